Background: an optimization exercise with open tools, aiming at small area and a short achievable clock period. Do not read the settings as production practice. At most, simulation tests tie the RTL to the original design; equivalence was not proved. The runs stand in the order in which they began. Some may have run side by side, so a run need not build on the results above it, and the first need not be the original design. Not every run is shown, and edits may drop behaviour that the tests do not exercise. For runs 2 to 4, only the layout was checked, not whether the RTL still works.

--- design/flow/run.sh ---
#!/bin/bash
# synth_recipe.tcl (not shown) runs the flow's synth.tcl, then flattens the netlist and writes it again
# the make line also repeats each setting of config.mk as NAME=value (left out here)
make -C /OpenROAD-flow-scripts/flow DESIGN_CONFIG=/design/flow/config.mk WORK_HOME=/design/flow/orfs CLKGATE_MAP_FILE= SYNTH_SCRIPT=/design/flow/synth_recipe.tcl finish
--- design/flow/config.mk ---
export PLATFORM = sky130hd
export DESIGN_NAME = sgbm_aggr_right_left
export DESIGN_NICKNAME = sgbm_aggr_right_left
export VERILOG_FILES = /design/flow/design.v
export SDC_FILE = /design/flow/constraint.sdc
export NUM_CORES = 8
export LEC_CHECK = 0
export CAP_MARGIN = 35
export CORE_MARGIN = 2
export CORE_UTILIZATION = 40
export SLEW_MARGIN = 35
--- design/flow/constraint.sdc ---
create_clock -name core_clock -period 33.0 [get_ports {clk}]
set_input_delay 6.6000 -clock core_clock [delete_from_list [all_inputs] [get_ports {clk}]]
set_output_delay 6.6000 -clock core_clock [all_outputs]
set_load 0.01 [all_outputs]
--- design/flow/design.v ---
`timescale 1ns / 1ns  
`default_nettype none
`timescale 1ns / 1ns  
`default_nettype none
module sgbm_aggr_right_left
(
    input wire                           clk,
    input wire                           rst,
    input wire [128*12-1:0]   i_cost,
    input wire                           i_cost_valid,
    input wire  [8-1:0]        i_min_disp,
    input wire  [8-1:0]        i_max_disp,
    input wire                           i_rst_aggr,
    input wire  [12-1:0]         i_P1,
    input wire  [12-1:0]         i_P2,
    output wire [128*12-1:0]   o_cost,
    output wire                          o_valid,
    output reg                           o_aggr_done
);
localparam
DispDHeapHeight = $clog2(128-1)+1,
DispDHeapWidth = 2**(DispDHeapHeight-1),
DispDHeapSize = 2**DispDHeapHeight-1;
wire [0:128-1 ][12-1:0]  cost_w;
assign cost_w = i_cost;
assign o_valid = i_cost_valid;
reg               [12-1:0]  Delta;
reg [0:128+1  ][12-1:0]  Lrp;
reg [0:128*4-1][12  :0]  Lr_p_stage0;
reg [0:128*2-1][12  :0]  Lr_p_stage1;
reg [0:128*1-1][12-1:0]  Lr_p_stage2;
reg [1:DispDHeapSize][12-1:0]  minL_heap;
integer ii;
reg       cost_valid_d1;
always @ (posedge clk) begin
    cost_valid_d1  <= i_cost_valid;
end
always @(posedge clk) begin
    Lrp[0]                <= 12'hfff;
    Lrp[128+1]         <= 12'hfff;
    for (ii = 1; ii <= 128; ii = ii+1) begin
        if (~i_cost_valid) begin
            Lrp[ii]       <= '0;
        end
        else begin
            if (ii<=i_max_disp-i_min_disp)
                Lrp[ii]   <= Lr_p_stage2[ii-1];
            else
                Lrp[ii]   <= 12'hfff;
        end
    end
end
always @(posedge clk) begin
    if (~i_cost_valid) begin
        Delta <= i_P2;
    end
    else begin
        Delta <= minL_heap[1] + i_P2;
    end
end
always @(*) begin
    for (ii = 0; ii < 128; ii = ii+1) begin
        Lr_p_stage0[ii*4+0] = Lrp[ii+0]+i_P1;
        Lr_p_stage0[ii*4+1] = Lrp[ii+1];
        Lr_p_stage0[ii*4+2] = Lrp[ii+2]+i_P1;
        Lr_p_stage0[ii*4+3] = Delta;
    end
end
always @(*) begin
        for (ii = 0; ii < 128; ii = ii+1) begin
            if (Lr_p_stage0[ii*4+0] < Lr_p_stage0[ii*4+1])
                Lr_p_stage1[ii*2+0] = Lr_p_stage0[ii*4+0];
            else
                Lr_p_stage1[ii*2+0] = Lr_p_stage0[ii*4+1];
            if (Lr_p_stage0[ii*4+2] < Lr_p_stage0[ii*4+3])
                Lr_p_stage1[ii*2+1] = Lr_p_stage0[ii*4+2];
            else
                Lr_p_stage1[ii*2+1] = Lr_p_stage0[ii*4+3];
        end
end
always @(*) begin
    for (ii = 0; ii < 128; ii = ii+1) begin
        if (Lr_p_stage1[ii*2+0] < Lr_p_stage1[ii*2+1])
            Lr_p_stage2[ii] = Lr_p_stage1[ii*2+0]+cost_w[ii]-Delta;
        else
            Lr_p_stage2[ii] = Lr_p_stage1[ii*2+1]+cost_w[ii]-Delta;
    end
end
reg  [8-1:0]        disp_range;
always @ (posedge clk)
    disp_range       <= i_max_disp-i_min_disp;
always @(*) begin
    for (ii = 0; ii < DispDHeapWidth; ii = ii + 1) begin
        if (ii < disp_range)
            minL_heap[DispDHeapWidth+ii] = Lr_p_stage2[ii];
        else
            minL_heap[DispDHeapWidth+ii] = 12'hfff;
    end
end
always @(*) begin
    for (ii = DispDHeapWidth-1; ii >0; ii = ii - 1) begin
        if (minL_heap[ii*2] < minL_heap[ii*2+1])
            minL_heap[ii] = minL_heap[ii*2];
        else
            minL_heap[ii] = minL_heap[ii*2+1];
    end
end
assign o_cost = Lr_p_stage2;
always @(posedge clk) begin
    if (rst) begin
        o_aggr_done      <= 1;
    end
    else if (i_rst_aggr) begin
        o_aggr_done      <= 0;
    end
    else if (i_cost_valid==0&&cost_valid_d1==1) begin
        o_aggr_done      <= 1;
    end
end
endmodule
==> results of run 1 <==
stage by stage:
step	setup slack, ps	setup TNS (ps)	cell area, um^2
after global routing	-123	-205	595000
after CTS	1010	0	592000
after global placement	-224	-466	582000
after floorplan	2.81	0	510000
final	1200	0	595000
after detailed placement	-87.2	-121	583000
cell usage in the layout, fill, tap and decap left out, types with 106 or more instances in the layout:
cell type        netlist  final
nor2_1              5596   5550
o31ai_1              221    199
xor2_1               775    763
mux2_2               947    947
a21boi_0             143    140
o21ai_0             3474   3310
o21bai_1            1390   1387
nor3_1               591    569
o31a_1               200    195
clkbuf_16              0    279
nor2b_1              727    723
or3_1                175    172
nand3_1              560    557
clkdlybuf4s50_1        0   3068
o2111ai_1            171    171
fa_1                2946   2945
a31oi_1              369    341
a21oi_1             6499   6414
diode_2                0    851
inv_1              12300  12300
mux2i_1             1656   1569
and4_1               106    106
conb_1                 2    256
nand2b_1             786    780
o21ai_1              218    325
o21a_1               824    820
nand4_1              591    591
ha_1               10300  10300
and2_1               257    251
o211ai_1             297    297
dfxtp_1             1558   1539
xnor2_1             3355   3308
a21o_1              2396   2393
a2111oi_0            177    167
or2_2                193    192
and3_1               166    161
a211oi_1             378    358
a211o_1              174    174
buf_4                 14   2932
nand2_1             3456   3418
repair_timing:
item / in CTS / in global routing
resized for setup: 0 / 209
setup buffers: 0 / 25
endpoints found under the setup margin: 0 / 7
area by class of cell:
class,instances,area (um^2),area share [%]
clock buffer,351,7620,1.28
clock inverter,135,1830,0.307
inverter,12300,46400,7.78
sequential,1558,31300,5.25
multi-input combinational,51900,430000,72.2
tap,16800,21100,3.54
timing repair buffer,6147,55200,9.27
antenna,851,2130,0.358
worst paths after layout:
kind	from	end	slack, ps	cells past startpoint
setup / recovery	i_P1[1]	Delta[10]	1200	116
hold reg to reg	cost_valid_d1	o_aggr_done	510	2
hold / removal	cost_valid_d1	o_aggr_done	510	2
setup reg to reg	Delta[9]	Delta[10]	6570	113
cells by family after synthesis:
kind of cell               synth area share, %
AOI/OAI and AO/OA                         22.1
xor gates and xnor gates                  7.11
adders and majority gates                 36.9
buffers and inverters                     10.2
DFF                                       6.13
muxes                                     5.40
other                                  0.00148
and+or+nand+nor                           12.2
metal layers:
metal / track usage (%) / vias up / routed length [um]
met4: 47.6 / 386 / 387000
met5: 0 / - / 2690
met2: 67.6 / 29500 / 1260000
met1: 54.3 / 255000 / 1150000
li1: - / 239000 / -
met3: 14.5 / 8108 / 352000
critical path: cells and delay by family:
kind / cells / cell delay (ps)
muxes: 6 / 1950
adders and majority gates: 12 / 3780
and+or+nand+nor: 35 / 5370
xor gates and xnor gates: 2 / 470
buffers and inverters: 16 / 3450
AOI/OAI and AO/OA: 45 / 10920
flip-flops by register name, summed over array words and instances (netlist names):
name / cells
o_aggr_done: 1
Lr_p_stage0: 1536
Delta: 12
disp_range: 8
cost_valid_d1: 1
==> run notes, run 1 <==
======================================================================================================
Required time reported for the critical path endpoint                                         33990 ps
Register area share after synthesis                                                              6.13%
Distinct cell type count after synthesis                                                           142
Deepest clock path buffer count                                                                      5
Pin count of the biggest net entering global routing                                               134
Top-area cell type share of the netlist area                                                     25.3%
Warning count from the yosys run                                                                     1
Number of violations of the max-capacitance limit                                                    0
Number of remaining DRC errors                                                                       0
Die outline area                                                                          1280000 um^2
Vias after detailed routing                                                                     533000
Largest clock skew in the final design                                                          110 ps
Die height                                                                                     1130 um
Leading cell types by total area after synthesis                                          ha_1, fa_1, inv_1
Hold-fix buffers, CTS                                                                                0
Critical path peak fanout                                                                           20
Clock insertion delay at the later pin of the skew report                                      1170 ps
Fin crit period                                                                               31800 ps
Max-slew violation total from the final report                                                       0
Per-cell via count in the routed design                                                           5.91
Die width                                                                                      1130 um
Peak per-stage delay on the critical path                                                       790 ps
Fraction of layout cells with a size suffix above 1                                              7.62%
Number of DRC markers in iteration 0                                                             59500
Clock transition at the register clock pins on the worst setup and hold paths after CTS          50 ps
Mapped Avg Cell Area                                                                         7.60 um^2
Crit path DAT                                                                                 32790 ps
Average routed wire per standard cell                                                          35.0 um
Initial cell density of the core                                                                 40.1%
Area growth, synth to finish                                                                     17.1%
Layout Cells excl Fill                                                                           90100
Combined area of all synthesized cells                                                     509000 um^2
Routed Wire Length                                                                          3150000 um
Number of hold-slack violations in the final timing report                                           0
Number of flip-flops and latches in the synthesized netlist                                       1558
H-tree lvl count                                                                                     5
Post-route worst hold slack                                                                     512 ps
Ranking of synthesized cells by instance count                                            inv_1, ha_1, a21oi_1, nor2_1, o21ai_0
Sinks on Clock Net                                                                                1558
Via count of the first global-routing pass                                                      494000
Worst min path class                                                                      register to register
TritonCTS clock tree                                                                             built
Total routing usage reported by global routing                                                   47.1%
First-pass GRT wire length                                                                  4170000 um
Setup Viol. Count Final                                                                              0
Worst slew slack as a fraction of its limit                                                      26.0%
Highest achievable clock rate                                                                 31.4 MHz
Sort of element at the end of the critical path                                               register
Crit-path most repeated cell                                                                     buf_4
Final layout net count                                                                           87000
Input/output buffers                                                                              3117
Grt total ovfl                                                                                       0
Post-synthesis async set-or-reset flop share                                                        0%
CORE AREA                                                                                 1270000 um^2
Most instantiated library cell after synthesis                                                   inv_1
Utilization after layout                                                                         46.9%
Number of antenna violations at the first check in global routing                                  859
Number of synthesized flops with an enable pin                                                       0
Row cnt                                                                                            414
Clock buffer count from CTS                                                                        274
Half-perimeter wire length after detailed placement                                         2670000 um
Run status                                                            no timing/DRC/antenna violations
Crit path max-delay cell type                                                                  o21ai_0
Drt pass-1 iters                                                                                     8
Top cell type by total area after synthesis                                                       ha_1
Part of the cycle the worst path needs                                                           96.4%
Critical path type                                                                        input pin to register
Buffer cell driving the clock tree root                                                      clkbuf_16
Final-layout fill cell count                                                                    130000
Kind of start point of the critical path                                                     input pin
Number of instances in the synthesized netlist                                                   66900
Slew at the pin closest to its max-slew limit                                                  1110 ps
Post-synth top flop                                                                            dfxtp_1
Placer congestion estimate                                                                        1.14
Placed cell count                                                                                88700
Antenna-violating nets left                                                                          0
Number of placed I/O pins                                                                         3118
======================================================================================================
Power of run 1 is left out: the tool's default activity adds up to more than one toggle a clock period on the data nets, which glitch-free logic cannot reach.
==> run 2, diff against run 1 <==
==> design/flow/design.v (replaced) <==
`timescale 1ns / 1ns  
`default_nettype none
`timescale 1ns / 1ns  
`default_nettype none
module sgbm_aggr_right_left
(
    input wire                           clk,
    input wire                           rst,
    input wire [128*12-1:0]   i_cost,
    input wire                           i_cost_valid,
    input wire  [8-1:0]        i_min_disp,
    input wire  [8-1:0]        i_max_disp,
    input wire                           i_rst_aggr,
    input wire  [12-1:0]         i_P1,
    input wire  [12-1:0]         i_P2,
    output wire [128*12-1:0]   o_cost,
    output wire                          o_valid,
    output reg                           o_aggr_done
);
localparam D  = 128;
localparam W  = 12;
localparam LG = $clog2(D);
function automatic [W:0] add_rc(input [W-1:0] a, input [W-1:0] b, input cin);
    reg c;
    integer i;
    begin
        c = cin;
        for (i = 0; i < W; i = i + 1) begin
            add_rc[i] = a[i] ^ b[i] ^ c;
            c = (a[i] & b[i]) | (c & (a[i] ^ b[i]));
        end
        add_rc[W] = c;
    end
endfunction
function automatic lt_rc12(input [W-1:0] a, input [W-1:0] b);
    reg c;
    integer i;
    begin
        c = 1'b0;
        for (i = 0; i < W; i = i + 1)
            c = (~a[i] & b[i]) | (~(a[i] & ~b[i]) & c);
        lt_rc12 = c;
    end
endfunction
function automatic lt_rc14(input [13:0] a, input [13:0] b);
    reg c;
    integer i;
    begin
        c = 1'b0;
        for (i = 0; i < 14; i = i + 1)
            c = (~a[i] & b[i]) | (~(a[i] & ~b[i]) & c);
        lt_rc14 = c;
    end
endfunction
function automatic lt_tree12(input [W-1:0] a, input [W-1:0] b);
    reg [15:0] lt, gt;
    integer i, s;
    begin
        lt = 16'b0;
        gt = 16'b0;
        for (i = 0; i < W; i = i + 1) begin
            lt[i] = ~a[i] & b[i];
            gt[i] = a[i] & ~b[i];
        end
        for (s = 1; s < 16; s = s * 2)
            for (i = 0; i + s < 16; i = i + 2 * s) begin
                lt[i] = lt[i+s] | (~gt[i+s] & lt[i]);
                gt[i] = gt[i+s] | (~lt[i+s] & gt[i]);
            end
        lt_tree12 = lt[0];
    end
endfunction
function automatic [W-1:0] add_fast(input [W-1:0] a, input [W-1:0] b);
    reg [15:0] g, p, gg, pp;
    integer i, l;
    begin
        g = 16'b0;
        p = 16'b0;
        for (i = 0; i < W; i = i + 1) begin
            g[i] = a[i] & b[i];
            p[i] = a[i] ^ b[i];
        end
        gg = g;
        pp = p;
        for (l = 0; l < 4; l = l + 1)
            for (i = 0; i < 16; i = i + 1)
                if (i[l]) begin
                    gg[i] = gg[i] | (pp[i] & gg[((i >> l) << l) - 1]);
                    pp[i] = pp[i] & pp[((i >> l) << l) - 1];
                end
        add_fast[0] = p[0];
        for (i = 1; i < W; i = i + 1)
            add_fast[i] = p[i] ^ gg[i-1];
    end
endfunction
function automatic [W-1:0] min2(input [W-1:0] a, input [W-1:0] b, input vb);
    begin
        min2 = (vb & lt_tree12(b, a)) ? b : a;
    end
endfunction
function automatic [W-1:0] min4(input [W-1:0] x0, input [W-1:0] x1, input [W-1:0] x2,
                                input [W-1:0] x3, input v1, input v2, input v3);
    reg c01, c02, c03, c12, c13, c23;
    reg s0, s1, s2, s3;
    begin
        c01 = v1 & lt_tree12(x1, x0);
        c02 = v2 & lt_tree12(x2, x0);
        c03 = v3 & lt_tree12(x3, x0);
        c12 = v2 & lt_tree12(x2, x1);
        c13 = v3 & lt_tree12(x3, x1);
        c23 = v3 & lt_tree12(x3, x2);
        s0 = ~c01 & ~c02 & ~c03;
        s1 = c01 & ~c12 & ~c13;
        s2 = c02 & c12 & ~c23;
        s3 = c03 & c13 & c23;
        min4 = ({W{s0}} & x0) | ({W{s1}} & x1) | ({W{s2}} & x2) | ({W{s3}} & x3);
    end
endfunction
assign o_valid = i_cost_valid;
reg  [0:D-1][W-1:0]  Lp;
reg  [W-1:0]         m_r;
reg  [W-1:0]         P1_r;
reg  [W-1:0]         P2_r;
reg  [8-1:0] R_r;
reg                  cost_valid_d1;
wire [0:D-1][W-1:0]  cost_w;
assign cost_w = i_cost;
wire                 first  = ~cost_valid_d1;
wire [W-1:0]         Delta  = m_r + P2_r;
wire [W:0]           K      = {1'b0, P1_r} - {1'b0, Delta};
wire [W-1:0]         nD     = {W{1'b0}} - Delta;
wire [W-1:0]         Dn     = ~Delta;
wire [D-1:0]         lv;
wire [0:D-1][W-1:0]  L;
genvar d, n;
generate
    for (d = 0; d < D; d = d + 1) begin : g_lane
        assign lv[d] = (d < R_r);
        wire [W-1:0] mbc;
        wire         has_n;
        if (d == 0) begin : g_l0
            assign mbc   = Lp[1];
            assign has_n = lv[1];
        end else if (d == D-1) begin : g_ln
            assign mbc   = Lp[D-2];
            assign has_n = 1'b1;
        end else begin : g_lm
            wire take_r = lv[d+1] & lt_rc12(Lp[d+1], Lp[d-1]);
            assign mbc   = take_r ? Lp[d+1] : Lp[d-1];
            assign has_n = 1'b1;
        end
        wire [W:0]  us = add_rc(Lp[d], Dn, 1'b1);
        wire [W:0]  u  = {~us[W], us[W-1:0]};
        wire [W:0]  vs = add_rc(mbc, K[W-1:0], 1'b0);
        wire [13:0] vn = {K[W] & ~vs[W], K[W] ^ vs[W], vs[W-1:0]};
        wire [13:0] ue     = {u[W], u};
        wire        u_lt_v = ~has_n | lt_rc14({~ue[13], ue[12:0]}, {~vn[13], vn[12:0]});
        wire        take_u = ~first & u_lt_v & u[W];
        wire        take_v = ~first & ~u_lt_v & vn[13];
        wire [W-1:0] t     = ({W{take_u}} & u[W-1:0]) | ({W{take_v}} & vn[W-1:0]) | ({W{first}} & nD);
        assign L[d] = add_fast(cost_w[d], t);
    end
endgenerate
wire [0:63][W-1:0] lv1;
wire [0:31][W-1:0] lv2;
wire [0:15][W-1:0] lv3;
wire [0:3][W-1:0]  lv4;
wire [W-1:0]       minL;
generate
    for (n = 0; n < 64; n = n + 1) begin : g_t1
        assign lv1[n] = min2(L[2*n], L[2*n+1], lv[2*n+1]);
    end
    for (n = 0; n < 32; n = n + 1) begin : g_t2
        assign lv2[n] = min2(lv1[2*n], lv1[2*n+1], lv[4*n+2]);
    end
    for (n = 0; n < 16; n = n + 1) begin : g_t3
        assign lv3[n] = min2(lv2[2*n], lv2[2*n+1], lv[8*n+4]);
    end
    for (n = 0; n < 4; n = n + 1) begin : g_t4
        assign lv4[n] = min4(lv3[4*n], lv3[4*n+1], lv3[4*n+2], lv3[4*n+3],
                             lv[32*n+8], lv[32*n+16], lv[32*n+24]);
    end
endgenerate
assign minL = min4(lv4[0], lv4[1], lv4[2], lv4[3], lv[32], lv[64], lv[96]);
assign o_cost = L;
always @(posedge clk) begin
    Lp            <= L;
    m_r           <= i_cost_valid ? minL : {W{1'b0}};
    P1_r          <= i_P1;
    P2_r          <= i_P2;
    R_r           <= i_max_disp - i_min_disp;
    cost_valid_d1 <= i_cost_valid;
end
always @(posedge clk) begin
    if (rst) begin
        o_aggr_done      <= 1;
    end
    else if (i_rst_aggr) begin
        o_aggr_done      <= 0;
    end
    else if (i_cost_valid==0&&cost_valid_d1==1) begin
        o_aggr_done      <= 1;
    end
end
endmodule
==> run notes, run 2 <==
==========================================================================
Run status                                                    stopped before the end   was no timing/DRC/antenna violations
Die height                                                          849 um   was 1130 um
Ranking of synthesized cells by instance count                o21ai_0, inv_1, nand2_1, fa_1, a21oi_1   was inv_1, ha_1, a21oi_1, nor2_1, o21ai_0
Post-synthesis async set-or-reset flop share                            0%   unchanged
Row cnt                                                                310   was 414
Leading cell types by total area after synthesis              fa_1, dfxtp_1, o21ai_0   was ha_1, fa_1, inv_1
Post-synth top flop                                                dfxtp_1   unchanged
Register area share after synthesis                                  11.1%   was 6.13%
Combined area of all synthesized cells                         285000 um^2   was 509000 um^2
Most instantiated library cell after synthesis                     o21ai_0   was inv_1
Top cell type by total area after synthesis                           fa_1   was ha_1
Tool error message                                            [ERROR PPL-0024] Number of IO pins (3118) exceeds maximum number of available positions (3082). Increase the die perimeter from 3394.88um to 4240.48um.
Number of flip-flops and latches in the synthesized netlist           1582   was 1558
Number of synthesized flops with an enable pin                           0   unchanged
Mapped Avg Cell Area                                             8.08 um^2   was 7.60 um^2
Warning count from the yosys run                                         1   unchanged
Initial cell density of the core                                     40.1%   about the same
Top-area cell type share of the netlist area                         23.4%   was 25.3%
Step where the flow halted                                    3_2_place_iop
Number of instances in the synthesized netlist                       35300   was 66900
Distinct cell type count after synthesis                               142   unchanged
Die width                                                           849 um   was 1130 um
==========================================================================
[run 2: logic make-up after synthesis]
group	share of synthesized area (%)
AO/OA/AOI/OAI	29.1
adder cells (fa/ha/maj)	34.8
XOR/XNOR	2.75
multiplexers	3.18
AND/OR/NAND/NOR	12.5
flip-flops	11.1
buffers and inverters	6.59
==> run 3, diff against run 2 <==
==> design/flow/design.v (replaced) <==
`timescale 1ns / 1ns  
`default_nettype none
`timescale 1ns / 1ns  
`default_nettype none
module sgbm_lt12
(
    input  wire [11:0] a,
    input  wire [11:0] b,
    output wire        lt
);
reg [15:0] l, g;
integer i, s;
always @(*) begin
    l = 16'b0;
    g = 16'b0;
    for (i = 0; i < 12; i = i + 1) begin
        l[i] = ~a[i] & b[i];
        g[i] = a[i] & ~b[i];
    end
    for (s = 1; s < 16; s = s * 2)
        for (i = 0; i + s < 16; i = i + 2 * s) begin
            l[i] = l[i+s] | (~g[i+s] & l[i]);
            g[i] = g[i+s] | (~l[i+s] & g[i]);
        end
end
assign lt = l[0];
endmodule
module sgbm_min2
(
    input  wire [11:0] a,
    input  wire [11:0] b,
    input  wire        vb,
    output wire [11:0] y
);
wire lt;
sgbm_lt12 u_lt (.a(b), .b(a), .lt(lt));
assign y = (vb & lt) ? b : a;
endmodule
module sgbm_min4
(
    input  wire [11:0] x0,
    input  wire [11:0] x1,
    input  wire [11:0] x2,
    input  wire [11:0] x3,
    input  wire        v1,
    input  wire        v2,
    input  wire        v3,
    output wire [11:0] y
);
wire l01, l02, l03, l12, l13, l23;
sgbm_lt12 u01 (.a(x1), .b(x0), .lt(l01));
sgbm_lt12 u02 (.a(x2), .b(x0), .lt(l02));
sgbm_lt12 u03 (.a(x3), .b(x0), .lt(l03));
sgbm_lt12 u12 (.a(x2), .b(x1), .lt(l12));
sgbm_lt12 u13 (.a(x3), .b(x1), .lt(l13));
sgbm_lt12 u23 (.a(x3), .b(x2), .lt(l23));
wire c01 = v1 & l01;
wire c02 = v2 & l02;
wire c03 = v3 & l03;
wire c12 = v2 & l12;
wire c13 = v3 & l13;
wire c23 = v3 & l23;
wire s0 = ~c01 & ~c02 & ~c03;
wire s1 = c01 & ~c12 & ~c13;
wire s2 = c02 & c12 & ~c23;
wire s3 = c03 & c13 & c23;
assign y = ({12{s0}} & x0) | ({12{s1}} & x1) | ({12{s2}} & x2) | ({12{s3}} & x3);
endmodule
module sgbm_add12
(
    input  wire [11:0] a,
    input  wire [11:0] b,
    output wire [11:0] s
);
reg [15:0] g, p, gg, pp;
reg [11:0] r;
integer i, l;
always @(*) begin
    g = 16'b0;
    p = 16'b0;
    for (i = 0; i < 12; i = i + 1) begin
        g[i] = a[i] & b[i];
        p[i] = a[i] ^ b[i];
    end
    gg = g;
    pp = p;
    for (l = 0; l < 4; l = l + 1)
        for (i = 0; i < 16; i = i + 1)
            if (i[l]) begin
                gg[i] = gg[i] | (pp[i] & gg[((i >> l) << l) - 1]);
                pp[i] = pp[i] & pp[((i >> l) << l) - 1];
            end
    r[0] = p[0];
    for (i = 1; i < 12; i = i + 1)
        r[i] = p[i] ^ gg[i-1];
end
assign s = r;
endmodule
module sgbm_lane
#(
    parameter EDGE = 0           
)
(
    input  wire [11:0] lp_l,     
    input  wire [11:0] lp_c,     
    input  wire [11:0] lp_r,     
    input  wire        v_r,      
    input  wire [11:0] Dn,       
    input  wire [12:0] K,        
    input  wire [11:0] nD,       
    input  wire        first,
    input  wire [11:0] c,
    output wire [11:0] L
);
function automatic [12:0] add_rc(input [11:0] a, input [11:0] b, input cin);
    reg cy;
    integer i;
    begin
        cy = cin;
        for (i = 0; i < 12; i = i + 1) begin
            add_rc[i] = a[i] ^ b[i] ^ cy;
            cy = (a[i] & b[i]) | (cy & (a[i] ^ b[i]));
        end
        add_rc[12] = cy;
    end
endfunction
function automatic lt_rc12(input [11:0] a, input [11:0] b);
    reg cy;
    integer i;
    begin
        cy = 1'b0;
        for (i = 0; i < 12; i = i + 1)
            cy = (~a[i] & b[i]) | (~(a[i] & ~b[i]) & cy);
        lt_rc12 = cy;
    end
endfunction
function automatic lt_rc14(input [13:0] a, input [13:0] b);
    reg cy;
    integer i;
    begin
        cy = 1'b0;
        for (i = 0; i < 14; i = i + 1)
            cy = (~a[i] & b[i]) | (~(a[i] & ~b[i]) & cy);
        lt_rc14 = cy;
    end
endfunction
wire [11:0] mbc;
wire        has_n;
generate
    if (EDGE == 1) begin : g_first
        assign mbc   = lp_r;
        assign has_n = v_r;
    end else if (EDGE == 2) begin : g_last
        assign mbc   = lp_l;
        assign has_n = 1'b1;
    end else begin : g_inner
        wire take_r = v_r & lt_rc12(lp_r, lp_l);
        assign mbc   = take_r ? lp_r : lp_l;
        assign has_n = 1'b1;
    end
endgenerate
wire [12:0] us = add_rc(lp_c, Dn, 1'b1);
wire [12:0] u  = {~us[12], us[11:0]};
wire [12:0] vs = add_rc(mbc, K[11:0], 1'b0);
wire [13:0] vn = {K[12] & ~vs[12], K[12] ^ vs[12], vs[11:0]};
wire        u_lt_v = ~has_n | lt_rc14({~u[12], u[12], u[11:0]}, {~vn[13], vn[12:0]});
wire        take_u = ~first & u_lt_v & u[12];
wire        take_v = ~first & ~u_lt_v & vn[13];
wire [11:0] t      = ({12{take_u}} & u[11:0]) | ({12{take_v}} & vn[11:0]) | ({12{first}} & nD);
sgbm_add12 u_add (.a(c), .b(t), .s(L));
endmodule
module sgbm_aggr_right_left
(
    input wire                           clk,
    input wire                           rst,
    input wire [128*12-1:0]   i_cost,
    input wire                           i_cost_valid,
    input wire  [8-1:0]        i_min_disp,
    input wire  [8-1:0]        i_max_disp,
    input wire                           i_rst_aggr,
    input wire  [12-1:0]         i_P1,
    input wire  [12-1:0]         i_P2,
    output wire [128*12-1:0]   o_cost,
    output wire                          o_valid,
    output reg                           o_aggr_done
);
localparam D = 128;
localparam W = 12;
assign o_valid = i_cost_valid;
reg  [0:D-1][W-1:0]    Lp;
reg  [W-1:0]           m_r;
reg  [W-1:0]           P1_r;
reg  [W-1:0]           P2_r;
reg  [8-1:0] R_r;
reg                    cost_valid_d1;
wire [0:D-1][W-1:0]    cost_w;
assign cost_w = i_cost;
wire                   first = ~cost_valid_d1;
wire [W-1:0]           Delta = m_r + P2_r;
wire [W-1:0]           Dn    = ~Delta;
wire [W:0]             K     = {1'b0, P1_r} - {1'b0, Delta};
wire [W-1:0]           nD    = {W{1'b0}} - Delta;
wire [D:0]             lv;
wire [0:D-1][W-1:0]    L;
assign lv[D] = 1'b0;
genvar d, n;
generate
    for (d = 0; d < D; d = d + 1) begin : g_lane
        assign lv[d] = (d < R_r);
        sgbm_lane #(.EDGE(d == 0 ? 1 : (d == D-1 ? 2 : 0))) u_lane (
            .lp_l (Lp[d == 0 ? 0 : d-1]),
            .lp_c (Lp[d]),
            .lp_r (Lp[d == D-1 ? D-1 : d+1]),
            .v_r  (lv[d+1]),
            .Dn   (Dn),
            .K    (K),
            .nD   (nD),
            .first(first),
            .c    (cost_w[d]),
            .L    (L[d])
        );
    end
endgenerate
wire [0:63][W-1:0] t1;
wire [0:15][W-1:0] t2;
wire [0:3][W-1:0]  t3;
wire [W-1:0]       minL;
generate
    for (n = 0; n < 64; n = n + 1) begin : g_t1
        sgbm_min2 u_m (.a(L[2*n]), .b(L[2*n+1]), .vb(lv[2*n+1]), .y(t1[n]));
    end
    for (n = 0; n < 16; n = n + 1) begin : g_t2
        sgbm_min4 u_m (.x0(t1[4*n]), .x1(t1[4*n+1]), .x2(t1[4*n+2]), .x3(t1[4*n+3]),
                       .v1(lv[8*n+2]), .v2(lv[8*n+4]), .v3(lv[8*n+6]), .y(t2[n]));
    end
    for (n = 0; n < 4; n = n + 1) begin : g_t3
        sgbm_min4 u_m (.x0(t2[4*n]), .x1(t2[4*n+1]), .x2(t2[4*n+2]), .x3(t2[4*n+3]),
                       .v1(lv[32*n+8]), .v2(lv[32*n+16]), .v3(lv[32*n+24]), .y(t3[n]));
    end
endgenerate
sgbm_min4 u_root (.x0(t3[0]), .x1(t3[1]), .x2(t3[2]), .x3(t3[3]),
                  .v1(lv[32]), .v2(lv[64]), .v3(lv[96]), .y(minL));
assign o_cost = L;
always @(posedge clk) begin
    Lp            <= L;
    m_r           <= i_cost_valid ? minL : {W{1'b0}};
    P1_r          <= i_P1;
    P2_r          <= i_P2;
    R_r           <= i_max_disp - i_min_disp;
    cost_valid_d1 <= i_cost_valid;
end
always @(posedge clk) begin
    if (rst) begin
        o_aggr_done      <= 1;
    end
    else if (i_rst_aggr) begin
        o_aggr_done      <= 0;
    end
    else if (i_cost_valid==0&&cost_valid_d1==1) begin
        o_aggr_done      <= 1;
    end
end
endmodule
--- a/design/flow/config.mk
+++ b/design/flow/config.mk
@@ -6,6 +6,6 @@
 export NUM_CORES = 8
 export LEC_CHECK = 0
 export CAP_MARGIN = 35
-export CORE_MARGIN = 2
-export CORE_UTILIZATION = 40
+export CORE_AREA = 5 5 1095 1095
+export DIE_AREA = 0 0 1100 1100
 export SLEW_MARGIN = 35
==> run notes, run 3 <==
======================================================================================================
Run status                                                            no timing/DRC/antenna violations   was stopped before the end
Die outline area                                                                          1210000 um^2
Max-slew violation total from the final report                                                       0
Sum Neg Setup Slack                                                                               0 ps
Die height                                                                                     1100 um   was 849 um
Fraction of layout cells with a size suffix above 1                                              7.91%
Part of the cycle the worst path needs                                                           76.8%
Most instantiated library cell after synthesis                                                 o21ai_0   unchanged
Clock buffer count from CTS                                                                        272
Sort of element at the end of the critical path                                               register
Area growth, synth to finish                                                                     24.2%
Number of violations of the max-capacitance limit                                                    0
Number of remaining DRC errors                                                                       0
Number of instances in the synthesized netlist                                                   36600   was 35300
Average routed wire per standard cell                                                          46.6 um
Mapped Avg Cell Area                                                                         8.07 um^2   was 8.08 um^2
Crit-path most repeated cell                                                                      fa_1
Critical path type                                                                        register to register
Worst slew slack as a fraction of its limit                                                      23.1%
Distinct cell type count after synthesis                                                           159   was 142
Routed Wire Length                                                                          2650000 um
Clock transition at the register clock pins on the worst setup and hold paths after CTS          60 ps
Deepest clock path buffer count                                                                      5
Grt total ovfl                                                                                       0
Post-CTS Setup Repair Bufs                                                                           0
Top cell type by total area after synthesis                                                       fa_1   unchanged
Buffer cell driving the clock tree root                                                      clkbuf_16
Top-area cell type share of the netlist area                                                     22.6%   was 23.4%
Fin crit period                                                                               25330 ps
Critical path peak fanout                                                                           24
Hold-fix buffers, CTS                                                                                0
Vias after detailed routing                                                                     357000
Post-synth top flop                                                                            dfxtp_1   unchanged
Input/output buffers                                                                              3117
Peak per-stage delay on the critical path                                                       930 ps
Largest register FFs                                                                              1536
Number of stages on the worst hold path                                                              2
Required time reported for the critical path endpoint                                         33960 ps
Number of hold-slack violations in the final timing report                                           0
Via count of the first global-routing pass                                                      322000
First-pass GRT wire length                                                                  3350000 um
Number of placed I/O pins                                                                         3118
Antenna-violating nets left                                                                          0
Leading cell types by total area after synthesis                                          fa_1, dfxtp_1, ha_1   was fa_1, dfxtp_1, o21ai_0
Sinks on Clock Net                                                                                1582
Crit path max-delay cell type                                                                  o21ai_0
Register area share after synthesis                                                              10.7%   was 11.1%
Number of flip-flops and latches in the synthesized netlist                                       1582   unchanged
Clock insertion delay at the later pin of the skew report                                      1110 ps
Ranking of synthesized cells by instance count                                            o21ai_0, inv_1, nand2_1, fa_1, a21oi_1   unchanged
Die width                                                                                      1100 um   was 849 um
Final layout net count                                                                           46900
Row cnt                                                                                            400   was 310
Slew at the pin closest to its max-slew limit                                                  1150 ps
Initial cell density of the core                                                                 24.9%   was 40.1%
Largest clock skew in the final design                                                          108 ps
Combined area of all synthesized cells                                                     295000 um^2   was 285000 um^2
Quantity of gates resized following cts                                                              0
Number of DRC markers in iteration 0                                                             54900
Setup Viol. Count Final                                                                              0
Worst min path class                                                                      register to register
Drt pass-1 iters                                                                                    10
Unrepaired setup endpoints after global routing                                                  false
Placer congestion estimate                                                                        1.16
Total routing usage reported by global routing                                                   41.7%
Final-layout fill cell count                                                                    127000
H-tree lvl count                                                                                     5
Highest achievable clock rate                                                                 39.5 MHz
Leading cell types in the layout, fill and taps excluded                                  o21ai_0, inv_1, nand2_1
Post-synthesis async set-or-reset flop share                                                        0%   unchanged
Kind of start point of the critical path                                                      register
Number of synthesized flops with an enable pin                                                       0   unchanged
Warning count from the yosys run                                                                     6   was 1
TritonCTS clock tree                                                                             built
Crit path DAT                                                                                 26290 ps
FF-to-FF path depth                                                                                 82
Per-cell via count in the routed design                                                           6.27
Half-perimeter wire length after detailed placement                                         2250000 um
Pin count of the biggest net entering global routing                                                48
Most common cell after layout, fill and taps aside                                             o21ai_0
Number of antenna violations at the first check in global routing                                  718
CORE AREA                                                                                 1190000 um^2
======================================================================================================
## run 3: cell count changes after synthesis, moves of 60 or more
cell	change
mux2_2	-81
o21ai_0	-60
xnor2_1	-91
nand3_1	+97
a221o_1	+73
o22ai_1	+134
mux2i_1	-137
maj3_1	+195
nor2_1	+151
nor3_1	+70
a222oi_1	+62
o221ai_1	+77
## run 3: layer usage
metal / vias to the layer above / GRT usage (%) / share of wire [%]
met3: 8107 / 18.9 / 14
met5: - / 0.523 / 0.091
met2: 29500 / 57.1 / 39
li1: 142000 / - / -
met4: 312 / 40.8 / 12
met1: 177000 / 47.2 / 35
## run 3: final cells by class
class / count / area (um^2) / share of cell area, %
inverter: 3899 / 14700 / 4.00
tap: 15700 / 19600 / 5.35
clock inverter: 145 / 1810 / 0.494
multi-input combinational: 30100 / 248000 / 67.6
clock buffer: 335 / 7550 / 2.06
antenna: 715 / 1790 / 0.488
timing repair buffer: 4477 / 41800 / 11.4
sequential: 1582 / 31700 / 8.65
## run 3: kinds of logic (layout without fill, tap and decap cells)
logic type,Yosys count,count (layout),share of synthesized area (%)
AOI/OAI and AO/OA,13800,13800,30.5
and+or+nand+nor,8349,8349,13.0
adders and majority gates,6377,6377,34.4
buffers and inverters,4955,8856,6.52
DFF,1582,1582,10.7
xor gates and xnor gates,818,818,2.44
muxes,677,677,2.44
other,0,715,0
## run 3: path summary, 6_finish.rpt
path         slack, ps     endpoint         from
max               7670       m_r[8]      Lp[456]
min                570  o_aggr_done  o_aggr_done
max reg2reg       7670       m_r[8]      Lp[456]
min reg2reg        570  o_aggr_done  o_aggr_done
## run 3: stage by stage
stage / instance area, um^2 / hold WS, ps / cells / setup WS (ps) / util, %
after floorplan: 295000 / 532 / 36600 / 1340 / -
after global placement: 354000 / 564 / 55600 / 8170 / 29.8
after detailed placement: 355000 / 557 / 55700 / 8390 / 30.0
after CTS: 364000 / 578 / 56200 / 8300 / 30.7
after global routing: 366000 / 631 / 56600 / 7450 / 30.9
final: 367000 / 565 / 56900 / 7670 / 30.9
## run 3: critical path, delay by kind of cell (launching register included)
kind	cells	cell delay (ps)
xor gates and xnor gates	1	240
buffers and inverters	5	1380
and+or+nand+nor	13	3080
DFF	1	440
adders and majority gates	21	7790
AOI/OAI and AO/OA	41	11260
muxes	1	870
Power of run 3 is left out for the same reason.
==> run 4, diff against run 3 <==
==> design/flow/design.v (replaced) <==
`timescale 1ns / 1ns  
`default_nettype none
`timescale 1ns / 1ns  
`default_nettype none
module sgbm_lt12
(
    input  wire [11:0] a,
    input  wire [11:0] b,
    output wire        lt
);
reg     c;
integer i;
always @(*) begin
    c = 1'b0;
    for (i = 0; i < 12; i = i + 1)
        c = (~a[i] & b[i]) | (~(a[i] & ~b[i]) & c);
end
assign lt = c;
endmodule
module sgbm_min2
(
    input  wire [11:0] a,
    input  wire [11:0] b,
    input  wire        vb,
    output wire [11:0] y
);
wire lt;
sgbm_lt12 u_lt (.a(b), .b(a), .lt(lt));
assign y = (vb & lt) ? b : a;
endmodule
module sgbm_min4
(
    input  wire [11:0] x0,
    input  wire [11:0] x1,
    input  wire [11:0] x2,
    input  wire [11:0] x3,
    input  wire        v1,
    input  wire        v2,
    input  wire        v3,
    output wire [11:0] y
);
wire l01, l02, l03, l12, l13, l23;
sgbm_lt12 u01 (.a(x1), .b(x0), .lt(l01));
sgbm_lt12 u02 (.a(x2), .b(x0), .lt(l02));
sgbm_lt12 u03 (.a(x3), .b(x0), .lt(l03));
sgbm_lt12 u12 (.a(x2), .b(x1), .lt(l12));
sgbm_lt12 u13 (.a(x3), .b(x1), .lt(l13));
sgbm_lt12 u23 (.a(x3), .b(x2), .lt(l23));
wire c01 = v1 & l01;
wire c02 = v2 & l02;
wire c03 = v3 & l03;
wire c12 = v2 & l12;
wire c13 = v3 & l13;
wire c23 = v3 & l23;
wire s0 = ~c01 & ~c02 & ~c03;
wire s1 = c01 & ~c12 & ~c13;
wire s2 = c02 & c12 & ~c23;
wire s3 = c03 & c13 & c23;
assign y = ({12{s0}} & x0) | ({12{s1}} & x1) | ({12{s2}} & x2) | ({12{s3}} & x3);
endmodule
module sgbm_add12
(
    input  wire [11:0] a,
    input  wire [11:0] b,
    output wire [11:0] s
);
reg [15:0] g, p, gg, pp;
reg [11:0] r;
integer i, l;
always @(*) begin
    g = 16'b0;
    p = 16'b0;
    for (i = 0; i < 12; i = i + 1) begin
        g[i] = a[i] & b[i];
        p[i] = a[i] ^ b[i];
    end
    gg = g;
    pp = p;
    for (l = 0; l < 4; l = l + 1)
        for (i = 0; i < 16; i = i + 1)
            if (i[l]) begin
                gg[i] = gg[i] | (pp[i] & gg[((i >> l) << l) - 1]);
                pp[i] = pp[i] & pp[((i >> l) << l) - 1];
            end
    r[0] = p[0];
    for (i = 1; i < 12; i = i + 1)
        r[i] = p[i] ^ gg[i-1];
end
assign s = r;
endmodule
module sgbm_aggr_right_left
(
    input wire                           clk,
    input wire                           rst,
    input wire [128*12-1:0]   i_cost,
    input wire                           i_cost_valid,
    input wire  [8-1:0]        i_min_disp,
    input wire  [8-1:0]        i_max_disp,
    input wire                           i_rst_aggr,
    input wire  [12-1:0]         i_P1,
    input wire  [12-1:0]         i_P2,
    output wire [128*12-1:0]   o_cost,
    output wire                          o_valid,
    output reg                           o_aggr_done
);
localparam D = 128;
localparam W = 12;
function automatic [W:0] add_rc(input [W-1:0] a, input [W-1:0] b, input cin);
    reg cy;
    integer i;
    begin
        cy = cin;
        for (i = 0; i < W; i = i + 1) begin
            add_rc[i] = a[i] ^ b[i] ^ cy;
            cy = (a[i] & b[i]) | (cy & (a[i] ^ b[i]));
        end
        add_rc[W] = cy;
    end
endfunction
assign o_valid = i_cost_valid;
reg  [0:D-1][W-1:0]    Lp;
reg  [W-1:0]           m_r;
reg  [W-1:0]           P2_r;      
reg  [W:0]             PP_r;      
reg  [W-1:0]           nP2_r;     
reg  [8-1:0] R_r;
reg                    cost_valid_d1;
wire [0:D-1][W-1:0]    cost_w;
assign cost_w = i_cost;
wire                   first = ~cost_valid_d1;
wire [W:0]             S     = {1'b0, m_r} + {1'b0, P2_r};
wire [W-1:0]           Dn    = ~S[W-1:0];
wire [W+1:0]           X     = {PP_r[W], PP_r} - {2'b00, m_r};
wire [W:0]             K     = {X[W] ^ S[W], X[W-1:0]};
wire [W-1:0]           nD    = nP2_r - m_r;
wire [D:0]             lv;
wire [0:D-1][W-1:0]    L;
assign lv[D] = 1'b0;
wire [0:D-1][W:0]      u;
wire [0:D-1][W+1:0]    v;
genvar d, n;
generate
    for (d = 0; d < D; d = d + 1) begin : g_reg
        assign lv[d] = (d < R_r);
        wire [W:0] us = add_rc(Lp[d], Dn, 1'b1);
        assign u[d] = {~us[W], us[W-1:0]};
        wire [W:0] vs = add_rc(Lp[d], K[W-1:0], 1'b0);
        assign v[d] = {K[W] & ~vs[W], K[W] ^ vs[W], vs[W-1:0]};
    end
    for (d = 0; d < D; d = d + 1) begin : g_lane
        wire [W+1:0] vn;
        wire         vneg;
        if (d == 0) begin : g_l0
            assign vn   = v[1];
            assign vneg = lv[1] & v[1][W+1];
        end else if (d == D-1) begin : g_ln
            assign vn   = v[D-2];
            assign vneg = v[D-2][W+1];
        end else begin : g_lm
            wire take_r = lv[d+1] & (Lp[d+1] < Lp[d-1]);
            assign vn   = take_r ? v[d+1] : v[d-1];
            assign vneg = vn[W+1];
        end
        wire         uneg   = u[d][W];
        wire         lo_lt  = u[d][W-1:0] < vn[W-1:0];
        wire         take_u = ~first & uneg & (~vneg | lo_lt);
        wire         take_v = ~first & vneg & ~(uneg & lo_lt);
        wire [W-1:0] t      = ({W{take_u}} & u[d][W-1:0]) | ({W{take_v}} & vn[W-1:0]) | ({W{first}} & nD);
        sgbm_add12 u_add (.a(cost_w[d]), .b(t), .s(L[d]));
    end
endgenerate
wire [0:63][W-1:0] t1;
wire [0:15][W-1:0] t2;
wire [0:3][W-1:0]  t3;
wire [W-1:0]       minL;
generate
    for (n = 0; n < 64; n = n + 1) begin : g_t1
        sgbm_min2 u_m (.a(L[2*n]), .b(L[2*n+1]), .vb(lv[2*n+1]), .y(t1[n]));
    end
    for (n = 0; n < 16; n = n + 1) begin : g_t2
        sgbm_min4 u_m (.x0(t1[4*n]), .x1(t1[4*n+1]), .x2(t1[4*n+2]), .x3(t1[4*n+3]),
                       .v1(lv[8*n+2]), .v2(lv[8*n+4]), .v3(lv[8*n+6]), .y(t2[n]));
    end
    for (n = 0; n < 4; n = n + 1) begin : g_t3
        sgbm_min4 u_m (.x0(t2[4*n]), .x1(t2[4*n+1]), .x2(t2[4*n+2]), .x3(t2[4*n+3]),
                       .v1(lv[32*n+8]), .v2(lv[32*n+16]), .v3(lv[32*n+24]), .y(t3[n]));
    end
endgenerate
sgbm_min4 u_root (.x0(t3[0]), .x1(t3[1]), .x2(t3[2]), .x3(t3[3]),
                  .v1(lv[32]), .v2(lv[64]), .v3(lv[96]), .y(minL));
assign o_cost = L;
always @(posedge clk) begin
    Lp            <= L;
    m_r           <= i_cost_valid ? minL : {W{1'b0}};
    P2_r          <= i_P2;
    PP_r          <= {1'b0, i_P1} - {1'b0, i_P2};
    nP2_r         <= {W{1'b0}} - i_P2;
    R_r           <= i_max_disp - i_min_disp;
    cost_valid_d1 <= i_cost_valid;
end
always @(posedge clk) begin
    if (rst) begin
        o_aggr_done      <= 1;
    end
    else if (i_rst_aggr) begin
        o_aggr_done      <= 0;
    end
    else if (i_cost_valid==0&&cost_valid_d1==1) begin
        o_aggr_done      <= 1;
    end
end
endmodule
==> design/flow/flow/run.sh (new file) <==
#!/bin/bash
# Layout flow: the standard ORFS flow (standard.sh), with small port buffers
# and timing repair aimed below the clock period.
set -euo pipefail
bash standard.sh "BUFFER_PORTS_ARGS=-buffer_cell sky130_fd_sc_hd__buf_2" SETUP_SLACK_MARGIN=12 finish > flow_make.log 2>&1
==> design/flow/standard.sh (new file) <==
#!/bin/bash
# synth_recipe.tcl (not shown) runs the flow's synth.tcl, then flattens the netlist and writes it again
# the make line also repeats each setting of config.mk as NAME=value (left out here)
make -C /OpenROAD-flow-scripts/flow DESIGN_CONFIG=/design/flow/config.mk WORK_HOME=/design/flow/orfs CLKGATE_MAP_FILE= SYNTH_SCRIPT=/design/flow/synth_recipe.tcl "${@:-finish}"
--- a/design/flow/config.mk
+++ b/design/flow/config.mk
@@ -9,3 +9,4 @@
 export CORE_AREA = 5 5 1095 1095
 export DIE_AREA = 0 0 1100 1100
 export SLEW_MARGIN = 35
+export SYNTH_HIERARCHICAL = 1
removed: design/flow/run.sh
==> run notes, run 4 <==
======================================================================================================
Placed cell count                                                                                56000   was 55700
Number of antenna violations at the first check in global routing                                  628   was 718
Pin count of the biggest net entering global routing                                                46   was 48
Ranking of synthesized cells by instance count                                            inv_1, ha_1, fa_1, nand2_1, a21oi_1   was o21ai_0, inv_1, nand2_1, fa_1, a21oi_1
Crit path max-delay cell type                                                                     fa_4   was o21ai_0
Final-layout fill cell count                                                                    126000   was 127000
Deepest clock path buffer count                                                                      5   unchanged
Clock insertion delay at the later pin of the skew report                                      1170 ps   was 1110 ps
Critical path type                                                                        register to register   unchanged
Crit-path most repeated cell                                                                      fa_1   unchanged
Slew at the pin closest to its max-slew limit                                                  1160 ps   was 1150 ps
Fin crit period                                                                               20570 ps   was 25330 ps
Register area share after synthesis                                                              9.72%   was 10.7%
H-tree lvl count                                                                                     4   was 5
Clock buffer count from CTS                                                                        241   was 272
Crit path DAT                                                                                 21580 ps   was 26290 ps
TritonCTS clock tree                                                                             built   unchanged
Top cell type by total area after synthesis                                                       fa_1   unchanged
Placer congestion estimate                                                                        1.12   was 1.16
Routed Wire Length                                                                          2450000 um   was 2650000 um
Required time reported for the critical path endpoint                                         34010 ps   was 33960 ps
Layout Cells excl Fill                                                                           57500   was 56900
Buffer cell driving the clock tree root                                                      clkbuf_16   unchanged
Number of synthesized flops with an enable pin                                                       0   unchanged
Clock transition at the register clock pins on the worst setup and hold paths after CTS          70 ps   was 60 ps
Worst min path class                                                                      register to register   unchanged
Part of the cycle the worst path needs                                                           62.3%   was 76.8%
Drt pass-1 iters                                                                                    10   unchanged
Leading cell types by total area after synthesis                                          fa_1, ha_1, dfxtp_1   was fa_1, dfxtp_1, ha_1
Layer carrying the most global-route usage                                                        met2   unchanged
Final worst-path setup slack                                                                  12430 ps   was 7670 ps
Post-synthesis async set-or-reset flop share                                                        0%   unchanged
Post-synth top flop                                                                            dfxtp_1   unchanged
Number of violations of the max-capacitance limit                                                    0   unchanged
Number of DRC markers in iteration 0                                                             45400   was 54900
Top-area cell type share of the netlist area                                                     20.3%   was 22.6%
Number of stages on the worst hold path                                                              2   unchanged
Global routing usage on met2                                                                     53.9%   was 57.1%
Fraction of layout cells with a size suffix above 1                                              18.2%   was 7.91%
Die outline area                                                                          1210000 um^2   unchanged
Die width                                                                                      1100 um   unchanged
Leading cell types in the layout, fill and taps excluded                                  inv_1, ha_1, fa_1   was o21ai_0, inv_1, nand2_1
Number of hold-slack violations in the final timing report                                           0   unchanged
Most instantiated library cell after synthesis                                                   inv_1   was o21ai_0
Area growth, synth to finish                                                                     16.9%   was 24.2%
Final layout net count                                                                           50000   was 46900
Per-cell via count in the routed design                                                           5.86   was 6.27
Critical path peak fanout                                                                           23   was 24
Via count of the first global-routing pass                                                      316000   was 322000
Met3 Use GR                                                                                      15.9%   was 18.9%
Input/output buffers                                                                              3117   unchanged
Minimum setup slack after placement                                                           11810 ps   was 8390 ps
Sort of element at the end of the critical path                                               register   unchanged
Kind of start point of the critical path                                                      register   unchanged
CORE AREA                                                                                 1190000 um^2   unchanged
Total routing usage reported by global routing                                                   38.7%   was 41.7%
Largest clock skew in the final design                                                          128 ps   was 108 ps
Unrepaired setup endpoints after global routing                                                  false   unchanged
Number of remaining DRC errors                                                                       0   unchanged
Peak per-stage delay on the critical path                                                       650 ps   was 930 ps
Highest achievable clock rate                                                                 48.6 MHz   was 39.5 MHz
Routing usage on met1                                                                            43.5%   was 47.2%
Largest register FFs                                                                              1536   unchanged
Most common cell after layout, fill and taps aside                                               inv_1   was o21ai_0
Vias after detailed routing                                                                     337000   was 357000
Worst slew slack as a fraction of its limit                                                      22.5%   was 23.1%
Warning count from the yosys run                                                                     9   was 6
Initial cell density of the core                                                                 27.7%   was 24.9%
Antenna-violating nets left                                                                          0   unchanged
Setup Viol. Count Final                                                                              0   unchanged
Number of flip-flops and latches in the synthesized netlist                                       1594   was 1582
Combined area of all synthesized cells                                                     328000 um^2   was 295000 um^2
Die height                                                                                     1100 um   unchanged
Row cnt                                                                                            400   unchanged
Sinks on Clock Net                                                                                1594   was 1582
Sum Neg Setup Slack                                                                               0 ps   unchanged
Mapped Avg Cell Area                                                                         8.88 um^2   was 8.07 um^2
Max-slew violation total from the final report                                                       0   unchanged
Hold-fix buffers, CTS                                                                                0   unchanged
Number of placed I/O pins                                                                         3118   unchanged
Distinct cell type count after synthesis                                                           111   was 159
Average routed wire per standard cell                                                          42.6 um   was 46.6 um
Grt total ovfl                                                                                       0   unchanged
Number of instances in the synthesized netlist                                                   37000   was 36600
Half-perimeter wire length after detailed placement                                         2080000 um   was 2250000 um
Run status                                                            no timing/DRC/antenna violations   unchanged
FF-to-FF path depth                                                                                 80   was 82
First-pass GRT wire length                                                                  3120000 um   was 3350000 um
======================================================================================================
==> run 4: worst paths after layout <==
path / from / to / slack (ps)
worst min-delay path: o_aggr_done / o_aggr_done / 520
worst max-delay path: m_r[0] / m_r[1] / 12430
worst min register to register: o_aggr_done / o_aggr_done / 520
worst max register to register: m_r[0] / m_r[1] / 12430
==> run 4: logic make-up (layout without fill, tap and decap cells) <==
family                   after synthesis  in the layout  share of synthesized area, %
multiplexers                        2372           2372                          8.34
AO/OA/AOI/OAI                       8053           8053                          17.8
XOR/XNOR                            1082           1082                          2.89
buffers and inverters               8879          12900                          10.6
flip-flops                          1594           1594                          9.72
adder cells (fa/ha/maj)             8668           8668                          40.1
AND/OR/NAND/NOR                     6309           6309                          10.6
other                                  0            866                             0
==> run 4: critical path, delay by kind of cell, from the launching register on <==
kind	cells	cell delay, ps
XOR/XNOR	1	440
adder cells (fa/ha/maj)	25	9150
flip-flops	1	380
AND/OR/NAND/NOR	19	3220
AO/OA/AOI/OAI	20	3910
multiplexers	2	590
buffers and inverters	13	2420
==> run 4: final cells by class <==
type | instances | area (um^2) | area share, %
tap | 15700 | 19600 | 5.11
timing repair buffer | 4530 | 27100 | 7.06
antenna | 866 | 2170 | 0.565
clock inverter | 150 | 2060 | 0.538
multi-input combinational | 26500 | 265000 | 69.0
clock buffer | 290 | 6540 | 1.70
sequential | 1594 | 31900 | 8.33
inverter | 7884 | 29600 | 7.73
==> run 4: metal layers <==
metal  routed length [um]  vias up
li1                     -   138000
met1               864000   165000
met2               969000    25200
met3               309000     7914
met4               307000      290
met5                 2260        -
==> run 4: Yosys stat by module (local to each module, per instance) <==
module                flops+latches  copies in the design  area, um^2  cells
sgbm_add12                        0                   128         472     59
sgbm_min4                         0                    21         390     74
sgbm_aggr_right_left           1594                     1      207000  20700
sgbm_lt12                         0                   190         213     33
sgbm_min2                         0                    64         190     14
==> run 4: timing repair <==
item,in CTS,in global routing
setup buffers,13,136
gates resized for setup,6,115
pin swaps,5,56
endpoints found under the setup margin,12,12
==> run 4: per-stage QoR <==
stage / utilization, % / hold slack [ps] / instance area [um^2]
2_1_floorplan: - / 531 / 329000
3_3_place_gp: 31.2 / 485 / 370000
3_5_place_dp: 31.2 / 505 / 370000
4_1_cts: 32.0 / 525 / 379000
5_1_grt: 32.3 / 573 / 383000
6_report: 32.4 / 522 / 384000
Power of run 4 is left out for the same reason.
==> run 5, diff against run 4 <==
--- a/design/flow/design.v
+++ b/design/flow/design.v
@@ -58,33 +58,79 @@
 wire s3 = c03 & c13 & c23;
 assign y = ({12{s0}} & x0) | ({12{s1}} & x1) | ({12{s2}} & x2) | ({12{s3}} & x3);
 endmodule
+module sgbm_min8
+(
+    input  wire [8*12-1:0] x,
+    input  wire [7:1]      v,
+    output wire [11:0]     y
+);
+wire [7:0] c [0:7];
+wire [7:0] s;
+genvar i, j;
+generate
+    for (i = 0; i < 8; i = i + 1) begin : g_i
+        for (j = 0; j < 8; j = j + 1) begin : g_j
+            if (j > i) begin : g_c
+                wire l;
+                sgbm_lt12 u_lt (.a(x[j*12 +: 12]), .b(x[i*12 +: 12]), .lt(l));
+                assign c[i][j] = v[j] & l;
+            end else begin : g_z
+                assign c[i][j] = 1'b0;
+            end
+        end
+    end
+    for (i = 0; i < 8; i = i + 1) begin : g_s
+        wire [7:0] w;
+        for (j = 0; j < 8; j = j + 1) begin : g_w
+            if (j < i) begin : g_e
+                assign w[j] = c[j][i];
+            end else if (j > i) begin : g_l
+                assign w[j] = ~c[i][j];
+            end else begin : g_o
+                assign w[j] = 1'b1;
+            end
+        end
+        assign s[i] = &w;
+    end
+endgenerate
+reg [11:0] r;
+integer k;
+always @(*) begin
+    r = 12'b0;
+    for (k = 0; k < 8; k = k + 1)
+        r = r | ({12{s[k]}} & x[k*12 +: 12]);
+end
+assign y = r;
+endmodule
 module sgbm_add12
 (
     input  wire [11:0] a,
     input  wire [11:0] b,
     output wire [11:0] s
 );
-reg [15:0] g, p, gg, pp;
+reg [11:0] g, p, G, P;
 reg [11:0] r;
-integer i, l;
+integer i, k;
 always @(*) begin
-    g = 16'b0;
-    p = 16'b0;
     for (i = 0; i < 12; i = i + 1) begin
         g[i] = a[i] & b[i];
         p[i] = a[i] ^ b[i];
     end
-    gg = g;
-    pp = p;
-    for (l = 0; l < 4; l = l + 1)
-        for (i = 0; i < 16; i = i + 1)
-            if (i[l]) begin
-                gg[i] = gg[i] | (pp[i] & gg[((i >> l) << l) - 1]);
-                pp[i] = pp[i] & pp[((i >> l) << l) - 1];
-            end
+    G = g;
+    P = p;
+    for (k = 1; k < 12; k = k * 2)
+        for (i = 2*k-1; i < 12; i = i + 2*k) begin
+            G[i] = G[i] | (P[i] & G[i-k]);
+            P[i] = P[i] & P[i-k];
+        end
+    for (k = 4; k >= 1; k = k / 2)
+        for (i = 3*k-1; i < 12; i = i + 2*k) begin
+            G[i] = G[i] | (P[i] & G[i-k]);
+            P[i] = P[i] & P[i-k];
+        end
     r[0] = p[0];
     for (i = 1; i < 12; i = i + 1)
-        r[i] = p[i] ^ gg[i-1];
+        r[i] = p[i] ^ G[i-1];
 end
 assign s = r;
 endmodule
@@ -115,6 +161,16 @@
             cy = (a[i] & b[i]) | (cy & (a[i] ^ b[i]));
         end
         add_rc[W] = cy;
+    end
+endfunction
+function automatic lt_rc(input [W-1:0] a, input [W-1:0] b);
+    reg cy;
+    integer i;
+    begin
+        cy = 1'b0;
+        for (i = 0; i < W; i = i + 1)
+            cy = (~a[i] & b[i]) | (~(a[i] & ~b[i]) & cy);
+        lt_rc = cy;
     end
 endfunction
 assign o_valid = i_cost_valid;
@@ -157,37 +213,33 @@
             assign vn   = v[D-2];
             assign vneg = v[D-2][W+1];
         end else begin : g_lm
-            wire take_r = lv[d+1] & (Lp[d+1] < Lp[d-1]);
+            wire take_r = lv[d+1] & lt_rc(Lp[d+1], Lp[d-1]);
             assign vn   = take_r ? v[d+1] : v[d-1];
             assign vneg = vn[W+1];
         end
         wire         uneg   = u[d][W];
-        wire         lo_lt  = u[d][W-1:0] < vn[W-1:0];
+        wire         lo_lt  = lt_rc(u[d][W-1:0], vn[W-1:0]);
         wire         take_u = ~first & uneg & (~vneg | lo_lt);
         wire         take_v = ~first & vneg & ~(uneg & lo_lt);
         wire [W-1:0] t      = ({W{take_u}} & u[d][W-1:0]) | ({W{take_v}} & vn[W-1:0]) | ({W{first}} & nD);
         sgbm_add12 u_add (.a(cost_w[d]), .b(t), .s(L[d]));
     end
 endgenerate
-wire [0:63][W-1:0] t1;
-wire [0:15][W-1:0] t2;
-wire [0:3][W-1:0]  t3;
+wire [0:31][W-1:0] t1;
+wire [0:7][W-1:0]  t2;
 wire [W-1:0]       minL;
 generate
-    for (n = 0; n < 64; n = n + 1) begin : g_t1
-        sgbm_min2 u_m (.a(L[2*n]), .b(L[2*n+1]), .vb(lv[2*n+1]), .y(t1[n]));
-    end
-    for (n = 0; n < 16; n = n + 1) begin : g_t2
+    for (n = 0; n < 32; n = n + 1) begin : g_t1
+        sgbm_min4 u_m (.x0(L[4*n]), .x1(L[4*n+1]), .x2(L[4*n+2]), .x3(L[4*n+3]),
+                       .v1(lv[4*n+1]), .v2(lv[4*n+2]), .v3(lv[4*n+3]), .y(t1[n]));
+    end
+    for (n = 0; n < 8; n = n + 1) begin : g_t2
         sgbm_min4 u_m (.x0(t1[4*n]), .x1(t1[4*n+1]), .x2(t1[4*n+2]), .x3(t1[4*n+3]),
-                       .v1(lv[8*n+2]), .v2(lv[8*n+4]), .v3(lv[8*n+6]), .y(t2[n]));
-    end
-    for (n = 0; n < 4; n = n + 1) begin : g_t3
-        sgbm_min4 u_m (.x0(t2[4*n]), .x1(t2[4*n+1]), .x2(t2[4*n+2]), .x3(t2[4*n+3]),
-                       .v1(lv[32*n+8]), .v2(lv[32*n+16]), .v3(lv[32*n+24]), .y(t3[n]));
+                       .v1(lv[16*n+4]), .v2(lv[16*n+8]), .v3(lv[16*n+12]), .y(t2[n]));
     end
 endgenerate
-sgbm_min4 u_root (.x0(t3[0]), .x1(t3[1]), .x2(t3[2]), .x3(t3[3]),
-                  .v1(lv[32]), .v2(lv[64]), .v3(lv[96]), .y(minL));
+sgbm_min8 u_root (.x({t2[7], t2[6], t2[5], t2[4], t2[3], t2[2], t2[1], t2[0]}),
+                  .v({lv[112], lv[96], lv[80], lv[64], lv[48], lv[32], lv[16]}), .y(minL));
 assign o_cost = L;
 always @(posedge clk) begin
     Lp            <= L;
==> run notes, run 5 <==
======================================================================================================
Crit path DAT                                                                                 21480 ps   was 21580 ps
Minimum setup slack after placement                                                           12530 ps   was 11810 ps
Per-cell via count in the routed design                                                           6.03   was 5.86
Row cnt                                                                                            400   unchanged
Average routed wire per standard cell                                                          42.2 um   was 42.6 um
Worst slew slack as a fraction of its limit                                                      25.3%   was 22.5%
Number of antenna violations at the first check in global routing                                  676   was 628
Sort of element at the end of the critical path                                               register   unchanged
Clock insertion delay at the later pin of the skew report                                      1200 ps   was 1170 ps
Number of violations of the max-capacitance limit                                                    0   unchanged
Final worst-path setup slack                                                                  12500 ps   was 12430 ps
Leading cell types by total area after synthesis                                          fa_1, dfxtp_1, inv_1   was fa_1, ha_1, dfxtp_1
Placer congestion estimate                                                                        1.19   was 1.12
Peak per-stage delay on the critical path                                                       910 ps   was 650 ps
Area of all sequential standard cells                                                       31900 um^2   about the same
First-pass GRT wire length                                                                  3140000 um   was 3120000 um
Number of instances in the synthesized netlist                                                   37500   was 37000
Grt total ovfl                                                                                       0   unchanged
Ranking of synthesized cells by instance count                                            inv_1, fa_1, nand2_1, maj3_1, dfxtp_1   was inv_1, ha_1, fa_1, nand2_1, a21oi_1
Max-slew violation total from the final report                                                       0   unchanged
Input/output buffers                                                                              3117   unchanged
Unrepaired setup endpoints after global routing                                                  false   unchanged
Final layout net count                                                                           47800   was 50000
Largest clock skew in the final design                                                          213 ps   was 128 ps
Deepest clock path buffer count                                                                      5   unchanged
Die outline area                                                                          1210000 um^2   unchanged
Required time reported for the critical path endpoint                                         33980 ps   was 34010 ps
Critical path type                                                                        register to register   unchanged
H-tree lvl count                                                                                     4   unchanged
Pin count of the biggest net entering global routing                                                47   was 46
Highest achievable clock rate                                                                 48.8 MHz   was 48.6 MHz
Post-synthesis async set-or-reset flop share                                                        0%   unchanged
Critical path peak fanout                                                                           15   was 23
Clock transition at the register clock pins on the worst setup and hold paths after CTS          70 ps   about the same
Largest register FFs                                                                              1536   unchanged
Hold-fix buffers, CTS                                                                                0   unchanged
CORE AREA                                                                                 1190000 um^2   unchanged
Number of placed I/O pins                                                                         3118   unchanged
Routed Wire Length                                                                          2450000 um   about the same
Area fraction in compound gates after synthesis                                                  20.7%   was 17.8%
Post-route worst hold slack                                                                     581 ps   was 522 ps
Run status                                                            no timing/DRC/antenna violations   unchanged
Sinks on Clock Net                                                                                1594   unchanged
Antenna-violating nets left                                                                          0   unchanged
Initial cell density of the core                                                                 26.8%   was 27.7%
Total routing usage reported by global routing                                                   38.5%   was 38.7%
Most instantiated library cell after synthesis                                                   inv_1   unchanged
Kind of start point of the critical path                                                      register   unchanged
Post-Synth XOR/XNOR Area                                                                         2.28%   was 2.89%
Fin crit period                                                                               20500 ps   was 20570 ps
Slew at the pin closest to its max-slew limit                                                  1120 ps   was 1160 ps
Combined area of all synthesized cells                                                     318000 um^2   was 328000 um^2
Top-area cell type share of the netlist area                                                     22.6%   was 20.3%
Crit-path most repeated cell                                                                      fa_1   unchanged
Main combinational cell family by area after synthesis                                     adder cells   unchanged
Number of synthesized flops with an enable pin                                                       0   unchanged
Via count of the first global-routing pass                                                      323000   was 316000
Area fraction in and, or, nand and nor cells after synthesis                                     15.1%   was 10.6%
Top cell type by total area after synthesis                                                       fa_1   unchanged
Worst min path class                                                                      register to register   unchanged
Post-synth top flop                                                                            dfxtp_1   unchanged
Leading cell types in the layout, fill and taps excluded                                  inv_1, fa_1, buf_2   was inv_1, ha_1, fa_1
Number of flip-flops and latches in the synthesized netlist                                       1594   unchanged
Area share of fa/ha/maj cells after synthesis                                                    35.9%   was 40.1%
Area taken by multi-input logic gates                                                      257000 um^2   was 265000 um^2
Number of DRC markers in iteration 0                                                             53300   was 45400
Mapped Avg Cell Area                                                                         8.47 um^2   was 8.88 um^2
Warning count from the yosys run                                                                    10   was 9
Final-layout fill cell count                                                                    126000   about the same
Setup Viol. Count Final                                                                              0   unchanged
Most common cell after layout, fill and taps aside                                               inv_1   unchanged
Number of remaining DRC errors                                                                       0   unchanged
Area growth, synth to finish                                                                     17.1%   was 16.9%
Layout Cells excl Fill                                                                           57900   was 57500
Distinct cell type count after synthesis                                                           122   was 111
Vias after detailed routing                                                                     350000   was 337000
Die width                                                                                      1100 um   unchanged
Drt pass-1 iters                                                                                    13   was 10
Fraction of layout cells with a size suffix above 1                                              17.7%   was 18.2%
TritonCTS clock tree                                                                             built   unchanged
Half-perimeter wire length after detailed placement                                         2050000 um   was 2080000 um
Register area share after synthesis                                                              10.0%   was 9.72%
Multiplexer area fraction after synthesis                                                        5.90%   was 8.34%
Crit path max-delay cell type                                                                     fa_4   unchanged
Placed cell count                                                                                56600   was 56000
Part of the cycle the worst path needs                                                           62.1%   was 62.3%
Die height                                                                                     1100 um   unchanged
Number of hold-slack violations in the final timing report                                           0   unchanged
Sum Neg Setup Slack                                                                               0 ps   unchanged
Buffer cell driving the clock tree root                                                      clkbuf_16   unchanged
Clock buffer count from CTS                                                                        232   was 241
======================================================================================================
run 5: kinds of logic after synthesis:
family	count (synthesis)
flip-flops	1594
AND/OR/NAND/NOR	8834
buffers and inverters	8226
XOR/XNOR	828
AO/OA/AOI/OAI	8853
multiplexers	1797
adder cells (fa/ha/maj)	7370
run 5: worst paths after layout:
path | startpoint | to | slack, ps | depth (start not counted)
max reg2reg | m_r[0] | m_r[1] | 12500 | 65
min | o_aggr_done | o_aggr_done | 580 | 2
max | m_r[0] | m_r[1] | 12500 | 65
min reg2reg | o_aggr_done | o_aggr_done | 580 | 2
run 5: area by class of cell:
| type | instances | area share, % |
|---|---|---|
| antenna | 890 | 0.598 |
| inverter | 7131 | 7.20 |
| sequential | 1594 | 8.58 |
| timing repair buffer | 4534 | 7.18 |
| clock inverter | 141 | 0.458 |
| tap | 15700 | 5.27 |
| multi-input combinational | 27700 | 69.0 |
| clock buffer | 278 | 1.69 |
run 5: critical path: cells and delay by family (launching register included):
kind	cells	cell delay (ps)
multiplexers	1	200
adder cells (fa/ha/maj)	23	9200
XOR/XNOR	1	130
AO/OA/AOI/OAI	18	4650
AND/OR/NAND/NOR	14	3630
buffers and inverters	8	1830
flip-flops	1	430
run 5: routing by layer:
metal / global-route usage (%) / routed length (um) / vias to the layer above
li1: - / - / 142000
met4: 38.7 / 309000 / 337
met2: 53.5 / 962000 / 27900
met1: 43.2 / 842000 / 171000
met5: 1.58 / 4300 / -
met3: 15.9 / 328000 / 8268
run 5: per-stage QoR:
step	cell area [um^2]	utilization [%]
2_1_floorplan	318000	-
3_3_place_gp	360000	30.3
3_5_place_dp	361000	30.5
4_1_cts	369000	31.1
5_1_grt	371000	31.3
6_report	372000	31.4
run 5: Yosys stat by module (local to each module, per instance):
module | copies in the design | area, um^2 | cells inside
sgbm_add12 | 128 | 427 | 46
sgbm_lt12 | 268 | 213 | 33
sgbm_aggr_right_left | 1 | 190000 | 19700
sgbm_min4 | 40 | 390 | 74
sgbm_min8 | 1 | 870 | 107
run 5: repair_timing:
item	CTS	global route
endpoints found under the hold margin	0	0
setup buffers	0	7
setup endpoints to repair	0	12
gates resized for setup	0	5
Power of run 5 is left out for the same reason.
==> run 6, diff against run 5 <==
==> design/flow/design.v (replaced) <==
`timescale 1ns / 1ns  
`default_nettype none
`timescale 1ns / 1ns  
`default_nettype none
module sgbm_lt12
(
    input  wire [11:0] a,
    input  wire [11:0] b,
    output wire        lt
);
reg     c;
integer i;
always @(*) begin
    c = 1'b0;
    for (i = 0; i < 12; i = i + 1)
        c = (~a[i] & b[i]) | (~(a[i] & ~b[i]) & c);
end
assign lt = c;
endmodule
module sgbm_mstage
(
    input  wire A,
    input  wire B,
    input  wire a,
    input  wire b,
    output wire An,
    output wire Bn,
    output wire y
);
assign y  = (A | b) & (B | a);
assign An = A | (~B & ~a & b);
assign Bn = B | (~A & a & ~b);
endmodule
module sgbm_mlast
(
    input  wire A,
    input  wire B,
    input  wire a,
    input  wire b,
    output wire y
);
assign y = (A | b) & (B | a);
endmodule
module sgbm_min2s
(
    input  wire [11:0] a,
    input  wire [11:0] b,
    input  wire        vb,
    output wire [11:0] y
);
wire [12:0] A, B;
assign A[12] = ~vb;
assign B[12] = 1'b0;
genvar i;
generate
    for (i = 11; i > 0; i = i - 1) begin : g_bit
        sgbm_mstage u_s (.A(A[i+1]), .B(B[i+1]), .a(a[i]), .b(b[i]),
                         .An(A[i]), .Bn(B[i]), .y(y[i]));
    end
endgenerate
sgbm_mlast u_l (.A(A[1]), .B(B[1]), .a(a[0]), .b(b[0]), .y(y[0]));
endmodule
module sgbm_glob
(
    input  wire [11:0] m,
    input  wire [11:0] P2,
    input  wire [12:0] PP,       
    input  wire [11:0] nP2,      
    output wire [11:0] Dn,
    output wire [12:0] K,
    output wire [11:0] nD
);
reg [12:0] S;
reg [13:0] X;
reg [11:0] N;
reg        cs, cx, cn;
integer    i;
always @(*) begin
    cs = 1'b0;
    cx = 1'b1;
    cn = 1'b1;
    for (i = 0; i < 12; i = i + 1) begin
        S[i] = m[i] ^ P2[i] ^ cs;
        cs   = (m[i] & P2[i]) | (cs & (m[i] ^ P2[i]));
        X[i] = PP[i] ^ ~m[i] ^ cx;
        cx   = (PP[i] & ~m[i]) | (cx & (PP[i] ^ ~m[i]));
        N[i] = nP2[i] ^ ~m[i] ^ cn;
        cn   = (nP2[i] & ~m[i]) | (cn & (nP2[i] ^ ~m[i]));
    end
    S[12]  = cs;
    X[12]  = PP[12] ^ 1'b1 ^ cx;
    X[13]  = 1'b0;
end
assign Dn = ~S[11:0];
assign K  = {X[12] ^ S[12], X[11:0]};
assign nD = N;
endmodule
module sgbm_add12
(
    input  wire [11:0] a,
    input  wire [11:0] b,
    output wire [11:0] s
);
reg [11:0] g, p, G, P;
reg [11:0] r;
integer i, k;
always @(*) begin
    for (i = 0; i < 12; i = i + 1) begin
        g[i] = a[i] & b[i];
        p[i] = a[i] ^ b[i];
    end
    G = g;
    P = p;
    for (k = 1; k < 12; k = k * 2)
        for (i = 2*k-1; i < 12; i = i + 2*k) begin
            G[i] = G[i] | (P[i] & G[i-k]);
            P[i] = P[i] & P[i-k];
        end
    for (k = 4; k >= 1; k = k / 2)
        for (i = 3*k-1; i < 12; i = i + 2*k) begin
            G[i] = G[i] | (P[i] & G[i-k]);
            P[i] = P[i] & P[i-k];
        end
    r[0] = p[0];
    for (i = 1; i < 12; i = i + 1)
        r[i] = p[i] ^ G[i-1];
end
assign s = r;
endmodule
module sgbm_aggr_right_left
(
    input wire                           clk,
    input wire                           rst,
    input wire [128*12-1:0]   i_cost,
    input wire                           i_cost_valid,
    input wire  [8-1:0]        i_min_disp,
    input wire  [8-1:0]        i_max_disp,
    input wire                           i_rst_aggr,
    input wire  [12-1:0]         i_P1,
    input wire  [12-1:0]         i_P2,
    output wire [128*12-1:0]   o_cost,
    output wire                          o_valid,
    output reg                           o_aggr_done
);
localparam D = 128;
localparam W = 12;
function automatic [W:0] add_rc(input [W-1:0] a, input [W-1:0] b, input cin);
    reg cy;
    integer i;
    begin
        cy = cin;
        for (i = 0; i < W; i = i + 1) begin
            add_rc[i] = a[i] ^ b[i] ^ cy;
            cy = (a[i] & b[i]) | (cy & (a[i] ^ b[i]));
        end
        add_rc[W] = cy;
    end
endfunction
function automatic lt_rc(input [W-1:0] a, input [W-1:0] b);
    reg cy;
    integer i;
    begin
        cy = 1'b0;
        for (i = 0; i < W; i = i + 1)
            cy = (~a[i] & b[i]) | (~(a[i] & ~b[i]) & cy);
        lt_rc = cy;
    end
endfunction
assign o_valid = i_cost_valid;
reg  [0:D-1][W-1:0]    Lp;
reg  [W-1:0]           m_r;
reg  [W-1:0]           P2_r;      
reg  [W:0]             PP_r;      
reg  [W-1:0]           nP2_r;     
reg  [8-1:0] R_r;
reg                    cost_valid_d1;
wire [0:D-1][W-1:0]    cost_w;
assign cost_w = i_cost;
wire                   first = ~cost_valid_d1;
localparam NG = 8;
wire [NG-1:0][W-1:0]   Dn_g;
wire [NG-1:0][W:0]     K_g;
wire [NG-1:0][W-1:0]   nD_g;
genvar gi;
generate
    for (gi = 0; gi < NG; gi = gi + 1) begin : g_glob
        sgbm_glob u_glob (.m(m_r), .P2(P2_r), .PP(PP_r), .nP2(nP2_r),
                          .Dn(Dn_g[gi]), .K(K_g[gi]), .nD(nD_g[gi]));
    end
endgenerate
wire [D:0]             lv;
wire [0:D-1][W-1:0]    L;
assign lv[D] = 1'b0;
wire [0:D-1][W:0]      u;
wire [0:D-1][W+1:0]    v;
genvar d, n;
generate
    for (d = 0; d < D; d = d + 1) begin : g_reg
        assign lv[d] = (d < R_r);
        wire [W:0] us = add_rc(Lp[d], Dn_g[d/16], 1'b1);
        assign u[d] = {~us[W], us[W-1:0]};
        wire [W:0] vs = add_rc(Lp[d], K_g[d/16][W-1:0], 1'b0);
        assign v[d] = {K_g[d/16][W] & ~vs[W], K_g[d/16][W] ^ vs[W], vs[W-1:0]};
    end
    for (d = 0; d < D; d = d + 1) begin : g_lane
        wire [W+1:0] vn;
        wire         vneg;
        if (d == 0) begin : g_l0
            assign vn   = v[1];
            assign vneg = lv[1] & v[1][W+1];
        end else if (d == D-1) begin : g_ln
            assign vn   = v[D-2];
            assign vneg = v[D-2][W+1];
        end else begin : g_lm
            wire take_r = lv[d+1] & lt_rc(Lp[d+1], Lp[d-1]);
            assign vn   = take_r ? v[d+1] : v[d-1];
            assign vneg = vn[W+1];
        end
        wire         uneg   = u[d][W];
        wire         lo_lt;
        sgbm_lt12 u_lo (.a(u[d][W-1:0]), .b(vn[W-1:0]), .lt(lo_lt));
        wire         take_u = ~first & uneg & (~vneg | lo_lt);
        wire         take_v = ~first & vneg & ~(uneg & lo_lt);
        wire [W-1:0] t      = ({W{take_u}} & u[d][W-1:0]) | ({W{take_v}} & vn[W-1:0]) | ({W{first}} & nD_g[d/16]);
        sgbm_add12 u_add (.a(cost_w[d]), .b(t), .s(L[d]));
    end
endgenerate
wire [0:63][W-1:0] t1;
wire [0:31][W-1:0] t2;
wire [0:15][W-1:0] t3;
wire [0:7][W-1:0]  t4;
wire [0:3][W-1:0]  t5;
wire [0:1][W-1:0]  t6;
wire [W-1:0]       minL;
generate
    for (n = 0; n < 64; n = n + 1) begin : g_t1
        sgbm_min2s u_m (.a(L[2*n]), .b(L[2*n+1]), .vb(lv[2*n+1]), .y(t1[n]));
    end
    for (n = 0; n < 32; n = n + 1) begin : g_t2
        sgbm_min2s u_m (.a(t1[2*n]), .b(t1[2*n+1]), .vb(lv[4*n+2]), .y(t2[n]));
    end
    for (n = 0; n < 16; n = n + 1) begin : g_t3
        sgbm_min2s u_m (.a(t2[2*n]), .b(t2[2*n+1]), .vb(lv[8*n+4]), .y(t3[n]));
    end
    for (n = 0; n < 8; n = n + 1) begin : g_t4
        sgbm_min2s u_m (.a(t3[2*n]), .b(t3[2*n+1]), .vb(lv[16*n+8]), .y(t4[n]));
    end
    for (n = 0; n < 4; n = n + 1) begin : g_t5
        sgbm_min2s u_m (.a(t4[2*n]), .b(t4[2*n+1]), .vb(lv[32*n+16]), .y(t5[n]));
    end
    for (n = 0; n < 2; n = n + 1) begin : g_t6
        sgbm_min2s u_m (.a(t5[2*n]), .b(t5[2*n+1]), .vb(lv[64*n+32]), .y(t6[n]));
    end
endgenerate
sgbm_min2s u_root (.a(t6[0]), .b(t6[1]), .vb(lv[64]), .y(minL));
assign o_cost = L;
always @(posedge clk) begin
    Lp            <= L;
    m_r           <= i_cost_valid ? minL : {W{1'b0}};
    P2_r          <= i_P2;
    PP_r          <= {1'b0, i_P1} - {1'b0, i_P2};
    nP2_r         <= {W{1'b0}} - i_P2;
    R_r           <= i_max_disp - i_min_disp;
    cost_valid_d1 <= i_cost_valid;
end
always @(posedge clk) begin
    if (rst) begin
        o_aggr_done      <= 1;
    end
    else if (i_rst_aggr) begin
        o_aggr_done      <= 0;
    end
    else if (i_cost_valid==0&&cost_valid_d1==1) begin
        o_aggr_done      <= 1;
    end
end
endmodule
==> design/flow/flow/run.sh (replaced) <==
#!/bin/bash
# Layout flow: the standard ORFS flow (standard.sh), with small port buffers
# and timing repair aimed below the clock period.
set -euo pipefail
bash standard.sh "BUFFER_PORTS_ARGS=-buffer_cell sky130_fd_sc_hd__buf_2" "PLACE_PINS_ARGS=-min_distance 1 -min_distance_in_tracks" SETUP_SLACK_MARGIN=14 finish > flow_make.log 2>&1
--- a/design/flow/config.mk
+++ b/design/flow/config.mk
@@ -6,7 +6,7 @@
 export NUM_CORES = 8
 export LEC_CHECK = 0
 export CAP_MARGIN = 35
-export CORE_AREA = 5 5 1095 1095
-export DIE_AREA = 0 0 1100 1100
+export CORE_AREA = 5 5 895 895
+export DIE_AREA = 0 0 900 900
 export SLEW_MARGIN = 35
 export SYNTH_HIERARCHICAL = 1
==> run notes, run 6 <==
======================================================================================================
Final layout net count                                                                           48700   was 47800
Worst min path class                                                                      register to register   unchanged
Largest register FFs                                                                              1536   unchanged
CORE AREA                                                                                  791000 um^2   was 1190000 um^2
Required time reported for the critical path endpoint                                         26400 ps   was 33980 ps
First-pass GRT wire length                                                                  2690000 um   was 3140000 um
Slew at the pin closest to its max-slew limit                                                  1280 ps   was 1120 ps
FF-to-FF path depth                                                                                 69   was 65
Final worst-path setup slack                                                                  14040 ps   was 12500 ps
Total routing usage reported by global routing                                                   48.3%   was 38.5%
Fraction of layout cells with a size suffix above 1                                              13.7%   was 17.7%
Largest clock skew in the final design                                                         94.8 ps   was 213 ps
Number of DRC markers in iteration 0                                                             46600   was 53300
Number of synthesized flops with an enable pin                                                       0   unchanged
Input/output buffers                                                                              3117   unchanged
Antenna-violating nets left                                                                          0   unchanged
Most instantiated library cell after synthesis                                                   inv_1   unchanged
Number of violations of the max-capacitance limit                                                    0   unchanged
Buffer cell driving the clock tree root                                                      clkbuf_16   unchanged
Drt pass-1 iters                                                                                    17   was 13
Clock buffer count from CTS                                                                        228   was 232
Final-layout fill cell count                                                                     79400   was 126000
Run status                                                            no timing/DRC/antenna violations   unchanged
Critical path endpoint                                                                     o_cost[401]   was m_r[1]
Die height                                                                                      900 um   was 1100 um
Warning count from the yosys run                                                                    10   unchanged
Number of remaining DRC errors                                                                       0   unchanged
Part of the cycle the worst path needs                                                           57.5%   was 62.1%
Worst slew slack as a fraction of its limit                                                      14.5%   was 25.3%
Critical path type                                                                        register to output port   was register to register
Kind of start point of the critical path                                                      register   unchanged
RR Endpoint                                                                                     m_r[0]   was m_r[1]
Max-slew violation total from the final report                                                       0   unchanged
Most common cell after layout, fill and taps aside                                               inv_1   unchanged
Routed Wire Length                                                                          2040000 um   was 2450000 um
Area growth, synth to finish                                                                     13.6%   was 17.1%
Flop2flop setup slack                                                                         15010 ps   was 12500 ps
Half-perimeter wire length after detailed placement                                         1710000 um   was 2050000 um
Average routed wire per standard cell                                                          38.4 um   was 42.2 um
Top cell type by total area after synthesis                                                       fa_1   unchanged
Die width                                                                                       900 um   was 1100 um
Sinks on Clock Net                                                                                1594   unchanged
Clock transition at the register clock pins on the worst setup and hold paths after CTS          70 ps   about the same
Row cnt                                                                                            327   was 400
Mapped Avg Cell Area                                                                         8.02 um^2   was 8.47 um^2
Crit-path most repeated cell                                                                      fa_1   unchanged
Register area share after synthesis                                                              10.3%   was 10.0%
Placer congestion estimate                                                                        1.16   was 1.19
Distinct cell type count after synthesis                                                           101   was 122
Post-synth top flop                                                                            dfxtp_1   unchanged
Via count of the first global-routing pass                                                      311000   was 323000
Pin count of the biggest net entering global routing                                                65   was 47
Ranking of synthesized cells by instance count                                            inv_1, nor2_1, fa_1, a21o_1, nand2_1   was inv_1, fa_1, nand2_1, maj3_1, dfxtp_1
TritonCTS clock tree                                                                             built   unchanged
Highest achievable clock rate                                                                 52.7 MHz   was 48.8 MHz
Crit path max-delay cell type                                                                     fa_2   was fa_4
Hold-fix buffers, CTS                                                                                0   unchanged
Fin crit period                                                                               18960 ps   was 20500 ps
Unrepaired setup endpoints after global routing                                                  false   unchanged
Leading cell types by total area after synthesis                                          fa_1, dfxtp_1, inv_1   unchanged
Die outline area                                                                           810000 um^2   was 1210000 um^2
Peak per-stage delay on the critical path                                                       790 ps   was 910 ps
Layout Cells excl Fill                                                                           53300   was 57900
Deepest clock path buffer count                                                                      4   was 5
Leading cell types in the layout, fill and taps excluded                                  inv_1, nor2_1, fa_1   was inv_1, fa_1, buf_2
Post-synthesis async set-or-reset flop share                                                        0%   unchanged
Initial cell density of the core                                                                 39.3%   was 26.8%
Number of placed I/O pins                                                                         3118   unchanged
Vias after detailed routing                                                                     333000   was 350000
Per-cell via count in the routed design                                                           6.25   was 6.03
Sort of element at the end of the critical path                                            output port   was register
Combined area of all synthesized cells                                                     311000 um^2   was 318000 um^2
Number of antenna violations at the first check in global routing                                  508   was 676
Crit path DAT                                                                                 12360 ps   was 21480 ps
Worst R2R Start                                                                                PP_r[0]   was m_r[0]
Sum Neg Setup Slack                                                                               0 ps   unchanged
H-tree lvl count                                                                                     4   unchanged
Top-area cell type share of the netlist area                                                     24.7%   was 22.6%
Setup Viol. Count Final                                                                              0   unchanged
Number of instances in the synthesized netlist                                                   38800   was 37500
Number of flip-flops and latches in the synthesized netlist                                       1594   unchanged
Number of hold-slack violations in the final timing report                                           0   unchanged
Clock insertion delay at the later pin of the skew report                                      1160 ps   was 1200 ps
Critical path peak fanout                                                                           16   was 15
Minimum setup slack after placement                                                           14630 ps   was 12530 ps
Grt total ovfl                                                                                       0   unchanged
Start point of the critical path                                                               PP_r[0]   was m_r[0]
Placed cell count                                                                                52100   was 56600
======================================================================================================
-- run 6: cell count changes in the layout (fill, tap and decap cells not counted), sizes merged, moves of 539 or more --
cell | before | now
nand2 | 2581 | 1948
or3 | 63 | 602
o221ai | 1381 | 186
buf | 4532 | 3857
a21o | 234 | 2960
nor2 | 1092 | 5878
mux2 | 614 | 66
nand4 | 1457 | 33
maj3 | 2318 | 1078
-- run 6: cell type report --
cell class                      count  area (um^2)  share of cell area [%]
Tap cell                        10500        13200                    3.73
Clock buffer                      269         6150                    1.74
Sequential cell                  1594        32100                    9.07
Multi-Input combinational cell  29000       250000                    70.6
Inverter                         7173        27000                    7.63
Clock inverter                    154         2050                   0.579
Antenna cell                      771         1930                   0.546
Timing Repair Buffer             3868        21600                    6.11
-- run 6: layer usage --
metal	vias to the layer above	wire length, um	GRT usage, %
li1	138000	-	-
met1	164000	727000	55.9
met2	24800	809000	67.1
met3	6600	276000	20.8
met4	206	226000	43.0
met5	-	5460	4.96
-- run 6: worst min path at each step --
stage / from / end / slack [ps] / cells after the start
2_1_floorplan: o_aggr_done / o_aggr_done / 530 / 2
3_3_place_gp: o_aggr_done / o_aggr_done / 480 / 2
3_5_place_dp: o_aggr_done / o_aggr_done / 510 / 2
4_1_cts: o_aggr_done / o_aggr_done / 520 / 2
5_1_grt: o_aggr_done / o_aggr_done / 570 / 2
6_report: o_aggr_done / o_aggr_done / 520 / 2
-- run 6: kinds of logic (layout without fill, tap and decap cells) --
group / after synthesis / after routing / synth area share [%]
compound gates: 9281 / 9281 / 22.4
other cells: 127 / 1025 / 0.153
fa+ha+maj: 6372 / 6372 / 34.2
mux: 1518 / 1518 / 4.91
flops: 1594 / 1594 / 10.3
buf+inv: 8388 / 11500 / 10.4
xor+xnor: 805 / 805 / 2.34
simple gates: 10700 / 10700 / 15.4
-- run 6: timing repair --
action / 4_1_cts / 5_1_grt
gates resized for setup: 24 / 69
endpoints found under the hold margin: 0 / 0
endpoints found under the setup margin: 158 / 385
pin swaps: 0 / 4
setup buffers: 3 / 29
-- run 6: per-module statistics from Yosys, one instance, submodules excluded --
module | copies in the design | flip-flops and latches | area, um^2
sgbm_aggr_right_left | 1 | 1594 | 183000
sgbm_glob | 8 | 0 | 988
sgbm_add12 | 128 | 0 | 427
sgbm_lt12 | 128 | 0 | 213
sgbm_mstage | 1397 | 0 | 26.3
sgbm_mlast | 127 | 0 | 8.76
sgbm_min2s | 127 | 0 | 7.51
-- run 6: worst max-delay path, delay by kind of cell (launching register included) --
kind | cells | cell delay, ps
adder cells (fa/ha/maj) | 16 | 7020
AND/OR/NAND/NOR | 5 | 990
XOR/XNOR | 1 | 410
flip-flops | 1 | 370
multiplexers | 1 | 110
AO/OA/AOI/OAI | 5 | 930
buffers and inverters | 8 | 1360
-- run 6: stage by stage --
step                hold WS, ps  area [um^2]  util, %
CTS                         524       350000     44.3
global placement            481       341000     43.1
detailed placement          507       342000     43.2
global route                567       353000     44.6
finish                      522       353000     44.7
floorplan                   531       312000        -
Power of run 6 is left out for the same reason.
==> run 7, diff against run 6 <==
--- a/design/flow/design.v
+++ b/design/flow/design.v
@@ -2,20 +2,30 @@
 `default_nettype none
 `timescale 1ns / 1ns  
 `default_nettype none
-module sgbm_lt12
+module sgbm_ltbit
+(
+    input  wire a,
+    input  wire b,
+    input  wire c,
+    output wire lt
+);
+assign lt = (~a & b) | (~(a & ~b) & c);
+endmodule
+module sgbm_lt12r
 (
     input  wire [11:0] a,
     input  wire [11:0] b,
     output wire        lt
 );
-reg     c;
-integer i;
-always @(*) begin
-    c = 1'b0;
-    for (i = 0; i < 12; i = i + 1)
-        c = (~a[i] & b[i]) | (~(a[i] & ~b[i]) & c);
-end
-assign lt = c;
+wire [12:0] c;
+assign c[0] = 1'b0;
+genvar i;
+generate
+    for (i = 0; i < 12; i = i + 1) begin : g_bit
+        sgbm_ltbit u_b (.a(a[i]), .b(b[i]), .c(c[i]), .lt(c[i+1]));
+    end
+endgenerate
+assign lt = c[12];
 endmodule
 module sgbm_mstage
 (
@@ -70,30 +80,11 @@
     output wire [12:0] K,
     output wire [11:0] nD
 );
-reg [12:0] S;
-reg [13:0] X;
-reg [11:0] N;
-reg        cs, cx, cn;
-integer    i;
-always @(*) begin
-    cs = 1'b0;
-    cx = 1'b1;
-    cn = 1'b1;
-    for (i = 0; i < 12; i = i + 1) begin
-        S[i] = m[i] ^ P2[i] ^ cs;
-        cs   = (m[i] & P2[i]) | (cs & (m[i] ^ P2[i]));
-        X[i] = PP[i] ^ ~m[i] ^ cx;
-        cx   = (PP[i] & ~m[i]) | (cx & (PP[i] ^ ~m[i]));
-        N[i] = nP2[i] ^ ~m[i] ^ cn;
-        cn   = (nP2[i] & ~m[i]) | (cn & (nP2[i] ^ ~m[i]));
-    end
-    S[12]  = cs;
-    X[12]  = PP[12] ^ 1'b1 ^ cx;
-    X[13]  = 1'b0;
-end
+wire [12:0] S = {1'b0, m} + {1'b0, P2};
+wire [13:0] X = {PP[12], PP} - {2'b00, m};
 assign Dn = ~S[11:0];
 assign K  = {X[12] ^ S[12], X[11:0]};
-assign nD = N;
+assign nD = nP2 - m;
 endmodule
 module sgbm_add12
 (
@@ -168,26 +159,15 @@
 endfunction
 assign o_valid = i_cost_valid;
 reg  [0:D-1][W-1:0]    Lp;
-reg  [W-1:0]           m_r;
-reg  [W-1:0]           P2_r;      
-reg  [W:0]             PP_r;      
-reg  [W-1:0]           nP2_r;     
 reg  [8-1:0] R_r;
 reg                    cost_valid_d1;
 wire [0:D-1][W-1:0]    cost_w;
 assign cost_w = i_cost;
 wire                   first = ~cost_valid_d1;
 localparam NG = 8;
-wire [NG-1:0][W-1:0]   Dn_g;
-wire [NG-1:0][W:0]     K_g;
-wire [NG-1:0][W-1:0]   nD_g;
-genvar gi;
-generate
-    for (gi = 0; gi < NG; gi = gi + 1) begin : g_glob
-        sgbm_glob u_glob (.m(m_r), .P2(P2_r), .PP(PP_r), .nP2(nP2_r),
-                          .Dn(Dn_g[gi]), .K(K_g[gi]), .nD(nD_g[gi]));
-    end
-endgenerate
+reg  [NG-1:0][W-1:0]   Dn_g;      
+reg  [NG-1:0][W:0]     K_g;       
+reg  [NG-1:0][W-1:0]   nD_g;      
 wire [D:0]             lv;
 wire [0:D-1][W-1:0]    L;
 assign lv[D] = 1'b0;
@@ -218,7 +198,7 @@
         end
         wire         uneg   = u[d][W];
         wire         lo_lt;
-        sgbm_lt12 u_lo (.a(u[d][W-1:0]), .b(vn[W-1:0]), .lt(lo_lt));
+        sgbm_lt12r u_lo (.a(u[d][W-1:0]), .b(vn[W-1:0]), .lt(lo_lt));
         wire         take_u = ~first & uneg & (~vneg | lo_lt);
         wire         take_v = ~first & vneg & ~(uneg & lo_lt);
         wire [W-1:0] t      = ({W{take_u}} & u[d][W-1:0]) | ({W{take_v}} & vn[W-1:0]) | ({W{first}} & nD_g[d/16]);
@@ -253,13 +233,19 @@
     end
 endgenerate
 sgbm_min2s u_root (.a(t6[0]), .b(t6[1]), .vb(lv[64]), .y(minL));
+wire [W-1:0]           m_n = i_cost_valid ? minL : {W{1'b0}};
+wire [W:0]             PP  = {1'b0, i_P1} - {1'b0, i_P2};
+wire [W-1:0]           nP2 = {W{1'b0}} - i_P2;
+wire [W-1:0]           Dn_n;
+wire [W:0]             K_n;
+wire [W-1:0]           nD_n;
+sgbm_glob u_glob (.m(m_n), .P2(i_P2), .PP(PP), .nP2(nP2), .Dn(Dn_n), .K(K_n), .nD(nD_n));
 assign o_cost = L;
 always @(posedge clk) begin
     Lp            <= L;
-    m_r           <= i_cost_valid ? minL : {W{1'b0}};
-    P2_r          <= i_P2;
-    PP_r          <= {1'b0, i_P1} - {1'b0, i_P2};
-    nP2_r         <= {W{1'b0}} - i_P2;
+    Dn_g          <= {NG{Dn_n}};
+    K_g           <= {NG{K_n}};
+    nD_g          <= {NG{nD_n}};
     R_r           <= i_max_disp - i_min_disp;
     cost_valid_d1 <= i_cost_valid;
 end
==> design/flow/flow/run.sh (replaced) <==
#!/bin/bash
# Layout flow: the standard ORFS flow (standard.sh), with small port buffers
# and timing repair aimed below the clock period.
set -euo pipefail
bash standard.sh "BUFFER_PORTS_ARGS=-buffer_cell sky130_fd_sc_hd__buf_2" "PLACE_PINS_ARGS=-min_distance 1 -min_distance_in_tracks" SETUP_SLACK_MARGIN=15 finish > flow_make.log 2>&1
--- a/design/flow/config.mk
+++ b/design/flow/config.mk
@@ -8,5 +8,6 @@
 export CAP_MARGIN = 35
 export CORE_AREA = 5 5 895 895
 export DIE_AREA = 0 0 900 900
+export PLACE_DENSITY = 0.75
 export SLEW_MARGIN = 35
 export SYNTH_HIERARCHICAL = 1
==> run notes, run 7 <==
===========================================================================
Post-synthesis async set-or-reset flop share                             0%   unchanged
First-pass GRT wire length                                       2590000 um
Deepest clock path buffer count                                           4   unchanged
Number of synthesized flops with an enable pin                            0   unchanged
Placer congestion estimate                                             1.20   was 1.16
Multiplexer area fraction after synthesis                             4.94%   was 4.91%
Step where the flow halted                                          5_1_grt
Area fraction in and, or, nand and nor cells after synthesis          14.2%   was 15.4%
Top cell type by total area after synthesis                            fa_1   unchanged
Sinks on Clock Net                                                     1583   was 1594
Most instantiated library cell after synthesis                        inv_1   unchanged
Die width                                                            900 um   unchanged
Distinct cell type count after synthesis                                105   was 101
Row cnt                                                                 327   unchanged
H-tree lvl count                                                          4   unchanged
Mapped Avg Cell Area                                              8.05 um^2   was 8.02 um^2
Warning count from the yosys run                                          8   was 10
Top-area cell type share of the netlist area                          23.9%   was 24.7%
Grt total ovfl                                                           42
Half-perimeter wire length after detailed placement              1580000 um   was 1710000 um
Tool error message                                             [ERROR GRT-0116] Global routing finished with congestion. Check the congestion regions in the DRC Viewer.
Main combinational cell family by area after synthesis          adder cells   unchanged
Input/output buffers                                                   3117   unchanged
Run status                                                     stopped before the end   was no timing/DRC/antenna violations
Register area share after synthesis                                   10.5%   was 10.3%
Post-Synth XOR/XNOR Area                                              2.38%   was 2.34%
Initial cell density of the core                                      38.0%   was 39.3%
Via count of the first global-routing pass                           304000
Number of instances in the synthesized netlist                        37400   was 38800
Combined area of all synthesized cells                          301000 um^2   was 311000 um^2
Total routing usage reported by global routing                        46.6%
Number of placed I/O pins                                              3118   unchanged
Leading cell types by total area after synthesis               fa_1, dfxtp_1, inv_1   unchanged
Buffer cell driving the clock tree root                           clkbuf_16   unchanged
Hold-fix buffers, CTS                                                     0   unchanged
Ranking of synthesized cells by instance count                 inv_1, nor2_1, fa_1, a21o_1, dfxtp_1   was inv_1, nor2_1, fa_1, a21o_1, nand2_1
Die height                                                           900 um   unchanged
Area share of fa/ha/maj cells after synthesis                         37.2%   was 34.2%
Area fraction in compound gates after synthesis                       20.5%   was 22.4%
Clock buffer count from CTS                                             231   was 228
Post-synth top flop                                                 dfxtp_1   unchanged
Number of flip-flops and latches in the synthesized netlist            1583   was 1594
Pin count of the biggest net entering global routing                     53
===========================================================================
==> run 7: kinds of logic after synthesis <==
family,after synthesis
muxes,1482
adders and majority gates,7015
DFF,1583
and+or+nand+nor,10100
buffers and inverters,7704
AOI/OAI and AO/OA,8414
other,255
xor gates and xnor gates,816
==> run 7: how the worst max path moves through the flow <==
stage	from	to	cells past startpoint
4_1_cts	Lp[361]	K_g[90]	77
3_5_place_dp	R_r[7]	K_g[90]	85
3_3_place_gp	R_r[7]	K_g[90]	83
2_1_floorplan	K_g[92]	o_cost[167]	26
==> run 7: timing repair <==
action	CTS
pin swaps	16
resized for setup	464
gates cloned	2
setup buffers	34
setup endpoints to repair	991
==> run 7: Yosys stat by module (local to each module, per instance) <==
module / cells / times used / flip-flops and latches
sgbm_min2s: 2 / 127 / 0
sgbm_lt12r: 1 / 128 / 0
sgbm_add12: 46 / 128 / 0
sgbm_glob: 218 / 1 / 0
sgbm_aggr_right_left: 20700 / 1 / 1583
sgbm_mlast: 1 / 127 / 0
sgbm_mstage: 5 / 1397 / 0
sgbm_ltbit: 2 / 1536 / 0
==> run 7: metrics by stage <==
step	hold WS (ps)	setup slack, ps	std cells	cell area, um^2	util, %
3_3_place_gp	485	12640	50600	332000	41.9
4_1_cts	501	14980	51100	343000	43.4
2_1_floorplan	531	15000	37500	302000	-
3_5_place_dp	488	12890	50600	332000	42.0
==> run 7: metal layers <==
metal	global-route usage [%]	overflow
met5	6.53	0
met4	38.9	14
met3	30.8	0
met2	59.4	27
met1	52.2	1
==> run 8, diff against run 7 <==
--- a/design/flow/config.mk
+++ b/design/flow/config.mk
@@ -8,6 +8,5 @@
 export CAP_MARGIN = 35
 export CORE_AREA = 5 5 895 895
 export DIE_AREA = 0 0 900 900
-export PLACE_DENSITY = 0.75
 export SLEW_MARGIN = 35
 export SYNTH_HIERARCHICAL = 1
==> run notes, run 8 <==
======================================================================================================
First-pass GRT wire length                                                                  2650000 um
Half-perimeter wire length after detailed placement                                         1710000 um   was 1580000 um
Vias after detailed routing                                                                     327000
Required time reported for the critical path endpoint                                         26400 ps
Deepest clock path buffer count                                                                      4   unchanged
Largest register FFs                                                                              1536
Fraction of layout cells with a size suffix above 1                                              20.1%
Die width                                                                                       900 um   unchanged
Number of violations of the max-capacitance limit                                                    0
Routed Wire Length                                                                          2040000 um
Number of DRC markers in iteration 0                                                             48200
Unrepaired setup endpoints after global routing                                                   true
Grt total ovfl                                                                                       0
Clock transition at the register clock pins on the worst setup and hold paths after CTS          70 ps
Mapped Avg Cell Area                                                                         8.05 um^2   unchanged
Area growth, synth to finish                                                                     17.8%
Fin crit period                                                                               18150 ps
Register area share after synthesis                                                              10.5%   unchanged
Number of instances in the synthesized netlist                                                   37400   unchanged
Final-layout fill cell count                                                                     78600
Part of the cycle the worst path needs                                                           55.0%
Leading cell types by total area after synthesis                                          fa_1, dfxtp_1, inv_1   unchanged
Number of flip-flops and latches in the synthesized netlist                                       1583   unchanged
Run status                                                            no timing/DRC/antenna violations   was stopped before the end
Buffer cell driving the clock tree root                                                      clkbuf_16   unchanged
Worst min path class                                                                      register to register
Crit-path most repeated cell                                                                      fa_1
TritonCTS clock tree                                                                             built
Initial cell density of the core                                                                 38.0%   unchanged
Combined area of all synthesized cells                                                     301000 um^2   unchanged
Clock buffer count from CTS                                                                        238   was 231
Per-cell via count in the routed design                                                           6.31
Final layout net count                                                                           47300
Distinct cell type count after synthesis                                                           105   unchanged
Number of hold-slack violations in the final timing report                                           0
Drt pass-1 iters                                                                                    14
Warning count from the yosys run                                                                     8   unchanged
Sum Neg Setup Slack                                                                               0 ps
Antenna-violating nets left                                                                          0
FF-to-FF path depth                                                                                 77
Max-slew violation total from the final report                                                       0
Total routing usage reported by global routing                                                   48.0%
H-tree lvl count                                                                                     4   unchanged
Post-synth top flop                                                                            dfxtp_1   unchanged
Peak per-stage delay on the critical path                                                       670 ps
Sort of element at the end of the critical path                                            output port
Via count of the first global-routing pass                                                      301000
Number of stages on the worst hold path                                                              2
Number of remaining DRC errors                                                                       0
Die height                                                                                      900 um   unchanged
Number of placed I/O pins                                                                         3118   unchanged
Pin count of the biggest net entering global routing                                                61
Sinks on Clock Net                                                                                1583   unchanged
Slew at the pin closest to its max-slew limit                                                  1330 ps
Most common cell after layout, fill and taps aside                                               inv_1
Row cnt                                                                                            327   unchanged
Placer congestion estimate                                                                        1.24   was 1.20
Average routed wire per standard cell                                                          39.3 um
Post-synthesis async set-or-reset flop share                                                        0%   unchanged
Die outline area                                                                           810000 um^2
Crit path DAT                                                                                 11550 ps
CORE AREA                                                                                  791000 um^2
Flop2flop setup slack                                                                         14990 ps
Critical path type                                                                        register to output port
Worst slew slack as a fraction of its limit                                                      11.4%
Setup Viol. Count Final                                                                              0
Most instantiated library cell after synthesis                                                   inv_1   unchanged
Number of synthesized flops with an enable pin                                                       0   unchanged
Ranking of synthesized cells by instance count                                            inv_1, nor2_1, fa_1, a21o_1, dfxtp_1   unchanged
Leading cell types in the layout, fill and taps excluded                                  inv_1, nor2_1, fa_1
Kind of start point of the critical path                                                      register
Top-area cell type share of the netlist area                                                     23.9%   unchanged
Highest achievable clock rate                                                                 55.1 MHz
Largest clock skew in the final design                                                         95.1 ps
Crit path max-delay cell type                                                                     fa_1
Critical path peak fanout                                                                           17
Clock insertion delay at the later pin of the skew report                                      1140 ps
Number of antenna violations at the first check in global routing                                  443
Top cell type by total area after synthesis                                                       fa_1   unchanged
Input/output buffers                                                                              3117   unchanged
======================================================================================================
-- run 8: critical path, delay by kind of cell (launching register included) --
family                   cells  cell delay, ps
AO/OA/AOI/OAI                5            1170
buffers and inverters        7            1280
flip-flops                   1             580
adder cells (fa/ha/maj)     15            6180
XOR/XNOR                     1             190
multiplexers                 1             140
AND/OR/NAND/NOR              3             760
-- run 8: logic make-up (layout without fill, tap and decap cells) --
| logic type | after synthesis | count (layout) | synth area share, % |
|---|---|---|---|
| AO/OA/AOI/OAI | 8414 | 8415 | 20.5 |
| XOR/XNOR | 816 | 816 | 2.38 |
| adder cells (fa/ha/maj) | 7015 | 7015 | 37.2 |
| buffers and inverters | 7704 | 11100 | 9.86 |
| flip-flops | 1583 | 1583 | 10.5 |
| multiplexers | 1482 | 1482 | 4.94 |
| other | 255 | 844 | 0.318 |
| AND/OR/NAND/NOR | 10100 | 10100 | 14.2 |
-- run 8: what timing repair did --
action / in CTS / in global routing
pin swaps: 27 / 150
buffers inserted: 57 / 217
hold endpoints to repair: 0 / 0
hold buffers: 0 / 0
gates cloned: 0 / 23
resized for setup: 548 / 1331
endpoints found under the setup margin: 894 / 818
-- run 8: metal layers --
layer | wire, um | up-vias | GRT usage (%)
li1 | - | 133000 | -
met1 | 743000 | 162000 | 58.1
met2 | 767000 | 26000 | 63.5
met3 | 292000 | 6769 | 20.8
met4 | 234000 | 222 | 42.8
met5 | 3940 | - | 3.44
-- run 8: cell type report --
class	instances	area [um^2]	share of cell area (%)
diodes	462	1160	0.326
multi-input cells	28200	249000	70.4
clock inverters	152	1870	0.529
repair inverters	1	5.00	0.00141
well taps	10500	13200	3.72
clock buffers	290	6460	1.82
flip-flops and latches	1583	31800	8.99
inverters	6456	24500	6.91
repair buffers	4193	25700	7.27
-- run 8: modules after synthesis (local to each module, per instance), excerpt --
module / cells inside / area, um^2
sgbm_glob: 218 / 1610
sgbm_lt12r: 1 / 3.75
sgbm_mstage: 5 / 26.3
sgbm_mlast: 1 / 8.76
sgbm_ltbit: 2 / 15.0
sgbm_min2s: 2 / 7.51
sgbm_add12: 46 / 427
-- run 8: path summary, 6_finish.rpt --
kind,start,to
max,K_g[91],o_cost[95]
min,o_aggr_done,o_aggr_done
max reg2reg,Lp[468],K_g[90]
min reg2reg,o_aggr_done,o_aggr_done
-- run 8: per-stage QoR --
stage          util [%]  area, um^2  hold slack, ps  setup WS [ps]  cells
6_report           44.8      354000             510          14850  51900
5_1_grt            44.7      354000             553          14640  51700
4_1_cts            43.6      345000             505          14770  51200
3_5_place_dp       42.1      333000             489          13760  50700
3_3_place_gp       42.0      332000             491          13660  50700
2_1_floorplan         -      302000             531          15000  37500
Power of run 8 is left out for the same reason.
==> run 9, diff against run 8 <==
==> design/flow/flow/run.sh (replaced) <==
#!/bin/bash
# Layout flow: the standard ORFS flow (standard.sh), with small port buffers
# and timing repair aimed below the clock period.
set -euo pipefail
bash standard.sh "BUFFER_PORTS_ARGS=-buffer_cell sky130_fd_sc_hd__buf_1" "PLACE_PINS_ARGS=-min_distance 1 -min_distance_in_tracks" SETUP_SLACK_MARGIN=15 finish > flow_make.log 2>&1
==> run notes, run 9 <==
======================================================================================================
Startpoint of the lowest-slack hold path                                                   o_aggr_done   unchanged
Warning count from the yosys run                                                                     8   unchanged
Distinct cell type count after synthesis                                                           105   unchanged
Area of all sequential standard cells                                                       31800 um^2   about the same
Number of synthesized flops with an enable pin                                                       0   unchanged
Fraction of layout cells with a size suffix above 1                                              13.3%   was 20.1%
Clock insertion delay at the later pin of the skew report                                      1170 ps   was 1140 ps
Antenna-violating nets left                                                                          0   unchanged
Row cnt                                                                                            327   unchanged
Most common cell after layout, fill and taps aside                                               inv_1   unchanged
First-pass GRT wire length                                                                  2660000 um   was 2650000 um
Most instantiated library cell after synthesis                                                   inv_1   unchanged
RR Endpoint                                                                                    K_g[90]   unchanged
Initial cell density of the core                                                                 38.0%   unchanged
Worst hold path endpoint                                                                   o_aggr_done   unchanged
Leading cell types by total area after synthesis                                          fa_1, dfxtp_1, inv_1   unchanged
Number of stages on the worst hold path                                                              2   unchanged
Kind of start point of the critical path                                                      register   unchanged
Mapped Avg Cell Area                                                                         8.05 um^2   unchanged
TritonCTS clock tree                                                                             built   unchanged
Max-slew violation total from the final report                                                       0   unchanged
Crit path DAT                                                                                 11480 ps   was 11550 ps
Largest register FFs                                                                              1536   unchanged
Input/output buffers                                                                              3117   unchanged
Crit-path leading delay family                                                             adder cells   unchanged
FF-to-FF path depth                                                                                 79   was 77
Worst slew slack as a fraction of its limit                                                      16.8%   was 11.4%
Top-area cell type share of the netlist area                                                     23.9%   unchanged
Drt pass-1 iters                                                                                    15   was 14
Setup Viol. Count Final                                                                              0   unchanged
Fin crit period                                                                               18080 ps   was 18150 ps
Peak per-stage delay on the critical path                                                       620 ps   was 670 ps
Unrepaired setup endpoints after global routing                                                   true   unchanged
Clock buffer count from CTS                                                                        237   was 238
Required time reported for the critical path endpoint                                         26400 ps   about the same
Buffer cell driving the clock tree root                                                      clkbuf_16   unchanged
Post-route standard cell area excluding fillers                                            351000 um^2   was 354000 um^2
Post-route worst hold slack                                                                     519 ps   was 510 ps
Slew at the pin closest to its max-slew limit                                                  1250 ps   was 1330 ps
Leading cell types in the layout, fill and taps excluded                                  inv_1, nor2_1, fa_1   unchanged
Average routed wire per standard cell                                                          39.4 um   was 39.3 um
Routed Wire Length                                                                          2050000 um   was 2040000 um
Number of hold-slack violations in the final timing report                                           0   unchanged
Top cell type by total area after synthesis                                                       fa_1   unchanged
Die width                                                                                       900 um   unchanged
Number of placed I/O pins                                                                         3118   unchanged
Grt total ovfl                                                                                       0   unchanged
Worst R2R Start                                                                                Lp[432]   was Lp[468]
Number of antenna violations at the first check in global routing                                  393   was 443
Critical path type                                                                        register to output port   unchanged
Critical path peak fanout                                                                           16   was 17
Sinks on Clock Net                                                                                1583   unchanged
Half-perimeter wire length after detailed placement                                         1710000 um   about the same
Sort of element at the end of the critical path                                            output port   unchanged
Final layout net count                                                                           47400   was 47300
Post-synth top flop                                                                            dfxtp_1   unchanged
Number of violations of the max-capacitance limit                                                    0   unchanged
Die outline area                                                                           810000 um^2   unchanged
Number of flip-flops and latches in the synthesized netlist                                       1583   unchanged
Highest achievable clock rate                                                                 55.3 MHz   was 55.1 MHz
Run status                                                            no timing/DRC/antenna violations   unchanged
Deepest clock path buffer count                                                                      4   unchanged
Flop2flop setup slack                                                                         15040 ps   was 14990 ps
Register area share after synthesis                                                              10.5%   unchanged
Post-synthesis async set-or-reset flop share                                                        0%   unchanged
Clock transition at the register clock pins on the worst setup and hold paths after CTS          70 ps   about the same
Area taken by multi-input logic gates                                                      250000 um^2   was 249000 um^2
Number of remaining DRC errors                                                                       0   unchanged
H-tree lvl count                                                                                     4   unchanged
Area growth, synth to finish                                                                     16.8%   was 17.8%
Crit path buffers/inverters                                                                          9   was 7
Ranking of synthesized cells by instance count                                            inv_1, nor2_1, fa_1, a21o_1, dfxtp_1   unchanged
Number of instances in the synthesized netlist                                                   37400   unchanged
Number of DRC markers in iteration 0                                                             48500   was 48200
Final-layout fill cell count                                                                     78700   was 78600
Worst min path class                                                                      register to register   unchanged
Via count of the first global-routing pass                                                      301000   about the same
Die height                                                                                      900 um   unchanged
Total routing usage reported by global routing                                                   48.1%   was 48.0%
Crit path max-delay cell type                                                                     fa_1   unchanged
Per-cell via count in the routed design                                                           6.34   was 6.31
Sum Neg Setup Slack                                                                               0 ps   unchanged
Largest clock skew in the final design                                                          127 ps   was 95.1 ps
Pin count of the biggest net entering global routing                                                51   was 61
Area of placed instances                                                                   329000 um^2   was 333000 um^2
Hold-fix buffers, CTS                                                                                0   unchanged
Combined area of all synthesized cells                                                     301000 um^2   unchanged
Crit-path most repeated cell                                                                      fa_1   unchanged
Placer congestion estimate                                                                        1.24   about the same
CORE AREA                                                                                  791000 um^2   unchanged
Part of the cycle the worst path needs                                                           54.8%   was 55.0%
Vias after detailed routing                                                                     329000   was 327000
======================================================================================================
run 9: what timing repair did:
item | CTS | global route
setup endpoints to repair | 886 | 865
buffers inserted | 69 | 279
cloned | 1 | 30
resized for setup | 789 | 1366
endpoints found under the hold margin | 0 | 0
pin swaps | 42 | 207
run 9: logic make-up after synthesis:
kind of cell / after synthesis / share of synthesized area (%)
flip-flops: 1583 / 10.5
AND/OR/NAND/NOR: 10100 / 14.2
XOR/XNOR: 816 / 2.38
other: 255 / 0.318
buffers and inverters: 7704 / 9.86
adder cells (fa/ha/maj): 7015 / 37.2
AO/OA/AOI/OAI: 8414 / 20.5
multiplexers: 1482 / 4.94
run 9: tightest hold or removal path: stages (launching register included):
cell and delay [ps]:
dfxtp_1 340, a21oi_1 50, o21bai_1 110
run 9: per-module statistics from Yosys, one instance, submodules excluded:
module / copies in the design / cells inside
sgbm_aggr_right_left: 1 / 20700
sgbm_min2s: 127 / 2
sgbm_ltbit: 1536 / 2
sgbm_add12: 128 / 46
sgbm_glob: 1 / 218
sgbm_mstage: 1397 / 5
sgbm_mlast: 127 / 1
sgbm_lt12r: 128 / 1
run 9: layout make-up:
type,instances,share of cell area (%)
multi-input cells,28200,71.1
flip-flops and latches,1583,9.06
inverters,6456,6.97
repair buffers,4303,6.55
well taps,10500,3.75
clock buffers,291,1.85
clock inverters,145,0.467
diodes,368,0.262
repair inverters,1,0.00143
run 9: metrics by stage:
| step | setup slack (ps) | cells | util [%] |
|---|---|---|---|
| 2_1_floorplan | 15000 | 37500 | - |
| 3_3_place_gp | 13260 | 50700 | 41.5 |
| 3_5_place_dp | 13520 | 50700 | 41.6 |
| 4_1_cts | 14980 | 51200 | 43.2 |
| 5_1_grt | 14570 | 51700 | 44.3 |
| 6_report | 14920 | 51900 | 44.4 |
run 9: worst max-delay path by stage:
stage	start	end	slack, ps	cells after the start
finish	K_g[91]	o_cost[1451]	14920	36
global route	Lp[432]	K_g[90]	14570	78
CTS	R_r[7]	o_cost[1511]	14980	42
detailed placement	R_r[7]	K_g[90]	13520	83
global placement	R_r[7]	K_g[90]	13260	82
floorplan	K_g[92]	o_cost[167]	15000	26
run 9: layer usage:
layer	wire length, um	GRT usage [%]	vias to the layer above
li1	-	-	133000
met1	744000	58.3	162000
met2	766000	63.4	26700
met3	300000	21.4	7060
met4	233000	42.4	232
met5	3040	2.66	-
Power of run 9 is left out for the same reason.
==> run 10, diff against run 9 <==
--- a/design/flow/design.v
+++ b/design/flow/design.v
@@ -80,11 +80,30 @@
     output wire [12:0] K,
     output wire [11:0] nD
 );
-wire [12:0] S = {1'b0, m} + {1'b0, P2};
-wire [13:0] X = {PP[12], PP} - {2'b00, m};
+reg [12:0] S;
+reg [13:0] X;
+reg [11:0] N;
+reg        cs, cx, cn;
+integer    i;
+always @(*) begin
+    cs = 1'b0;
+    cx = 1'b1;
+    cn = 1'b1;
+    for (i = 0; i < 12; i = i + 1) begin
+        S[i] = m[i] ^ P2[i] ^ cs;
+        cs   = (m[i] & P2[i]) | (cs & (m[i] ^ P2[i]));
+        X[i] = PP[i] ^ ~m[i] ^ cx;
+        cx   = (PP[i] & ~m[i]) | (cx & (PP[i] ^ ~m[i]));
+        N[i] = nP2[i] ^ ~m[i] ^ cn;
+        cn   = (nP2[i] & ~m[i]) | (cn & (nP2[i] ^ ~m[i]));
+    end
+    S[12]  = cs;
+    X[12]  = PP[12] ^ 1'b1 ^ cx;
+    X[13]  = 1'b0;
+end
 assign Dn = ~S[11:0];
 assign K  = {X[12] ^ S[12], X[11:0]};
-assign nD = nP2 - m;
+assign nD = N;
 endmodule
 module sgbm_add12
 (
@@ -159,15 +178,26 @@
 endfunction
 assign o_valid = i_cost_valid;
 reg  [0:D-1][W-1:0]    Lp;
+reg  [W-1:0]           m_r;
+reg  [W-1:0]           P2_r;      
+reg  [W:0]             PP_r;      
+reg  [W-1:0]           nP2_r;     
 reg  [8-1:0] R_r;
 reg                    cost_valid_d1;
 wire [0:D-1][W-1:0]    cost_w;
 assign cost_w = i_cost;
 wire                   first = ~cost_valid_d1;
 localparam NG = 8;
-reg  [NG-1:0][W-1:0]   Dn_g;      
-reg  [NG-1:0][W:0]     K_g;       
-reg  [NG-1:0][W-1:0]   nD_g;      
+wire [NG-1:0][W-1:0]   Dn_g;
+wire [NG-1:0][W:0]     K_g;
+wire [NG-1:0][W-1:0]   nD_g;
+genvar gi;
+generate
+    for (gi = 0; gi < NG; gi = gi + 1) begin : g_glob
+        sgbm_glob u_glob (.m(m_r), .P2(P2_r), .PP(PP_r), .nP2(nP2_r),
+                          .Dn(Dn_g[gi]), .K(K_g[gi]), .nD(nD_g[gi]));
+    end
+endgenerate
 wire [D:0]             lv;
 wire [0:D-1][W-1:0]    L;
 assign lv[D] = 1'b0;
@@ -233,19 +263,13 @@
     end
 endgenerate
 sgbm_min2s u_root (.a(t6[0]), .b(t6[1]), .vb(lv[64]), .y(minL));
-wire [W-1:0]           m_n = i_cost_valid ? minL : {W{1'b0}};
-wire [W:0]             PP  = {1'b0, i_P1} - {1'b0, i_P2};
-wire [W-1:0]           nP2 = {W{1'b0}} - i_P2;
-wire [W-1:0]           Dn_n;
-wire [W:0]             K_n;
-wire [W-1:0]           nD_n;
-sgbm_glob u_glob (.m(m_n), .P2(i_P2), .PP(PP), .nP2(nP2), .Dn(Dn_n), .K(K_n), .nD(nD_n));
 assign o_cost = L;
 always @(posedge clk) begin
     Lp            <= L;
-    Dn_g          <= {NG{Dn_n}};
-    K_g           <= {NG{K_n}};
-    nD_g          <= {NG{nD_n}};
+    m_r           <= i_cost_valid ? minL : {W{1'b0}};
+    P2_r          <= i_P2;
+    PP_r          <= {1'b0, i_P1} - {1'b0, i_P2};
+    nP2_r         <= {W{1'b0}} - i_P2;
     R_r           <= i_max_disp - i_min_disp;
     cost_valid_d1 <= i_cost_valid;
 end
==> run notes, run 10 <==
======================================================================================================
Total routing usage reported by global routing                                                   47.5%   was 48.1%
Area taken by multi-input logic gates                                                      254000 um^2   was 250000 um^2
H-tree lvl count                                                                                     4   unchanged
Number of DRC markers in iteration 0                                                             42000   was 48500
Crit path max-delay cell type                                                                     fa_1   unchanged
Routed Wire Length                                                                          2020000 um   was 2050000 um
FF-to-FF path depth                                                                                 66   was 79
Number of stages on the worst hold path                                                              2   unchanged
Number of remaining DRC errors                                                                       0   unchanged
Required time reported for the critical path endpoint                                         26400 ps   about the same
Half-perimeter wire length after detailed placement                                         1690000 um   was 1710000 um
Fin crit period                                                                               18020 ps   was 18080 ps
Area of all sequential standard cells                                                       32100 um^2   was 31800 um^2
Part of the cycle the worst path needs                                                           54.6%   was 54.8%
Hold-fix buffers, CTS                                                                                0   unchanged
Grt total ovfl                                                                                       0   unchanged
Area share of fa/ha/maj cells after synthesis                                                    38.1%   was 37.2%
Crit-path most repeated cell                                                                      fa_1   unchanged
Placed cell count                                                                                51100   was 50700
Leading cell types in the layout, fill and taps excluded                                  inv_1, nor2_1, fa_1   unchanged
Die height                                                                                      900 um   unchanged
Sum Neg Setup Slack                                                                               0 ps   unchanged
Number of instances in the synthesized netlist                                                   37700   was 37400
TritonCTS clock tree                                                                             built   unchanged
Via count of the first global-routing pass                                                      303000   was 301000
Area growth, synth to finish                                                                     17.6%   was 16.8%
Antenna-violating nets left                                                                          0   unchanged
Average routed wire per standard cell                                                          38.3 um   was 39.4 um
Deepest clock path buffer count                                                                      4   unchanged
Leading cell types by total area after synthesis                                          fa_1, dfxtp_1, inv_1   unchanged
Post-synthesis async set-or-reset flop share                                                        0%   unchanged
Clock transition at the register clock pins on the worst setup and hold paths after CTS          70 ps   about the same
Row cnt                                                                                            327   unchanged
Register area share after synthesis                                                              10.4%   was 10.5%
Max-slew violation total from the final report                                                       0   unchanged
Buffer cell driving the clock tree root                                                      clkbuf_16   unchanged
Post-synth top flop                                                                            dfxtp_1   unchanged
Drt pass-1 iters                                                                                    13   was 15
Area fraction in and, or, nand and nor cells after synthesis                                     13.3%   was 14.2%
Worst min path class                                                                      register to register   unchanged
Multiplexer area fraction after synthesis                                                        4.85%   was 4.94%
Critical path type                                                                        register to output port   unchanged
Largest clock skew in the final design                                                         90.7 ps   was 127 ps
Final worst-path setup slack                                                                  14980 ps   was 14920 ps
Slew at the pin closest to its max-slew limit                                                  1220 ps   was 1250 ps
Final layout net count                                                                           48300   was 47400
Setup Viol. Count Final                                                                              0   unchanged
Flop2flop setup slack                                                                         15360 ps   was 15040 ps
Area fraction in compound gates after synthesis                                                  20.2%   was 20.5%
Post-Synth XOR/XNOR Area                                                                         2.39%   was 2.38%
Number of flip-flops and latches in the synthesized netlist                                       1594   was 1583
Peak per-stage delay on the critical path                                                       640 ps   was 620 ps
Highest achievable clock rate                                                                 55.5 MHz   was 55.3 MHz
Number of antenna violations at the first check in global routing                                  521   was 393
Post-route worst hold slack                                                                     525 ps   was 519 ps
Final-layout fill cell count                                                                     78400   was 78700
Worst hold path endpoint                                                                   o_aggr_done   unchanged
First-pass GRT wire length                                                                  2650000 um   was 2660000 um
Top cell type by total area after synthesis                                                       fa_1   unchanged
Largest register FFs                                                                              1536   unchanged
Fraction of layout cells with a size suffix above 1                                              13.8%   was 13.3%
Distinct cell type count after synthesis                                                            97   was 105
Clock buffer count from CTS                                                                        241   was 237
Most instantiated library cell after synthesis                                                   inv_1   unchanged
Input/output buffers                                                                              3117   unchanged
Initial cell density of the core                                                                 38.7%   was 38.0%
Crit path DAT                                                                                 11420 ps   was 11480 ps
Layout Cells excl Fill                                                                           52600   was 51900
Unrepaired setup endpoints after global routing                                                   true   unchanged
Main combinational cell family by area after synthesis                                     adder cells   unchanged
Pin count of the biggest net entering global routing                                                51   unchanged
Ranking of synthesized cells by instance count                                            inv_1, nor2_1, fa_1, a21o_1, nand2_1   was inv_1, nor2_1, fa_1, a21o_1, dfxtp_1
Clock insertion delay at the later pin of the skew report                                      1130 ps   was 1170 ps
Worst R2R Start                                                                                 m_r[0]   was Lp[432]
Mapped Avg Cell Area                                                                         8.12 um^2   was 8.05 um^2
Startpoint of the lowest-slack hold path                                                   o_aggr_done   unchanged
Placer congestion estimate                                                                        1.18   was 1.24
Top-area cell type share of the netlist area                                                     25.1%   was 23.9%
Worst slew slack as a fraction of its limit                                                      18.5%   was 16.8%
Sinks on Clock Net                                                                                1594   was 1583
Die outline area                                                                           810000 um^2   unchanged
Combined area of all synthesized cells                                                     306000 um^2   was 301000 um^2
Number of hold-slack violations in the final timing report                                           0   unchanged
Warning count from the yosys run                                                                     9   was 8
Critical path peak fanout                                                                           16   unchanged
Number of placed I/O pins                                                                         3118   unchanged
Kind of start point of the critical path                                                      register   unchanged
Die width                                                                                       900 um   unchanged
Number of synthesized flops with an enable pin                                                       0   unchanged
Run status                                                            no timing/DRC/antenna violations   unchanged
Number of violations of the max-capacitance limit                                                    0   unchanged
RR Endpoint                                                                                     m_r[0]   was K_g[90]
Sort of element at the end of the critical path                                            output port   unchanged
Per-cell via count in the routed design                                                           6.17   was 6.34
Minimum setup slack after placement                                                           14700 ps   was 13520 ps
CORE AREA                                                                                  791000 um^2   unchanged
Vias after detailed routing                                                                     325000   was 329000
Most common cell after layout, fill and taps aside                                               inv_1   unchanged
======================================================================================================
## run 10: cell count changes after synthesis, moves of 80 or more
cell	previous run	this run
o21ai_1	311	26
nand2_1	1418	1800
a211oi_1	473	66
nor3_1	801	451
fa_1	3589	3842
o311ai_0	98	243
a21oi_1	753	847
o221a_2	29	109
nor2_1	6169	5905
o2111ai_1	661	578
o311a_1	4	361
inv_1	6445	7168
o311ai_1	136	24
o21ai_0	924	1061
## run 10: modules after synthesis, one instance, submodules excluded
| module | cells inside | copies in the design |
|---|---|---|
| sgbm_min2s | 2 | 127 |
| sgbm_mlast | 1 | 127 |
| sgbm_glob | 105 | 8 |
| sgbm_mstage | 5 | 1397 |
| sgbm_aggr_right_left | 20500 | 1 |
| sgbm_lt12r | 1 | 128 |
| sgbm_add12 | 46 | 128 |
| sgbm_ltbit | 2 | 1536 |
## run 10: worst max-delay path by stage
stage	start	to	cells past startpoint
6_report	m_r[0]	o_cost[154]	34
5_1_grt	Lp[696]	o_cost[695]	39
4_1_cts	Lp[372]	o_cost[395]	38
3_5_place_dp	m_r[1]	o_cost[1331]	30
2_1_floorplan	m_r[1]	o_cost[815]	31
3_3_place_gp	R_r[7]	o_cost[1511]	40
## run 10: metal layers
metal	up-vias	global-route usage (%)	wire, um	part of all wire [%]
met5	-	2.86	4210	0.21
met1	160000	54.6	709000	35
met4	232	41.7	233000	12
li1	134000	-	-	-
met3	7172	19.3	261000	13
met2	23200	67.7	809000	40
## run 10: critical path, delay by kind of cell (launching register included)
family                   cells  cell delay (ps)
AND/OR/NAND/NOR              4              730
AO/OA/AOI/OAI                5             1100
adder cells (fa/ha/maj)     17             6930
flip-flops                   1              460
buffers and inverters        8              840
## run 10: what timing repair did
action | in CTS | in global routing
endpoints found under the hold margin | 0 | 0
pin swaps | 104 | 309
setup buffers | 169 | 397
gates cloned | 4 | 52
endpoints found under the setup margin | 997 | 925
gates resized for setup | 1150 | 1316
## run 10: area by class of cell
| class | count | share of cell area [%] |
|---|---|---|
| antenna | 436 | 0.303 |
| clock buffer | 295 | 1.83 |
| timing repair buffer | 4438 | 6.69 |
| tap | 10500 | 3.65 |
| multi-input combinational | 28000 | 70.5 |
| clock inverter | 154 | 0.542 |
| sequential | 1594 | 8.91 |
| inverter | 7169 | 7.52 |
| timing repair inverter | 3 | 0.00486 |
## run 10: through the flow
step                      utilization, %  cell area [um^2]
after detailed placement            42.2            334000
after global routing                45.5            360000
after floorplan                        -            307000
final                               45.6            360000
after global placement              42.1            333000
after CTS                           44.2            349000
## run 10: cell families after synthesis
group,count (synthesis)
simple gates,9742
buf+inv,8312
compound gates,8304
fa+ha+maj,7254
flops,1594
mux,1477
xor+xnor,807
other cells,255
Power of run 10 is left out for the same reason.
==> run 11, diff against run 10 <==
==> design/flow/flow/run.sh (replaced) <==
#!/bin/bash
# Layout flow: the standard ORFS flow (standard.sh), with small port buffers
# and timing repair aimed below the clock period.
set -euo pipefail
bash standard.sh "BUFFER_PORTS_ARGS=-buffer_cell sky130_fd_sc_hd__buf_1" "PLACE_PINS_ARGS=-min_distance 1 -min_distance_in_tracks" SETUP_SLACK_MARGIN=14 finish > flow_make.log 2>&1
==> run notes, run 11 <==
======================================================================================================
Run status                                                            no timing/DRC/antenna violations   unchanged
Area growth, synth to finish                                                                     12.6%   was 17.6%
Warning count from the yosys run                                                                     9   unchanged
Number of flip-flops and latches in the synthesized netlist                                       1594   unchanged
Number of DRC markers in iteration 0                                                             40400   was 42000
Setup Viol. Count Final                                                                              0   unchanged
Fraction of layout cells with a size suffix above 1                                              9.50%   was 13.8%
Initial cell density of the core                                                                 38.7%   unchanged
Largest clock skew in the final design                                                          109 ps   was 90.7 ps
Die height                                                                                      900 um   unchanged
CORE AREA                                                                                  791000 um^2   unchanged
Clock transition at the register clock pins on the worst setup and hold paths after CTS          70 ps   about the same
Distinct cell type count after synthesis                                                            97   unchanged
Required time reported for the critical path endpoint                                         26400 ps   about the same
Deepest clock path buffer count                                                                      4   unchanged
Post-synthesis async set-or-reset flop share                                                        0%   unchanged
Drt pass-1 iters                                                                                    12   was 13
Crit-path most repeated cell                                                                      fa_1   unchanged
Buffer cell driving the clock tree root                                                      clkbuf_16   unchanged
Pin count of the biggest net entering global routing                                                51   unchanged
Via count of the first global-routing pass                                                      301000   was 303000
Sum Neg Setup Slack                                                                               0 ps   unchanged
Placer congestion estimate                                                                        1.18   unchanged
Number of violations of the max-capacitance limit                                                    0   unchanged
Top-area cell type share of the netlist area                                                     25.1%   unchanged
Die outline area                                                                           810000 um^2   unchanged
Unrepaired setup endpoints after global routing                                                   true   unchanged
Die width                                                                                       900 um   unchanged
Leading cell types in the layout, fill and taps excluded                                  inv_1, nor2_1, fa_1   unchanged
Sort of element at the end of the critical path                                            output port   unchanged
Fin crit period                                                                               19040 ps   was 18020 ps
Half-perimeter wire length after detailed placement                                         1690000 um   unchanged
Routed Wire Length                                                                          1990000 um   was 2020000 um
Sinks on Clock Net                                                                                1594   unchanged
TritonCTS clock tree                                                                             built   unchanged
Max-slew violation total from the final report                                                       0   unchanged
Combined area of all synthesized cells                                                     306000 um^2   unchanged
Grt total ovfl                                                                                       0   unchanged
Peak per-stage delay on the critical path                                                       810 ps   was 640 ps
Input/output buffers                                                                              3117   unchanged
Number of instances in the synthesized netlist                                                   37700   unchanged
H-tree lvl count                                                                                     4   unchanged
Worst min path class                                                                      register to register   unchanged
Final layout net count                                                                           47700   was 48300
Number of hold-slack violations in the final timing report                                           0   unchanged
Leading cell types by total area after synthesis                                          fa_1, dfxtp_1, inv_1   unchanged
Total routing usage reported by global routing                                                   47.2%   was 47.5%
Number of antenna violations at the first check in global routing                                  514   was 521
Mapped Avg Cell Area                                                                         8.12 um^2   unchanged
Register area share after synthesis                                                              10.4%   unchanged
Clock insertion delay at the later pin of the skew report                                      1150 ps   was 1130 ps
Antenna-violating nets left                                                                          0   unchanged
Vias after detailed routing                                                                     319000   was 325000
Per-cell via count in the routed design                                                           6.15   was 6.17
Crit path DAT                                                                                 12440 ps   was 11420 ps
Crit path max-delay cell type                                                                     fa_1   unchanged
Critical path peak fanout                                                                           16   unchanged
Clock buffer count from CTS                                                                        241   unchanged
Number of placed I/O pins                                                                         3118   unchanged
Ranking of synthesized cells by instance count                                            inv_1, nor2_1, fa_1, a21o_1, nand2_1   unchanged
Most common cell after layout, fill and taps aside                                               inv_1   unchanged
Largest register FFs                                                                              1536   unchanged
Worst slew slack as a fraction of its limit                                                      14.0%   was 18.5%
Hold-fix buffers, CTS                                                                                0   unchanged
Average routed wire per standard cell                                                          38.2 um   was 38.3 um
Highest achievable clock rate                                                                 52.5 MHz   was 55.5 MHz
Critical path type                                                                        register to output port   unchanged
Post-synth top flop                                                                            dfxtp_1   unchanged
Number of synthesized flops with an enable pin                                                       0   unchanged
Row cnt                                                                                            327   unchanged
Part of the cycle the worst path needs                                                           57.7%   was 54.6%
Kind of start point of the critical path                                                      register   unchanged
Most instantiated library cell after synthesis                                                   inv_1   unchanged
Top cell type by total area after synthesis                                                       fa_1   unchanged
Slew at the pin closest to its max-slew limit                                                  1290 ps   was 1220 ps
Number of remaining DRC errors                                                                       0   unchanged
First-pass GRT wire length                                                                  2630000 um   was 2650000 um
======================================================================================================
run 11: through the flow:
step | cells | worst slack, ps | util [%] | hold slack [ps] | area (um^2)
3_5_place_dp | 51100 | 14700 | 42.2 | 488 | 334000
6_report | 52000 | 13960 | 43.6 | 515 | 345000
4_1_cts | 51500 | 13810 | 43.3 | 503 | 342000
3_3_place_gp | 51100 | 14480 | 42.1 | 480 | 333000
5_1_grt | 51900 | 13820 | 43.6 | 549 | 345000
2_1_floorplan | 37900 | 16680 | - | 531 | 307000
run 11: cell type report:
class	instances	area (um^2)
repair buffers	3865	17600
inverters	7169	26900
fillers	79700	446000
clock inverters	154	1950
well taps	10500	13200
flip-flops and latches	1594	32000
multi-input cells	28000	246000
diodes	400	1000
clock buffers	295	6600
run 11: per-layer routing:
metal,vias to the layer above,wire [um],part of all wire [%],track usage (%)
met2,22300,796000,40,66.9
met3,6650,251000,13,19.2
met4,258,229000,12,42.2
met5,-,4440,0.22,3.05
li1,133000,-,-,-
met1,158000,705000,35,54.2
run 11: path summary, 6_finish.rpt:
| path | from | end | slack (ps) | cells past startpoint |
|---|---|---|---|---|
| max | nP2_r[0] | o_cost[1330] | 13960 | 30 |
| min | o_aggr_done | o_aggr_done | 510 | 2 |
| max reg2reg | nP2_r[0] | m_r[0] | 14600 | 65 |
| min reg2reg | o_aggr_done | o_aggr_done | 510 | 2 |
run 11: cell families (layout without fill, tap and decap cells):
| group | after synthesis | in the layout | share of synthesized area, % |
|---|---|---|---|
| xor gates and xnor gates | 807 | 807 | 2.39 |
| and+or+nand+nor | 9742 | 9742 | 13.3 |
| muxes | 1477 | 1477 | 4.85 |
| adders and majority gates | 7254 | 7254 | 38.1 |
| other | 255 | 782 | 0.312 |
| buffers and inverters | 8312 | 11500 | 10.4 |
| AOI/OAI and AO/OA | 8304 | 8304 | 20.2 |
| DFF | 1594 | 1594 | 10.4 |
run 11: critical path: cells and delay by family, from the launching register on:
family          cells  cell delay, ps
simple gates        1             400
fa+ha+maj          16            7080
buf+inv             7            1580
compound gates      6            1600
flops               1             660
run 11: modules after synthesis (local to each module, per instance):
module | flops+latches | copies in the design | area, um^2 | cells inside
sgbm_add12 | 0 | 128 | 427 | 46
sgbm_aggr_right_left | 1594 | 1 | 182000 | 20500
sgbm_glob | 0 | 8 | 981 | 105
sgbm_lt12r | 0 | 128 | 3.75 | 1
sgbm_ltbit | 0 | 1536 | 15.0 | 2
sgbm_min2s | 0 | 127 | 7.51 | 2
sgbm_mlast | 0 | 127 | 8.76 | 1
sgbm_mstage | 0 | 1397 | 26.3 | 5
run 11: what timing repair did:
action | CTS | global route
setup endpoints to repair | 56 | 276
setup buffers | 0 | 14
resized for setup | 19 | 165
pin swaps | 0 | 5
Power of run 11 is left out for the same reason.

[re-timing with driven ports]
Ports are ideal in the flow. The routed layouts listed here were re-timed in OpenROAD. Step 1: set_driving_cell puts a clkbuf_16 on clk and a buf_2 on each other input, an assumption about the parent block. Step 2 moves the port delays by t, midway between the first and last clock arrival at a register: inputs arrive t later, outputs are due t later. That takes back most of the time a late clock gives input paths. a / b / c = ideal ports / drivers / drivers and shift; a / b = the first two.
run | t (ns) | setup WS [ns] | hold slack, ns | worst setup path at the end
run 1 | 1.330 | 1.203 / 1.359 / 0.029 | 0.512 / 0.512 / 0.512 | input to register
run 3 | 1.239 | 7.669 / 7.669 / 7.669 | 0.565 / 0.565 / 0.565 | register to register
run 4 | 1.262 | 12.426 / 12.426 / 12.426 | 0.522 / 0.522 / 0.522 | register to register
run 5 | 1.265 | 12.505 / 12.505 / 12.505 | 0.581 / 0.581 / 0.581 | register to register
run 6 | 1.267 | 14.038 / 13.867 / 15.014 | 0.522 / 0.522 / 0.522 | register to register
run 8 | 1.259 | 14.847 / 14.673 / 14.988 | 0.510 / 0.510 / 0.510 | register to register
run 9 | 1.271 | 14.922 / 14.764 / 15.044 | 0.519 / 0.519 / 0.519 | register to register
run 10 | 1.247 | 14.981 / 14.811 / 15.357 | 0.525 / 0.525 / 0.525 | register to register
run 11 | 1.240 | 13.959 / 13.801 / 14.602 | 0.515 / 0.515 / 0.515 | register to register
After both steps every run listed still meets setup and hold. The setup slack of run 1, which loses most, moves by +0.156 ns with the drivers and by -1.174 ns with both steps.
